Background: an optimization exercise with open tools, aiming at small area. Do not read the settings as production practice. In this exercise RTL edits were held to simulation tests only and were not proved equivalent to the original. The runs stand in the order in which they began. Some may have run side by side, so a run need not build on the results above it, and the first need not be the original design. The series may have gaps, and a smaller design here may also do less where the tests do not look. No driver is modelled on the clock port, so clocking that relies on it looks cheaper here than on a real chip. Power and IR drop assume default switching activity.

==> design.v <==
module fault_fsm #(
    parameter int NUM_CELLS = 4,
    parameter int ADC_WIDTH = 12,
    parameter int V_WARN = 330,
    parameter int V_FAULT = 300,
    parameter int I_WARN = 150,
    parameter int I_FAULT = 200,
    parameter int T_WARN = 60,
    parameter int T_FAULT = 80,
    parameter int DEBOUNCE_CYCLES = 8,
    parameter int PERSIST_TO_FAULT = 50,
    parameter int TELEM_WIDTH = 16,
    localparam int DEBOUNCE_WIDTH = $clog2(DEBOUNCE_CYCLES+1)
) (
    input  logic                          clk,
    input  logic                          rst_n,
    input  logic [(NUM_CELLS*ADC_WIDTH)-1:0] cell_voltage_packed,
    input  logic [ADC_WIDTH-1:0]          current_raw,
    input  logic [ADC_WIDTH-1:0]          temp_raw,
    input  logic                          mask_voltage,
    input  logic                          mask_current,
    input  logic                          mask_temp,
    input  logic                          manual_reset,
    output logic [1:0]                    state_o,
    output logic                          fault_latched_o,
    output logic [1:0]                    active_fault_code_o,
    output logic [TELEM_WIDTH-1:0]        fault_count_o,
    output logic [TELEM_WIDTH-1:0]        warning_count_o,
    output logic [TELEM_WIDTH-1:0]        last_fault_cycle_o
);
    localparam STATE_NORMAL   = 2'd0;
    localparam STATE_WARNING  = 2'd1;
    localparam STATE_FAULT    = 2'd2;
    localparam STATE_SHUTDOWN = 2'd3;
    function automatic logic [ADC_WIDTH-1:0] get_cell(input int idx);
        get_cell = cell_voltage_packed[(idx+1)*ADC_WIDTH-1 -: ADC_WIDTH];
    endfunction
    function automatic logic [1:0] resolve_code(input logic v, input logic c, input logic t,
                                                 input logic m_v, input logic m_c, input logic m_t);
        if (t && !m_t) resolve_code = 2'd3;
        else if (c && !m_c) resolve_code = 2'd2;
        else if (v && !m_v) resolve_code = 2'd1;
        else resolve_code = 2'd0;
    endfunction
    logic [DEBOUNCE_WIDTH-1:0] cell_cnt [NUM_CELLS];
    logic [DEBOUNCE_WIDTH-1:0] curr_cnt;
    logic [DEBOUNCE_WIDTH-1:0] temp_cnt;
    logic cell_debounced [NUM_CELLS];
    logic curr_debounced;
    logic temp_debounced;
    logic [1:0] state_reg, state_nxt;
    logic [31:0] warning_persist_cnt;
    logic fault_latched_reg;
    logic [1:0] active_fault_code_reg;
    logic [TELEM_WIDTH-1:0] fault_count_reg;
    logic [TELEM_WIDTH-1:0] warning_count_reg;
    logic [TELEM_WIDTH-1:0] last_fault_cycle_reg;
    logic [TELEM_WIDTH-1:0] cycle_counter;
    logic any_cell_deb;
    logic any_cell_now;
    always_comb begin
        any_cell_now = 1'b0;
        for (int k=0;k<NUM_CELLS;k=k+1) any_cell_now = any_cell_now | cell_debounced[k];
    end
    logic [1:0] cur_code;
    int i;
    always_ff @(posedge clk or negedge rst_n) begin
        if (!rst_n) begin
            for (i=0;i<NUM_CELLS;i=i+1) begin
                cell_cnt[i] <= '0;
                cell_debounced[i] <= 1'b0;
            end
            curr_cnt <= '0; temp_cnt <= '0;
            curr_debounced <= 1'b0; temp_debounced <= 1'b0;
            state_reg <= STATE_NORMAL;
            warning_persist_cnt <= 32'd0;
            fault_latched_reg <= 1'b0;
            active_fault_code_reg <= 2'd0;
            fault_count_reg <= '0;
            warning_count_reg <= '0;
            last_fault_cycle_reg <= '0;
            cycle_counter <= '0;
            any_cell_deb <= 1'b0;
        end else begin
            cycle_counter <= cycle_counter + 1;
            for (i=0;i<NUM_CELLS;i=i+1) begin
                if (get_cell(i) < ADC_WIDTH'(V_WARN))
                    cell_cnt[i] <= (cell_cnt[i] == DEBOUNCE_WIDTH'(DEBOUNCE_CYCLES)) ? cell_cnt[i] : cell_cnt[i] + 1;
                else
                    cell_cnt[i] <= '0;
                cell_debounced[i] <= (cell_cnt[i] >= DEBOUNCE_WIDTH'(DEBOUNCE_CYCLES));
            end
            if (current_raw > ADC_WIDTH'(I_WARN))
                curr_cnt <= (curr_cnt == DEBOUNCE_WIDTH'(DEBOUNCE_CYCLES)) ? curr_cnt : curr_cnt + 1;
            else curr_cnt <= '0;
            curr_debounced <= (curr_cnt >= DEBOUNCE_WIDTH'(DEBOUNCE_CYCLES));
            if (temp_raw > ADC_WIDTH'(T_WARN))
                temp_cnt <= (temp_cnt == DEBOUNCE_WIDTH'(DEBOUNCE_CYCLES)) ? temp_cnt : temp_cnt + 1;
            else temp_cnt <= '0;
            temp_debounced <= (temp_cnt >= DEBOUNCE_WIDTH'(DEBOUNCE_CYCLES));
            any_cell_deb <= any_cell_now;
            cur_code = resolve_code(any_cell_deb, curr_debounced, temp_debounced,
                                   mask_voltage, mask_current, mask_temp);
            state_nxt = state_reg;
            case (state_reg)
                STATE_NORMAL: if (cur_code != 2'd0) begin state_nxt = STATE_WARNING; warning_count_reg <= warning_count_reg + 1; end
                STATE_WARNING: begin
                    if (cur_code == 2'd0) begin
                        if (warning_persist_cnt == 0) state_nxt = STATE_NORMAL;
                        else warning_persist_cnt <= warning_persist_cnt - 1;
                    end else begin
                        warning_persist_cnt <= warning_persist_cnt + 1;
                        if (warning_persist_cnt >= PERSIST_TO_FAULT) begin
                            state_nxt = STATE_FAULT;
                        end
                    end
                end
                STATE_FAULT: begin
                    if (manual_reset) begin
                        state_nxt = STATE_NORMAL;
                    end else if (temp_debounced && !mask_temp) begin
                        state_nxt = STATE_SHUTDOWN;
                    end
                end
                STATE_SHUTDOWN: if (manual_reset) state_nxt = STATE_NORMAL;
            endcase
            if (state_nxt == STATE_FAULT && state_reg != STATE_FAULT) begin
                fault_latched_reg <= 1'b1;
                active_fault_code_reg <= cur_code;
                fault_count_reg <= fault_count_reg + 1;
                last_fault_cycle_reg <= cycle_counter;
            end
            if (state_nxt == STATE_SHUTDOWN && state_reg != STATE_SHUTDOWN) begin
                fault_latched_reg <= 1'b1;
                active_fault_code_reg <= 2'd3;
                fault_count_reg <= fault_count_reg + 1;
                last_fault_cycle_reg <= cycle_counter;
            end
            if (manual_reset) begin
                fault_latched_reg <= 1'b0;
                active_fault_code_reg <= 2'd0;
                warning_persist_cnt <= 32'd0;
            end
            state_reg <= state_nxt;
        end
    end
    assign state_o = state_reg;
    assign fault_latched_o = fault_latched_reg;
    assign active_fault_code_o = active_fault_code_reg;
    assign fault_count_o = fault_count_reg;
    assign warning_count_o = warning_count_reg;
    assign last_fault_cycle_o = last_fault_cycle_reg;
endmodule
==> run.sh <==
#!/bin/bash
# synth_recipe.tcl (not shown) runs the flow's synth.tcl, then flattens the netlist and writes it again
# the make line also repeats each setting of config.mk as NAME=value (left out here)
make -C /OpenROAD-flow-scripts/flow DESIGN_CONFIG=/design/flow/config.mk WORK_HOME=/design/flow/orfs CLKGATE_MAP_FILE= SYNTH_SCRIPT=/design/flow/synth_recipe.tcl finish
==> config.mk <==
export PLATFORM = sky130hd
export DESIGN_NAME = fault_fsm
export DESIGN_NICKNAME = fault_fsm
export VERILOG_FILES = /design/flow/design.v
export SDC_FILE = /design/flow/constraint.sdc
export NUM_CORES = 4
export LEC_CHECK = 0
export CAP_MARGIN = 20
export CORE_MARGIN = 2
export CORE_UTILIZATION = 40
export PLACE_DENSITY = 0.6
export SLEW_MARGIN = 20
==> constraint.sdc <==
create_clock -name core_clock -period 10.0 [get_ports {clk}]
set_input_delay 2.0000 -clock core_clock [delete_from_list [all_inputs] [get_ports {clk}]]
set_output_delay 2.0000 -clock core_clock [all_outputs]
set_load 0.01 [all_outputs]
==> flow_metrics.py, run 1 <==
metrics = {
    "timing": {
        "max-slew-margin-rel": 0.523,
        "fin_skew_ns": 0.0102,
        "setup_viol": 0,
        "tightest_slew_ns": 0.709,
        "setup-tns-final_ns": 0,
        "rsz0062_at_grt": "false",
        "max_freq_mhz": 187,
        "final.min_clock_period_ns": 5.34,
        "finalCritPeriodShare": 0.534,
        "hold_violations": 0,
        "slew_viol_final": 0,
    },
    "placement": {
        "port_buffers": 126,
        "gp_congestion": 0.840,
        "hpwlAfterDp_mm": 12.1,
    },
    "setup_path": {
        "slowest_stage": "clkdlybuf4s50_1",
        "path_cells": "clkdlybuf4s50_1 > nand2b_1 > nor3b_4 > buf_4 > ha_1 > a21oi_1 > o211ai_1 > a21oi_1 > o2111ai_1 > a21o_1 > and3_1 > nor3_1 > mux2_2",
        "endpoint_kind": "flop",
        "cp_slowest_stage_delay_ns": 0.44,
        "cp_common_cell": "a21oi_1",
        "critPathArrivalTime_ns": 5.64,
        "critical_path.max_fanout": 38,
        "critPathLaunchType": "input port",
        "path_class": "input port to flop",
        "worst-path-buf-inv": 2,
        "required_ns": 10.30,
        "worst_path_dominant_cell_family": "compound AO/OA/AOI/OAI gates",
    },
    "layout": {
        "nNetsFinal": 1055,
        "most-common-layout-cells": "132 x dfrtp_1, 125 x clkdlybuf4s50_1, 95 x nand2_1, 74 x nor2_1, 58 x a21oi_1",
        "largest_reg_flops": 32,
        "final_core_util": 0.518,
        "syn2layout_area_growth_pct": 26.7,
        "mostFrequentLayoutCell": "dfrtp_1",
        "top_register": "warning_persist_cnt",
        "antenna_cells": 0,
        "drive_gt1_frac": 0.0847,
    },
    "grt": {
        "gr-total-overflow": 0,
        "grt.total_usage": 0.179,
        "grt_pass1_wl_mm": 29.5,
        "grt_pass1_vias": 6149,
        "grt_max_degree": 76,
        "antenna_found_initial": 0,
    },
    "cts": {
        "clk_pin_slew_ns": 0.06,
        "cts-root-buf": "clkbuf_16",
        "cts_resized": 0,
        "numCtsBuffers": 17,
        "cts_buffer_depth": 2,
        "htreeDepth": 4,
        "insertion_delay_ns": 0.42,
        "post_cts.repair.setup_buffers": 0,
        "cts_sinks": 132,
        "cts_tree": "yes",
        "cts_hold_buf": 0,
    },
    "routing": {
        "wl_mm": 17.1,
        "drtIter0Drc": 313,
        "routed-via-count": 6183,
        "wl_per_cell_um": 14.5,
        "drcViolationCount": 0,
        "vias_per_cell": 5.25,
        "ant_nets": 0,
        "first_pass_iters": 4,
    },
    "logic_synthesis": {
        "synthFlopType": "dfrtp_1",
        "syn-num-nets": 928,
        "async_flop_share": 1.00,
        "synth-edff-count": 0,
        "synthCells": 804,
        "yosysWarnings": 3,
        "syn_area_per_cell_um2": 9.51,
        "seq_area_frac_synth": 0.432,
        "synthDistinctLibCells": 68,
        "synth_area_mm2": 0.00765,
        "ys_seq_elements": 132,
    },
    "power_and_ir_drop": {
        "clkPwrFrac": 0.217,
        "p_int_mw": 1.58,
        "power.density_mw_per_mm2": 280,
        "switching_power_mw": 1.14,
        "seqPwrFrac": 0.279,
        "irDropWorstVdd_mv": 0.134,
        "combinationalPowerShare": 0.504,
        "leakage_nw": 4.21,
        "swShare": 0.418,
    },
    "floorplanning": {
        "dieArea_mm2": 0.0202,
        "die_h_um": 142,
        "rows": 50,
        "core_region_area_mm2": 0.0187,
        "fp.dieW_um": 142,
        "ios": 131,
        "initial_core_util": 0.409,
    },
    "status": {
        "status": "timing/DRC/antenna clean",
    },
    "run": {
        "cap_violations": 0,
    },
    "worst_hold_path": {
        "hold_path_class": "flop to flop",
    },
}
-- cell type report --
| class | instances | area [um^2] |
|---|---|---|
| Timing Repair Buffer | 132 | 1310 |
| Inverter | 27 | 101 |
| Clock buffer | 19 | 443 |
| Clock inverter | 13 | 111 |
| Multi-Input combinational cell | 621 | 4130 |
| Sequential cell | 132 | 3300 |
| Tap cell | 234 | 293 |
| Fill cell | 1750 | 9010 |
-- logic make-up after synthesis --
logic type | after synthesis | synth area share
flops | 132 | 0.432
compound gates | 174 | 0.150
simple gates | 301 | 0.190
buf+inv | 51 | 0.0299
xor+xnor | 74 | 0.0847
fa+ha+maj | 46 | 0.0762
mux | 26 | 0.0371
-- synth_stat cells (2+ instances only) --
| cell | count | share of area |
|---|---|---|
| dfrtp_1 | 132 | 0.43 |
| nand2_1 | 95 | 0.047 |
| nor2_1 | 74 | 0.036 |
| a21oi_1 | 58 | 0.038 |
| xnor2_1 | 47 | 0.054 |
| ha_1 | 45 | 0.074 |
| o21ai_0 | 36 | 0.024 |
| nand3_1 | 35 | 0.023 |
| inv_1 | 27 | 0.013 |
| xor2_1 | 27 | 0.031 |
| mux2_2 | 19 | 0.028 |
| nor3_1 | 19 | 0.012 |
| nand4_1 | 16 | 0.013 |
| clkbuf_1 | 14 | 0.0069 |
| a211oi_1 | 10 | 0.0098 |
| and3_1 | 9 | 0.0074 |
| nor4_1 | 9 | 0.0074 |
| a21boi_0 | 7 | 0.0069 |
| a21o_1 | 7 | 0.0069 |
| mux2i_1 | 7 | 0.0092 |
| nand2b_1 | 7 | 0.0057 |
| a31oi_1 | 6 | 0.0049 |
| o211ai_1 | 6 | 0.0059 |
| o21a_1 | 6 | 0.0059 |
| o21ai_1 | 6 | 0.0039 |
| or3_1 | 5 | 0.0041 |
| buf_2 | 4 | 0.0026 |
| nor2b_1 | 4 | 0.0033 |
| o21bai_1 | 4 | 0.0039 |
| or4_1 | 4 | 0.0039 |
| a31o_2 | 3 | 0.0034 |
| and2_1 | 3 | 0.0025 |
| and4_1 | 3 | 0.0034 |
| buf_6 | 3 | 0.0044 |
| nor4b_1 | 3 | 0.0034 |
| o2111ai_1 | 3 | 0.0034 |
| or2_2 | 3 | 0.0025 |
| a211o_1 | 2 | 0.0023 |
| a311oi_1 | 2 | 0.0023 |
| and2_4 | 2 | 0.0023 |
| and3_2 | 2 | 0.0020 |
| nand3b_1 | 2 | 0.0020 |
| o311ai_1 | 2 | 0.0023 |
| o31ai_1 | 2 | 0.0020 |
-- path summary, 6_finish.rpt --
| check | from | endpoint | slack, ns | cells past startpoint |
|---|---|---|---|---|
| max in group asynchronous | rst_n | warning_persist_cnt[22]$_DFFE_PN0P_ | 7.40 | 2 |
| worst min-delay path | temp_cnt[3]$_DFFE_PN0P_ | temp_debounced$_DFF_PN0_ | 0.44 | 0 |
| worst max register to register | temp_debounced$_DFF_PN0_ | warning_persist_cnt[31]$_DFFE_PN0P_ | 6.32 | 12 |
| min in group asynchronous | rst_n | cell_cnt[3][1]$_DFFE_PN0P_ | 1.52 | 1 |
| worst max-delay path | mask_current | warning_persist_cnt[31]$_DFFE_PN0P_ | 4.66 | 13 |
| worst min register to register | temp_cnt[3]$_DFFE_PN0P_ | temp_debounced$_DFF_PN0_ | 0.44 | 0 |
-- power by group through the flow --
stage	clock [mW]	sequential [mW]	combinational, mW
after global placement	0	0.764	1.35
final	0.590	0.757	1.37
after floorplan	0	0.757	1.01
after global routing	0.630	0.775	1.54
after CTS	0.606	0.756	1.37
after detailed placement	0	0.765	1.36
-- metrics by stage --
step | setup slack, ns | instances | total power [mW] | hold slack, ns | cell area (um^2)
4_1_cts | 4.67 | 1178 | 2.73 | 0.448 | 9690
6_report | 4.66 | 1178 | 2.72 | 0.445 | 9690
3_5_place_dp | 4.25 | 1146 | 2.12 | 0.432 | 9140
3_3_place_gp | 4.25 | 1146 | 2.11 | 0.425 | 9140
2_1_floorplan | 4.42 | 804 | 1.77 | 0.408 | 7650
5_1_grt | 4.42 | 1178 | 2.94 | 0.474 | 9690
-- worst register-to-register path, delay by kind of cell (launching register included) --
family	cells	cell delay, ns
buffers and inverters	1	0.43
adders and majority gates	1	0.43
DFF	1	0.37
and+or+nand+nor	4	0.67
muxes	1	0.35
AOI/OAI and AO/OA	5	1.30
-- per-layer routing --
metal | vias to the layer above | track usage | wire (um) | part of all wire
met5 | - | 0 | 0 | 0
met3 | 11 | 0.0404 | 783 | 0.046
li1 | 3122 | - | - | -
met1 | 2919 | 0.249 | 8160 | 0.48
met4 | 0 | 0.0463 | 176 | 0.010
met2 | 131 | 0.284 | 7930 | 0.47
==> inputs of run 2 (changes only) <==
==> design.v (replaced) <==
module fault_fsm (
    input  logic        clk,
    input  logic        rst_n,
    input  logic [47:0] cell_voltage_packed,
    input  logic [11:0] current_raw,
    input  logic [11:0] temp_raw,
    input  logic        mask_voltage,
    input  logic        mask_current,
    input  logic        mask_temp,
    input  logic        manual_reset,
    output logic [1:0]  state_o,
    output logic        fault_latched_o,
    output logic [1:0]  active_fault_code_o,
    output logic [15:0] fault_count_o,
    output logic [15:0] warning_count_o,
    output logic [15:0] last_fault_cycle_o
);
    localparam logic [1:0] S_NORMAL   = 2'd0;
    localparam logic [1:0] S_WARNING  = 2'd1;
    localparam logic [1:0] S_FAULT    = 2'd2;
    localparam logic [1:0] S_SHUTDOWN = 2'd3;
    logic [3:0] cell_low;
    always_comb
        for (int k = 0; k < 4; k++)
            cell_low[k] = cell_voltage_packed[12*k +: 12] < 12'd330;
    wire curr_high = current_raw > 12'd150;
    wire temp_high = temp_raw > 12'd60;
    logic [3:0] cell_cnt [4];
    logic [3:0] curr_cnt, temp_cnt;
    logic       cell_any_q;    
    logic       any_cell_deb;  
    logic       curr_deb, temp_deb;
    function automatic logic [3:0] deb_next(input logic cond, input logic [3:0] c);
        deb_next = cond ? (c[3] ? c : c + 4'd1) : 4'd0;
    endfunction
    logic [1:0] state;
    logic [5:0] persist;
    logic [1:0] code_q;
    logic [15:0] fault_cnt, warn_cnt, last_fault, cycle_cnt;
    logic [1:0] cur_code;
    always_comb begin
        if (temp_deb && !mask_temp)         cur_code = 2'd3;
        else if (curr_deb && !mask_current) cur_code = 2'd2;
        else if (any_cell_deb && !mask_voltage) cur_code = 2'd1;
        else                                cur_code = 2'd0;
    end
    wire code_nz   = cur_code != 2'd0;
    wire persist_z = persist == 6'd0;
    wire persist_hi = persist[5] & persist[4] & persist[1];  
    wire in_n = state == S_NORMAL;
    wire in_w = state == S_WARNING;
    wire in_f = state == S_FAULT;
    wire in_s = state == S_SHUTDOWN;
    wire enter_f = in_w & code_nz & persist_hi;
    wire enter_s = in_f & ~manual_reset & (cur_code == 2'd3);
    wire enter_w = in_n & code_nz;
    wire enter_any = enter_f | enter_s;
    logic [1:0] state_nxt;
    always_comb begin
        state_nxt = state;
        case (state)
            S_NORMAL:   if (code_nz) state_nxt = S_WARNING;
            S_WARNING:  if (!code_nz && persist_z) state_nxt = S_NORMAL;
                        else if (code_nz && persist_hi) state_nxt = S_FAULT;
            S_FAULT:    if (manual_reset) state_nxt = S_NORMAL;
                        else if (cur_code == 2'd3) state_nxt = S_SHUTDOWN;
            S_SHUTDOWN: if (manual_reset) state_nxt = S_NORMAL;
        endcase
    end
    logic [5:0] persist_nxt;
    always_comb begin
        if (manual_reset || !in_w) persist_nxt = 6'd0;
        else if (code_nz)          persist_nxt = persist + 6'd1;
        else if (persist_z)        persist_nxt = 6'd0;
        else                       persist_nxt = persist - 6'd1;
    end
    always_ff @(posedge clk or negedge rst_n) begin
        if (!rst_n) begin
            for (int k = 0; k < 4; k++) cell_cnt[k] <= 4'd0;
            curr_cnt <= 4'd0;
            temp_cnt <= 4'd0;
            cell_any_q <= 1'b0;
            any_cell_deb <= 1'b0;
            curr_deb <= 1'b0;
            temp_deb <= 1'b0;
            state <= S_NORMAL;
            persist <= 6'd0;
            code_q <= 2'd0;
            fault_cnt <= 16'd0;
            warn_cnt <= 16'd0;
            last_fault <= 16'd0;
            cycle_cnt <= 16'd0;
        end else begin
            for (int k = 0; k < 4; k++) cell_cnt[k] <= deb_next(cell_low[k], cell_cnt[k]);
            curr_cnt <= deb_next(curr_high, curr_cnt);
            temp_cnt <= deb_next(temp_high, temp_cnt);
            cell_any_q <= cell_cnt[0][3] | cell_cnt[1][3] | cell_cnt[2][3] | cell_cnt[3][3];
            any_cell_deb <= cell_any_q;
            curr_deb <= curr_cnt[3];
            temp_deb <= temp_cnt[3];
            state <= state_nxt;
            persist <= persist_nxt;
            if (manual_reset)  code_q <= 2'd0;
            else if (enter_f)  code_q <= cur_code;
            else if (enter_s)  code_q <= 2'd3;
            cycle_cnt <= cycle_cnt + 16'd1;
            if (enter_any) begin
                fault_cnt  <= fault_cnt + 16'd1;
                last_fault <= cycle_cnt;
            end
            if (enter_w) warn_cnt <= warn_cnt + 16'd1;
        end
    end
    assign state_o             = state;
    assign fault_latched_o     = code_q != 2'd0;
    assign active_fault_code_o = code_q;
    assign fault_count_o       = fault_cnt;
    assign warning_count_o     = warn_cnt;
    assign last_fault_cycle_o  = last_fault;
endmodule
==> run 2 against run 1 <==
Design area fell by 32%. Cell count shrank 41%. Sequential power fell by 34%. Still clean on timing, DRC and antenna. Synthesized area down 37%. Register-to-register slack gained 1.4 ns. Hold slack got worse by 0.082 ns. Power decreased by 59%. Largest cell class is now registers. Non-clock buffer count is 2 lower. Global-route usage shrank 1.4 points. Highest routed layer unchanged.
==> flow_metrics.py, run 2 <==
metrics = {
    "layout": {
        "seq_area_mm2": 0.00255,
        "multi_input_area_mm2": 0.00216,
        "syn2layout_area_growth_pct": 36.8,
        "mostFrequentLayoutCell": "clkdlybuf4s50_1",
        "nNetsFinal": 636,
        "antenna_cells": 0,
        "drive_gt1_frac": 0.0833,
        "final_area_mm2": 0.00659,
        "fill_cells": 1047,
        "most-common-layout-cells": "125 x clkdlybuf4s50_1, 102 x dfrtp_1, 37 x xnor2_1, 24 x nor3_1, 21 x nor2_1",
        "final_core_util": 0.556,
    },
    "setup_path": {
        "critPathLaunchType": "input port",
        "r2r_slack_ns": 7.68,
        "rr_endpoint": "last_fault[9]$_DFFE_PN0P_",
        "critical_path.max_fanout": 18,
        "critPathArrivalTime_ns": 4.32,
        "required_ns": 10.22,
        "path_class": "input port to flop",
        "startpoint": "mask_temp",
        "rr_startpoint": "state[0]$_DFFE_PN0P_",
        "reg2reg_depth": 5,
        "endpoint_kind": "flop",
    },
    "worst_hold_path": {
        "holdPathEnd": "any_cell_deb$_DFF_PN0_",
        "min_path_cells": 0,
        "hold_start": "cell_any_q$_DFF_PN0_",
        "hold_path_class": "flop to flop",
    },
    "cts": {
        "cts_hold_buf": 0,
        "cts_tree": "yes",
        "cts_buffer_depth": 2,
        "htreeDepth": 3,
        "cts_resized": 0,
        "insertion_delay_ns": 0.34,
        "numCtsBuffers": 9,
        "post_cts.repair.setup_buffers": 0,
        "cts_sinks": 102,
        "cts-root-buf": "clkbuf_16",
        "clk_pin_slew_ns": 0.06,
    },
    "timing": {
        "setup_viol": 0,
        "setup-tns-final_ns": 0,
        "final.min_clock_period_ns": 4.10,
        "max_freq_mhz": 244,
        "rsz0062_at_grt": "false",
        "whs_ns": 0.362,
        "max-slew-margin-rel": 0.401,
        "tightest_slew_ns": 0.892,
        "hold_violations": 0,
        "slew_viol_final": 0,
        "finalCritPeriodShare": 0.410,
        "fin_skew_ns": 0.00692,
    },
    "logic_synthesis": {
        "yosysWarnings": 2,
        "synthCells": 417,
        "synthDistinctLibCells": 48,
        "syn-num-nets": 506,
        "ys_seq_elements": 102,
        "synth-edff-count": 0,
        "async_flop_share": 1.00,
        "synth_top_area_cell": "dfrtp_1",
        "synth_simple_gate_area_frac": 0.168,
        "ys_top_cells_by_count": "102 x dfrtp_1, 37 x xnor2_1, 24 x nor3_1, 21 x nor2_1, 20 x xor2_1",
        "syn_area_per_cell_um2": 11.6,
        "synthMuxAreaShare": 0.0639,
        "yosys.area.top_type_share": 0.530,
        "seq_area_frac_synth": 0.530,
        "synthXorXnorAreaFrac": 0.104,
        "synthFlopType": "dfrtp_1",
        "yosys.area_share.adder": 0.0286,
        "synth_most_common_cell": "dfrtp_1",
        "synth_top_family_by_area": "simple AND/OR/NAND/NOR gates",
        "synth_area_mm2": 0.00482,
        "synthTopCellsByArea": "dfrtp_1 53%, xnor2_1 6.7%, xor2_1 3.6%",
        "synth_compound_area_frac": 0.0847,
    },
    "routing": {
        "vias_per_cell": 5.32,
        "drtIter0Drc": 212,
        "drcViolationCount": 0,
        "routed-via-count": 3718,
        "first_pass_iters": 4,
        "wl_mm": 10.2,
        "ant_nets": 0,
        "wl_per_cell_um": 14.6,
    },
    "floorplanning": {
        "core_region_area_mm2": 0.0119,
        "fp.dieW_um": 114,
        "ios": 131,
        "dieArea_mm2": 0.0129,
        "die_h_um": 114,
        "initial_core_util": 0.406,
        "rows": 40,
    },
    "placement": {
        "gp_congestion": 0.778,
        "postPlaceCellArea_mm2": 0.00624,
        "hpwlAfterDp_mm": 7.33,
        "port_buffers": 126,
    },
    "grt": {
        "grt.total_usage": 0.165,
        "met2_usage": 0.261,
        "antenna_found_initial": 0,
        "grt_max_degree": 85,
        "grt_pass1_vias": 3638,
        "grt_busiest_layer": "met2",
        "grt_pass1_wl_mm": 17.3,
        "use_met1": 0.228,
        "gr-total-overflow": 0,
        "met3_usage": 0.0393,
    },
    "power_and_ir_drop": {
        "leakage_nw": 2.87,
        "irDropWorstVdd_mv": 0.0841,
        "total_power_mw": 1.11,
        "power.density_mw_per_mm2": 168,
    },
    "run": {
        "cap_violations": 0,
    },
    "status": {
        "status": "timing/DRC/antenna clean",
    },
}
-- run 2: routing by layer --
metal / part of all wire / vias to the layer above
met4: 0.0097 / 0
met5: 0 / -
met3: 0.061 / 9
met1: 0.47 / 1815
li1: - / 1788
met2: 0.46 / 106
-- run 2: critical path: stages --
cell and delay (ns):
clkdlybuf4s50_1 0.42, nand2b_1 0.37, a311oi_4 0.85, nor2_2 0.08, buf_4 0.25, mux2_4 0.32
-- run 2: report_power, final --
group	leakage (nW)	total, mW	internal [mW]	switching, mW
clock	0.166	0.404	0.252	0.152
combinational	1.35	0.200	0.108	0.0922
sequential	1.36	0.501	0.451	0.0499
-- run 2: worst max-delay path by stage --
stage                            endpoint  cells after the start
3_3_place_gp   last_fault[14]$_DFFE_PN0P_                      6
4_1_cts         last_fault[9]$_DFFE_PN0P_                      6
6_report        last_fault[9]$_DFFE_PN0P_                      6
3_5_place_dp   last_fault[14]$_DFFE_PN0P_                      6
5_1_grt         last_fault[8]$_DFFE_PN0P_                      6
2_1_floorplan  last_fault[10]$_DFFE_PN0P_                      6
-- run 2: cell type report --
type	count	share of cell area
Multi-Input combinational cell	291	0.328
Tap cell	147	0.0279
Inverter	13	0.00740
Sequential cell	102	0.387
Clock buffer	11	0.0368
Clock inverter	5	0.0161
Timing Repair Buffer	130	0.196
-- run 2: logic make-up (layout without fill, tap and decap cells) --
kind of cell    Yosys count  after routing
fa+ha+maj                11             11
simple gates            145            145
compound gates           53             53
buf+inv                  24            159
mux                      25             25
flops                   102            102
xor+xnor                 57             57
-- run 2: through the flow --
step	std cells	setup slack, ns
2_1_floorplan	417	6.46
4_1_cts	699	5.89
6_report	699	5.90
3_3_place_gp	683	5.59
3_5_place_dp	683	5.54
5_1_grt	699	5.79
==> inputs of run 3 (changes only) <==
==> flow/run.sh (new file) <==
#!/bin/bash
# Standard synthesis and layout, with small port buffers and a lighter clock tree.
set -euo pipefail
cd "$(dirname "$0")/.."
# one buffer on every input and output port, as the standard flow does, but the smallest one
export BUFFER_PORTS_ARGS="-buffer_cell sky130_fd_sc_hd__buf_1"
# clock tree from small clock buffers, without dummy balancing loads
export CTS_ARGS="-sink_clustering_enable -repair_clock_nets -buf_list {sky130_fd_sc_hd__clkbuf_8 sky130_fd_sc_hd__clkbuf_4} -dont_use_dummy_load"
bash standard.sh synth > synth.log 2>&1
bash standard.sh finish > layout.log 2>&1
==> standard.sh (new file) <==
#!/bin/bash
# synth_recipe.tcl (not shown) runs the flow's synth.tcl, then flattens the netlist and writes it again
# the make line also repeats each setting of config.mk as NAME=value (left out here)
make -C /OpenROAD-flow-scripts/flow DESIGN_CONFIG=/design/flow/config.mk WORK_HOME=/design/flow/orfs CLKGATE_MAP_FILE= SYNTH_SCRIPT=/design/flow/synth_recipe.tcl "${@:-finish}"
removed: run.sh
==> run 3 against run 2 <==
Non-clock buffer count did not move. Utilization shrank 8.5 points. Synthesized cell count unchanged. Highest routed layer unchanged. Combinational power decreased by 18%. Critical path depth did not move. Sequential share of layout area grew 7.0 points. Hold slack gained 0.0044 ns.
==> flow_metrics.py, run 3 <==
metrics = {
    "layout": {
        "mostFrequentLayoutCell": "buf_1",
        "most-common-layout-cells": "125 x buf_1, 102 x dfrtp_1, 37 x xnor2_1, 24 x nor3_1, 21 x nor2_1",
        "final_area_mm2": 0.00558,
        "syn2layout_area_growth_pct": 15.9,
        "nNetsFinal": 636,
        "instances_no_fill": 692,
        "drive_gt1_frac": 0.0734,
        "antenna_cells": 0,
        "final_core_util": 0.471,
    },
    "cts": {
        "insertion_delay_ns": 0.36,
        "htreeDepth": 3,
        "cts_buffer_depth": 2,
        "cts-root-buf": "clkbuf_8",
        "cts_hold_buf": 0,
        "cts_sinks": 102,
        "clk_pin_slew_ns": 0.09,
        "numCtsBuffers": 9,
        "post_cts.repair.setup_buffers": 0,
        "cts_tree": "yes",
        "cts_resized": 0,
    },
    "grt": {
        "grt.total_usage": 0.154,
        "antenna_found_initial": 0,
        "grt_pass1_vias": 3491,
        "gr-total-overflow": 0,
        "grt_pass1_wl_mm": 16.1,
        "grt_max_degree": 59,
    },
    "timing": {
        "final.min_clock_period_ns": 3.62,
        "hold_violations": 0,
        "finalCritPeriodShare": 0.362,
        "tightest_slew_ns": 0.800,
        "slew_viol_final": 0,
        "setup-tns-final_ns": 0,
        "fin_skew_ns": 0.0223,
        "max_freq_mhz": 276,
        "whs_ns": 0.367,
        "rsz0062_at_grt": "false",
        "setup_viol": 0,
        "max-slew-margin-rel": 0.463,
    },
    "floorplanning": {
        "rows": 40,
        "initial_core_util": 0.406,
        "ios": 131,
        "fp.dieW_um": 114,
        "core_region_area_mm2": 0.0119,
        "dieArea_mm2": 0.0129,
        "die_h_um": 114,
    },
    "power_and_ir_drop": {
        "power.density_mw_per_mm2": 156,
        "irDropWorstVdd_mv": 0.0538,
        "leakage_nw": 2.46,
    },
    "logic_synthesis": {
        "synth_simple_gate_area_frac": 0.168,
        "synth_area_mm2": 0.00482,
        "ys_top_cells_by_count": "102 x dfrtp_1, 37 x xnor2_1, 24 x nor3_1, 21 x nor2_1, 20 x xor2_1",
        "async_flop_share": 1.00,
        "synth_top_family_by_area": "simple AND/OR/NAND/NOR gates",
        "synth-edff-count": 0,
        "yosys.area_share.adder": 0.0286,
        "yosysWarnings": 2,
        "yosys.area.top_type_share": 0.530,
        "syn_area_per_cell_um2": 11.6,
        "synthDistinctLibCells": 48,
        "synth_top_area_cell": "dfrtp_1",
        "ys_seq_elements": 102,
        "synth_most_common_cell": "dfrtp_1",
        "synthMuxAreaShare": 0.0639,
        "synth_compound_area_frac": 0.0847,
        "synthFlopType": "dfrtp_1",
        "synthCells": 417,
        "seq_area_frac_synth": 0.530,
        "synthTopCellsByArea": "dfrtp_1 53%, xnor2_1 6.7%, xor2_1 3.6%",
        "synthXorXnorAreaFrac": 0.104,
        "syn-num-nets": 506,
    },
    "placement": {
        "dpl.cell_count": 683,
        "postPlaceCellArea_mm2": 0.00546,
        "port_buffers": 126,
        "hpwlAfterDp_mm": 6.91,
        "gp_congestion": 0.753,
    },
    "status": {
        "status": "timing/DRC/antenna clean",
    },
    "routing": {
        "dr.max_layer_used": "met4",
        "first_pass_iters": 5,
        "wl_mm": 9.45,
        "wl_met1_mm": 4.46,
        "drcViolationCount": 0,
        "wl_met2_mm": 4.33,
        "drtIter0Drc": 194,
        "wl_per_cell_um": 13.7,
        "routed-via-count": 3630,
        "vias_per_cell": 5.25,
        "ant_nets": 0,
        "wl_met3_um": 509,
    },
    "setup_path": {
        "critical_path.max_fanout": 18,
        "slowest_stage": "nor2_4",
        "reg2reg_depth": 5,
        "startpoint": "mask_temp",
        "path_class": "input port to flop",
        "rr_endpoint": "last_fault[4]$_DFFE_PN0P_",
        "required_ns": 10.24,
        "r2r_slack_ns": 7.77,
        "path_cells": "buf_1 > nand2b_1 > a311oi_4 > buf_4 > nor2_4 > mux2_2",
        "critPathLaunchType": "input port",
        "critPathArrivalTime_ns": 3.86,
        "cp_slowest_stage_delay_ns": 0.56,
        "endpoint_kind": "flop",
        "critPathCapture": "last_fault[4]$_DFFE_PN0P_",
        "rr_startpoint": "temp_deb$_DFF_PN0_",
    },
    "worst_hold_path": {
        "hold_path_class": "flop to flop",
    },
    "run": {
        "cap_violations": 0,
    },
}
==> run 3: area by class of cell <==
type,instances,area [um^2]
fillers,1112,6280
flip-flops and latches,102,2550
multi-input cells,291,2170
repair buffers,130,507
well taps,147,184
clock buffers,9,124
inverters,13,48.8
==> run 3: through the flow <==
step	setup WS [ns]	power, mW
after floorplan	6.46	0.615
after global placement	5.67	0.668
after detailed placement	6.02	0.674
after CTS	6.41	0.883
after global routing	6.27	0.932
final	6.38	0.869
==> run 3: how the worst min path moves through the flow <==
| stage | cells past startpoint | from | endpoint | slack (ns) |
|---|---|---|---|---|
| 2_1_floorplan | 0 | cell_any_q$_DFF_PN0_ | any_cell_deb$_DFF_PN0_ | 0.33 |
| 3_3_place_gp | 0 | cell_any_q$_DFF_PN0_ | any_cell_deb$_DFF_PN0_ | 0.36 |
| 3_5_place_dp | 0 | cell_any_q$_DFF_PN0_ | any_cell_deb$_DFF_PN0_ | 0.35 |
| 4_1_cts | 0 | cell_any_q$_DFF_PN0_ | any_cell_deb$_DFF_PN0_ | 0.37 |
| 5_1_grt | 0 | cell_any_q$_DFF_PN0_ | any_cell_deb$_DFF_PN0_ | 0.39 |
| 6_report | 0 | cell_any_q$_DFF_PN0_ | any_cell_deb$_DFF_PN0_ | 0.37 |
==> run 3: cells by family after synthesis <==
family | Yosys count
xor+xnor | 57
simple gates | 145
buf+inv | 24
compound gates | 53
mux | 25
fa+ha+maj | 11
flops | 102
==> run 3: where the power goes <==
| group | leakage [nW] | switching (mW) | total [mW] | internal [mW] |
|---|---|---|---|---|
| sequential | 1.36 | 0.0494 | 0.500 | 0.451 |
| combinational | 1.03 | 0.0893 | 0.165 | 0.0754 |
| clock | 0.0647 | 0.123 | 0.204 | 0.0810 |
| total | 2.46 | 0.262 | 0.869 | 0.607 |
==> run 3: metal layers <==
layer / up-vias / GRT usage
li1: 1762 / -
met1: 1751 / 0.205
met2: 104 / 0.248
met3: 13 / 0.0329
met4: 0 / 0.0585
met5: - / 0
==> run 3: worst max-delay path: cells and delay by family <==
kind	cells	cell delay, ns
multiplexers	1	0.41
AND/OR/NAND/NOR	2	0.98
buffers and inverters	2	0.30
AO/OA/AOI/OAI	1	0.14
==> inputs of run 4 (changes only) <==
--- a/design.v
+++ b/design.v
@@ -19,6 +19,32 @@
     localparam logic [1:0] S_WARNING  = 2'd1;
     localparam logic [1:0] S_FAULT    = 2'd2;
     localparam logic [1:0] S_SHUTDOWN = 2'd3;
+    function automatic logic [3:0] cnt_next(input logic c, input logic [3:0] s);
+        cnt_next[0] = (~s[3] & c) | (~s[1] & c);
+        cnt_next[1] = (s[2] & c) | (s[1] & s[3] & c);
+        cnt_next[2] = (~s[0] & c);
+        cnt_next[3] = (~s[2] & c) | (~s[1] & c);
+    endfunction
+    function automatic logic cnt_at8(input logic [3:0] s);
+        cnt_at8 = ~s[1] & ~s[2] & s[3];
+    endfunction
+    function automatic logic [3:0] deb_next(input logic c, input logic [3:0] s);
+        deb_next[0] = (~s[1] & ~s[2] & c) | (s[0] & s[1] & c);
+        deb_next[1] = (~s[0] & c) | (~s[3] & c) | (~s[1] & ~s[2] & c);
+        deb_next[2] = (~s[1] & c) | (s[2] & s[3] & c);
+        deb_next[3] = (s[0] & c) | (~s[0] & s[1] & ~s[2]);
+    endfunction
+    function automatic logic deb_flag(input logic [3:0] s);
+        deb_flag = ~s[0] & ~s[2] & s[3];
+    endfunction
+    function automatic logic [15:0] incr16(input logic [15:0] q, input logic inc);
+        logic t;
+        t = inc;
+        for (int i = 0; i < 16; i++) begin
+            incr16[i] = q[i] ^ t;
+            t = t & q[i];
+        end
+    endfunction
     logic [3:0] cell_low;
     always_comb
         for (int k = 0; k < 4; k++)
@@ -26,31 +52,28 @@
     wire curr_high = current_raw > 12'd150;
     wire temp_high = temp_raw > 12'd60;
     logic [3:0] cell_cnt [4];
-    logic [3:0] curr_cnt, temp_cnt;
+    logic [3:0] curr_s, temp_s;
     logic       cell_any_q;    
     logic       any_cell_deb;  
-    logic       curr_deb, temp_deb;
-    function automatic logic [3:0] deb_next(input logic cond, input logic [3:0] c);
-        deb_next = cond ? (c[3] ? c : c + 4'd1) : 4'd0;
-    endfunction
+    wire curr_deb = deb_flag(curr_s);
+    wire temp_deb = deb_flag(temp_s);
     logic [1:0] state;
     logic [5:0] persist;
     logic [1:0] code_q;
     logic [15:0] fault_cnt, warn_cnt, last_fault, cycle_cnt;
     logic [1:0] cur_code;
     always_comb begin
-        if (temp_deb && !mask_temp)         cur_code = 2'd3;
-        else if (curr_deb && !mask_current) cur_code = 2'd2;
+        if (temp_deb && !mask_temp)             cur_code = 2'd3;
+        else if (curr_deb && !mask_current)     cur_code = 2'd2;
         else if (any_cell_deb && !mask_voltage) cur_code = 2'd1;
-        else                                cur_code = 2'd0;
+        else                                    cur_code = 2'd0;
     end
-    wire code_nz   = cur_code != 2'd0;
-    wire persist_z = persist == 6'd0;
+    wire code_nz    = cur_code != 2'd0;
+    wire persist_z  = persist == 6'd0;
     wire persist_hi = persist[5] & persist[4] & persist[1];  
     wire in_n = state == S_NORMAL;
     wire in_w = state == S_WARNING;
     wire in_f = state == S_FAULT;
-    wire in_s = state == S_SHUTDOWN;
     wire enter_f = in_w & code_nz & persist_hi;
     wire enter_s = in_f & ~manual_reset & (cur_code == 2'd3);
     wire enter_w = in_n & code_nz;
@@ -77,12 +100,10 @@
     always_ff @(posedge clk or negedge rst_n) begin
         if (!rst_n) begin
             for (int k = 0; k < 4; k++) cell_cnt[k] <= 4'd0;
-            curr_cnt <= 4'd0;
-            temp_cnt <= 4'd0;
+            curr_s <= 4'd0;
+            temp_s <= 4'd0;
             cell_any_q <= 1'b0;
             any_cell_deb <= 1'b0;
-            curr_deb <= 1'b0;
-            temp_deb <= 1'b0;
             state <= S_NORMAL;
             persist <= 6'd0;
             code_q <= 2'd0;
@@ -91,24 +112,21 @@
             last_fault <= 16'd0;
             cycle_cnt <= 16'd0;
         end else begin
-            for (int k = 0; k < 4; k++) cell_cnt[k] <= deb_next(cell_low[k], cell_cnt[k]);
-            curr_cnt <= deb_next(curr_high, curr_cnt);
-            temp_cnt <= deb_next(temp_high, temp_cnt);
-            cell_any_q <= cell_cnt[0][3] | cell_cnt[1][3] | cell_cnt[2][3] | cell_cnt[3][3];
+            for (int k = 0; k < 4; k++) cell_cnt[k] <= cnt_next(cell_low[k], cell_cnt[k]);
+            curr_s <= deb_next(curr_high, curr_s);
+            temp_s <= deb_next(temp_high, temp_s);
+            cell_any_q <= cnt_at8(cell_cnt[0]) | cnt_at8(cell_cnt[1]) |
+                          cnt_at8(cell_cnt[2]) | cnt_at8(cell_cnt[3]);
             any_cell_deb <= cell_any_q;
-            curr_deb <= curr_cnt[3];
-            temp_deb <= temp_cnt[3];
             state <= state_nxt;
             persist <= persist_nxt;
             if (manual_reset)  code_q <= 2'd0;
             else if (enter_f)  code_q <= cur_code;
             else if (enter_s)  code_q <= 2'd3;
-            cycle_cnt <= cycle_cnt + 16'd1;
-            if (enter_any) begin
-                fault_cnt  <= fault_cnt + 16'd1;
-                last_fault <= cycle_cnt;
-            end
-            if (enter_w) warn_cnt <= warn_cnt + 16'd1;
+            cycle_cnt <= incr16(cycle_cnt, 1'b1);
+            fault_cnt <= incr16(fault_cnt, enter_any);
+            warn_cnt  <= incr16(warn_cnt, enter_w);
+            if (enter_any) last_fault <= cycle_cnt;
         end
     end
     assign state_o             = state;
==> run 4 against run 3 <==
Cell count decreased by 17%. Largest power group unchanged. Largest cell class unchanged. Synthesized cell count decreased by 27%. Non-clock buffer count decreased by 2. First-iteration DRC count decreased by 68%. Critical endpoint is now fault_cnt[15]$_DFF_PN0_. Design area decreased by 11%. Via count decreased by 20%. Utilization increased by 1.1 points. Clock power decreased by 3%. Still clean. Count of clock-buffer cells in the layout unchanged. Wire length decreased by 22%.
==> flow_metrics.py, run 4 <==
metrics = {
    "placement": {
        "port_buffers": 126,
        "dpl.cell_count": 565,
        "pre_cts_ws_ns": 3.92,
        "hpwlAfterDp_mm": 5.48,
        "postPlaceCellArea_mm2": 0.00483,
        "gp_congestion": 0.763,
    },
    "setup_path": {
        "cp_slowest_stage_delay_ns": 0.34,
        "critPathLaunchType": "input port",
        "slowest_stage": "and3_4",
        "path_cells": "buf_1 > nand2b_1 > and3_4 > o32ai_4 > buf_4 > ha_1 > ha_1 > ha_1 > ha_1 > ha_1 > ha_1 > ha_1 > ha_1 > ha_1 > ha_1 > ha_1 > ha_1 > ha_1 > ha_1 > ha_1 > xor2_1",
        "path_class": "input port to flop",
        "r2r_slack_ns": 5.64,
        "required_ns": 10.24,
        "endpoint_kind": "flop",
        "critical_path.max_fanout": 18,
        "critPathArrivalTime_ns": 5.91,
        "cp_common_cell": "ha_1",
    },
    "power_and_ir_drop": {
        "swShare": 0.288,
        "p_int_uw": 600,
        "irDropWorstVdd_mv": 0.0735,
        "seqPwrFrac": 0.570,
        "combinationalPowerShare": 0.195,
        "power.density_mw_per_mm2": 170,
        "total_power_uw": 844,
        "clkPwrFrac": 0.235,
        "switching_power_uw": 243,
        "leakage_nw": 2.46,
    },
    "cts": {
        "post_cts.repair.setup_buffers": 0,
        "cts-root-buf": "clkbuf_8",
        "clk_pin_slew_ns": 0.10,
        "insertion_delay_ns": 0.35,
        "cts_sinks": 100,
        "htreeDepth": 3,
        "cts_resized": 0,
        "cts_hold_buf": 0,
        "numCtsBuffers": 9,
        "cts_tree": "yes",
        "cts_buffer_depth": 2,
    },
    "logic_synthesis": {
        "ys_seq_elements": 100,
        "synth_most_common_cell": "dfrtp_1",
        "synth_area_mm2": 0.00421,
        "ys_top_cells_by_count": "100 x dfrtp_1, 46 x ha_1, 14 x nor2_1, 13 x nor3_1, 12 x a21oi_1",
        "synthDistinctLibCells": 42,
        "async_flop_share": 1.00,
        "syn_area_per_cell_um2": 13.8,
        "synthCells": 306,
        "synthFlopType": "dfrtp_1",
        "synth_top_area_cell": "dfrtp_1",
        "synthTopCellsByArea": "dfrtp_1 59%, ha_1 14%, mux2_4 2.9%",
        "synth-edff-count": 0,
        "yosysWarnings": 2,
        "yosys.area.top_type_share": 0.595,
        "seq_area_frac_synth": 0.595,
        "syn-num-nets": 430,
    },
    "timing": {
        "setup-tns-final_ns": 0,
        "final.min_clock_period_ns": 5.66,
        "slew_viol_final": 0,
        "hold_violations": 0,
        "finalCritPeriodShare": 0.566,
        "setup_viol": 0,
        "fin_ws_ns": 4.34,
        "tightest_slew_ns": 0.769,
        "whs_ns": 0.338,
        "fin_skew_ns": 0.0329,
        "rsz0062_at_grt": "false",
        "max_freq_mhz": 177,
        "max-slew-margin-rel": 0.487,
    },
    "routing": {
        "wl_per_cell_um": 12.9,
        "wl_mm": 7.38,
        "drtIter0Drc": 62,
        "routed-via-count": 2918,
        "drcViolationCount": 0,
        "first_pass_iters": 4,
        "vias_per_cell": 5.08,
        "ant_nets": 0,
    },
    "floorplanning": {
        "rows": 37,
        "die_h_um": 107,
        "fp.dieW_um": 107,
        "initial_core_util": 0.409,
        "dieArea_mm2": 0.0114,
        "ios": 131,
        "core_region_area_mm2": 0.0103,
    },
    "layout": {
        "drive_gt1_frac": 0.0913,
        "final_area_mm2": 0.00495,
        "instances_no_fill": 574,
        "antenna_cells": 0,
        "final_core_util": 0.482,
        "most-common-layout-cells": "125 x buf_1, 100 x dfrtp_1, 46 x ha_1, 14 x nor2_1, 13 x nor3_1",
        "nNetsFinal": 564,
        "syn2layout_area_growth_pct": 17.6,
        "mostFrequentLayoutCell": "buf_1",
    },
    "grt": {
        "antenna_found_initial": 0,
        "grt_max_degree": 64,
        "grt_pass1_vias": 2833,
        "gr-total-overflow": 0,
        "grt.total_usage": 0.140,
        "grt_pass1_wl_mm": 12.6,
    },
    "status": {
        "status": "timing/DRC/antenna clean",
    },
    "run": {
        "cap_violations": 0,
    },
    "worst_hold_path": {
        "hold_path_class": "flop to flop",
    },
}
==> run 4: final timing paths <==
check                                           from                 endpoint  cells past startpoint
min in group asynchronous                      rst_n   warn_cnt[14]$_DFF_PN0_                      1
worst max register to register   curr_s[3]$_DFF_PN0_  fault_cnt[15]$_DFF_PN0_                     20
worst min-delay path            cell_any_q$_DFF_PN0_   any_cell_deb$_DFF_PN0_                      0
worst max-delay path                    mask_voltage  fault_cnt[15]$_DFF_PN0_                     21
worst min register to register  cell_any_q$_DFF_PN0_   any_cell_deb$_DFF_PN0_                      0
max in group asynchronous                      rst_n    warn_cnt[3]$_DFF_PN0_                      2
==> run 4: area by class of cell <==
class                           count  area (um^2)
Timing Repair Buffer              128          492
Tap cell                          136          170
Multi-Input combinational cell    193         1630
Sequential cell                   100         2500
Fill cell                         974         5330
Clock buffer                        9          124
Inverter                            8         30.0
==> run 4: worst max-delay path: cells and delay by family <==
| kind | cells | cell delay (ns) |
|---|---|---|
| fa+ha+maj | 15 | 2.71 |
| xor+xnor | 1 | 0.16 |
| simple gates | 2 | 0.60 |
| buf+inv | 2 | 0.33 |
| compound gates | 1 | 0.10 |
==> run 4: power groups by stage <==
stage / logic (mW) / clock network, mW / registers (mW)
global route: 0.188 / 0.227 / 0.489
finish: 0.165 / 0.198 / 0.481
global placement: 0.162 / 0 / 0.486
CTS: 0.167 / 0.209 / 0.481
floorplan: 0.120 / 0 / 0.485
detailed placement: 0.166 / 0 / 0.489
==> run 4: routing by layer <==
layer	up-vias	GRT usage	wire [um]
met5	-	0	0
met1	1419	0.177	3230
li1	1392	-	-
met4	0	0.0584	86
met3	6	0.0319	464
met2	101	0.231	3600
==> run 4: logic make-up (layout without fill, tap and decap cells) <==
family | count (synthesis) | in the layout | share of synthesized area
AO/OA/AOI/OAI | 57 | 57 | 0.0984
XOR/XNOR | 5 | 5 | 0.0104
adder cells (fa/ha/maj) | 46 | 46 | 0.137
buffers and inverters | 13 | 145 | 0.0175
flip-flops | 100 | 100 | 0.595
multiplexers | 19 | 19 | 0.0571
AND/OR/NAND/NOR | 66 | 66 | 0.0850
==> inputs of run 5 (changes only) <==
--- a/design.v
+++ b/design.v
@@ -15,10 +15,6 @@
     output logic [15:0] warning_count_o,
     output logic [15:0] last_fault_cycle_o
 );
-    localparam logic [1:0] S_NORMAL   = 2'd0;
-    localparam logic [1:0] S_WARNING  = 2'd1;
-    localparam logic [1:0] S_FAULT    = 2'd2;
-    localparam logic [1:0] S_SHUTDOWN = 2'd3;
     function automatic logic [3:0] cnt_next(input logic c, input logic [3:0] s);
         cnt_next[0] = (~s[3] & c) | (~s[1] & c);
         cnt_next[1] = (s[2] & c) | (s[1] & s[3] & c);
@@ -57,9 +53,7 @@
     logic       any_cell_deb;  
     wire curr_deb = deb_flag(curr_s);
     wire temp_deb = deb_flag(temp_s);
-    logic [1:0] state;
-    logic [5:0] persist;
-    logic [1:0] code_q;
+    logic [5:0] fsm;
     logic [15:0] fault_cnt, warn_cnt, last_fault, cycle_cnt;
     logic [1:0] cur_code;
     always_comb begin
@@ -68,34 +62,30 @@
         else if (any_cell_deb && !mask_voltage) cur_code = 2'd1;
         else                                    cur_code = 2'd0;
     end
-    wire code_nz    = cur_code != 2'd0;
-    wire persist_z  = persist == 6'd0;
-    wire persist_hi = persist[5] & persist[4] & persist[1];  
-    wire in_n = state == S_NORMAL;
-    wire in_w = state == S_WARNING;
-    wire in_f = state == S_FAULT;
-    wire enter_f = in_w & code_nz & persist_hi;
+    wire code_nz = cur_code != 2'd0;
+    wire in_fs   = fsm[5] & fsm[4] & fsm[3];          
+    wire in_f    = in_fs & fsm[2];
+    wire at_n    = fsm == 6'd0;                       
+    wire at_top  = fsm[5] & fsm[4] & fsm[1] & fsm[0];  
+    wire enter_f = ~in_fs & code_nz & at_top;
     wire enter_s = in_f & ~manual_reset & (cur_code == 2'd3);
-    wire enter_w = in_n & code_nz;
+    wire enter_w = at_n & code_nz;
     wire enter_any = enter_f | enter_s;
-    logic [1:0] state_nxt;
+    logic [5:0] fsm_nxt;
     always_comb begin
-        state_nxt = state;
-        case (state)
-            S_NORMAL:   if (code_nz) state_nxt = S_WARNING;
-            S_WARNING:  if (!code_nz && persist_z) state_nxt = S_NORMAL;
-                        else if (code_nz && persist_hi) state_nxt = S_FAULT;
-            S_FAULT:    if (manual_reset) state_nxt = S_NORMAL;
-                        else if (cur_code == 2'd3) state_nxt = S_SHUTDOWN;
-            S_SHUTDOWN: if (manual_reset) state_nxt = S_NORMAL;
-        endcase
-    end
-    logic [5:0] persist_nxt;
-    always_comb begin
-        if (manual_reset || !in_w) persist_nxt = 6'd0;
-        else if (code_nz)          persist_nxt = persist + 6'd1;
-        else if (persist_z)        persist_nxt = 6'd0;
-        else                       persist_nxt = persist - 6'd1;
+        if (in_fs) begin
+            if (manual_reset)  fsm_nxt = 6'd0;
+            else if (enter_s)  fsm_nxt = 6'd59;
+            else               fsm_nxt = fsm;
+        end else if (enter_f) begin
+            fsm_nxt = manual_reset ? 6'd60 : {4'b1111, cur_code};
+        end else if (manual_reset) begin
+            fsm_nxt = (code_nz || (!at_n && fsm != 6'd1)) ? 6'd1 : 6'd0;
+        end else if (code_nz) begin
+            fsm_nxt = fsm + 6'd1;
+        end else begin
+            fsm_nxt = at_n ? 6'd0 : fsm - 6'd1;
+        end
     end
     always_ff @(posedge clk or negedge rst_n) begin
         if (!rst_n) begin
@@ -104,9 +94,7 @@
             temp_s <= 4'd0;
             cell_any_q <= 1'b0;
             any_cell_deb <= 1'b0;
-            state <= S_NORMAL;
-            persist <= 6'd0;
-            code_q <= 2'd0;
+            fsm <= 6'd0;
             fault_cnt <= 16'd0;
             warn_cnt <= 16'd0;
             last_fault <= 16'd0;
@@ -118,20 +106,16 @@
             cell_any_q <= cnt_at8(cell_cnt[0]) | cnt_at8(cell_cnt[1]) |
                           cnt_at8(cell_cnt[2]) | cnt_at8(cell_cnt[3]);
             any_cell_deb <= cell_any_q;
-            state <= state_nxt;
-            persist <= persist_nxt;
-            if (manual_reset)  code_q <= 2'd0;
-            else if (enter_f)  code_q <= cur_code;
-            else if (enter_s)  code_q <= 2'd3;
+            fsm <= fsm_nxt;
             cycle_cnt <= incr16(cycle_cnt, 1'b1);
             fault_cnt <= incr16(fault_cnt, enter_any);
             warn_cnt  <= incr16(warn_cnt, enter_w);
             if (enter_any) last_fault <= cycle_cnt;
         end
     end
-    assign state_o             = state;
-    assign fault_latched_o     = code_q != 2'd0;
-    assign active_fault_code_o = code_q;
+    assign state_o             = in_fs ? {1'b1, ~fsm[2]} : {1'b0, ~at_n};
+    assign active_fault_code_o = in_fs ? fsm[1:0] : 2'd0;
+    assign fault_latched_o     = in_fs & (fsm[1] | fsm[0]);
     assign fault_count_o       = fault_cnt;
     assign warning_count_o     = warn_cnt;
     assign last_fault_cycle_o  = last_fault;
==> flow/run.sh (replaced) <==
#!/bin/bash
# Standard synthesis steps with an area-oriented ABC mapping script, then the standard
# layout with the smallest port buffers and a lighter clock tree.
set -euo pipefail
cd "$(dirname "$0")/.."
# ORFS's scripts, with the ABC script that synthesis uses replaced by flow/abc_area.script
rm -rf scripts_area
cp -r "$FLOW_HOME/scripts" scripts_area
cp flow/abc_area.script scripts_area/abc_speed.script
export SCRIPTS_DIR="$PWD/scripts_area"
# one buffer on every input and output port, as the standard flow does, but the smallest one
export BUFFER_PORTS_ARGS="-buffer_cell sky130_fd_sc_hd__buf_1"
# clock tree without dummy balancing loads
export CTS_ARGS="-sink_clustering_enable -repair_clock_nets -buf_list {sky130_fd_sc_hd__clkbuf_8 sky130_fd_sc_hd__clkbuf_4} -dont_use_dummy_load"
bash standard.sh synth > synth.log 2>&1
bash standard.sh finish > layout.log 2>&1
==> flow/abc_area.script (new file) <==
strash
&get -n
&deepsyn -T 60
&put
dch -f
map -a
topo
==> run 5 against run 4 <==
Die area decreased by 5.2%. First-iteration DRC count increased by 97%. Clock power decreased by 2%. Sequential power decreased by 4%. Register-to-register slack got worse by 0.43 ns. Hold slack improved by 0.039 ns. Synthesized cell count increased by 17%. Largest cell class unchanged. Still clean on timing, DRC and antenna. Global-route usage increased by 0.95 points.
==> flow_metrics.py, run 5 <==
metrics = {
    "logic_synthesis": {
        "seq_area_frac_synth": 0.603,
        "synth_top_area_cell": "dfrtp_1",
        "yosys.area.top_type_share": 0.603,
        "syn_area_per_cell_um2": 11.1,
        "syn-num-nets": 483,
        "ys_top_cells_by_count": "96 x dfrtp_1, 68 x nand2_1, 47 x ha_1, 35 x nor2_1, 27 x clkinv_1",
        "synth_most_common_cell": "dfrtp_1",
        "synthTopCellsByArea": "dfrtp_1 60%, ha_1 15%, nand2_1 6.4%",
        "synth_area_mm2": 0.00398,
        "ys_seq_elements": 96,
        "synthDistinctLibCells": 22,
        "synthCells": 358,
        "yosysWarnings": 2,
        "synthFlopType": "dfrtp_1",
        "synth-edff-count": 0,
        "async_flop_share": 1.00,
    },
    "layout": {
        "antenna_cells": 0,
        "most-common-layout-cells": "125 x buf_1, 96 x dfrtp_1, 68 x nand2_1, 47 x ha_1, 35 x nor2_1",
        "instances_no_fill": 627,
        "nNetsFinal": 621,
        "mostFrequentLayoutCell": "buf_1",
        "drive_gt1_frac": 0.0304,
        "syn2layout_area_growth_pct": 19.4,
    },
    "power_and_ir_drop": {
        "power.density_mw_per_mm2": 179,
        "irDropWorstVdd_mv": 0.0819,
        "clkPwrFrac": 0.228,
        "p_int_uw": 585,
        "total_power_uw": 854,
        "switching_power_uw": 269,
        "combinationalPowerShare": 0.232,
        "seqPwrFrac": 0.541,
        "leakage_nw": 2.47,
        "swShare": 0.315,
    },
    "cts": {
        "clk_pin_slew_ns": 0.08,
        "cts_buffer_depth": 2,
        "post_cts.repair.setup_buffers": 0,
        "numCtsBuffers": 9,
        "cts_sinks": 96,
        "cts_tree": "yes",
        "htreeDepth": 3,
        "insertion_delay_ns": 0.36,
        "cts_resized": 0,
        "cts_hold_buf": 0,
        "cts-root-buf": "clkbuf_8",
    },
    "timing": {
        "rsz0062_at_grt": "false",
        "whs_ns": 0.376,
        "setup_viol": 0,
        "max-slew-margin-rel": 0.444,
        "setup-tns-final_ns": 0,
        "max_freq_mhz": 164,
        "fin_skew_ns": 0.0227,
        "slew_viol_final": 0,
        "final.min_clock_period_ns": 6.10,
        "hold_violations": 0,
        "tightest_slew_ns": 0.834,
        "finalCritPeriodShare": 0.610,
    },
    "setup_path": {
        "path_cells": "buf_1 > nor4_1 > clkinv_1 > nand2_1 > a21oi_1 > nor2_1 > nand2_1 > nand2_1 > ha_1 > ha_1 > ha_1 > ha_1 > ha_1 > ha_1 > ha_1 > ha_1 > ha_1 > ha_1 > ha_1 > ha_1 > ha_1 > ha_1 > ha_1 > xor2_1",
        "path_class": "input port to flop",
        "critPathLaunchType": "input port",
        "critical_path.max_fanout": 20,
        "worst_path_dominant_cell_family": "adder cells",
        "cp_common_cell": "ha_1",
        "slowest_stage": "nand2_1",
        "worst-path-buf-inv": 2,
        "endpoint_kind": "flop",
        "required_ns": 10.24,
        "critPathArrivalTime_ns": 6.35,
        "r2r_slack_ns": 5.21,
        "cp_slowest_stage_delay_ns": 0.43,
    },
    "placement": {
        "gp_congestion": 0.836,
        "dpl.cell_count": 618,
        "hpwlAfterDp_mm": 5.63,
        "port_buffers": 126,
    },
    "routing": {
        "wl_per_cell_um": 11.8,
        "vias_per_cell": 4.81,
        "first_pass_iters": 5,
        "drcViolationCount": 0,
        "wl_mm": 7.42,
        "routed-via-count": 3015,
        "ant_nets": 0,
        "drtIter0Drc": 122,
    },
    "floorplanning": {
        "core_region_area_mm2": 0.00973,
        "initial_core_util": 0.409,
        "ios": 131,
        "dieArea_mm2": 0.0108,
        "rows": 36,
        "die_h_um": 104,
        "fp.dieW_um": 104,
    },
    "grt": {
        "antenna_found_initial": 0,
        "gr-total-overflow": 0,
        "grt_pass1_wl_mm": 13.1,
        "grt_pass1_vias": 3054,
        "grt.total_usage": 0.149,
        "grt_max_degree": 69,
    },
    "worst_hold_path": {
        "hold_path_class": "flop to flop",
    },
    "status": {
        "status": "timing/DRC/antenna clean",
    },
    "run": {
        "cap_violations": 0,
    },
}
==> run 5: cell types whose count changed in the layout (fill, tap and decap cells not counted), moves of 5 or more <==
cell / delta
a21oi_1: +8
clkinv_1: +27
or3_1: -6
mux2_2: -8
nor2_1: +21
nand2_1: +60
inv_1: -8
a211oi_1: -10
nor4_1: +5
mux2_4: -8
o21ai_0: +8
==> run 5: cell families (layout without fill, tap and decap cells) <==
family                     after synthesis  in the layout  share of synthesized area
adders and majority gates               47             47                      0.148
AOI/OAI and AO/OA                       56             56                     0.0820
and+or+nand+nor                        126            126                      0.129
DFF                                     96             96                      0.603
xor gates and xnor gates                 5              5                     0.0110
buffers and inverters                   28            164                     0.0273
==> run 5: worst paths after layout <==
path,start,end,cells past startpoint
worst min-delay path,cell_any_q$_DFF_PN0_,any_cell_deb$_DFF_PN0_,0
worst min register to register,cell_any_q$_DFF_PN0_,any_cell_deb$_DFF_PN0_,0
min in group asynchronous,rst_n,curr_s[1]$_DFF_PN0_,1
worst max-delay path,mask_temp,fault_cnt[15]$_DFF_PN0_,24
worst max register to register,temp_s[3]$_DFF_PN0_,fault_cnt[15]$_DFF_PN0_,24
max in group asynchronous,rst_n,fault_cnt[4]$_DFF_PN0_,2
==> run 5: area by class of cell <==
type	count	area [um^2]
Sequential cell	96	2400
Inverter	27	101
Tap cell	133	166
Timing Repair Buffer	128	492
Multi-Input combinational cell	234	1470
Clock buffer	9	124
Fill cell	943	4970
==> run 5: power groups by stage <==
stage | combinational, mW | sequential, mW | clock [mW]
finish | 0.198 | 0.462 | 0.194
global route | 0.225 | 0.468 | 0.222
CTS | 0.197 | 0.462 | 0.205
detailed placement | 0.197 | 0.469 | 0
global placement | 0.191 | 0.468 | 0
floorplan | 0.131 | 0.469 | 0
==> run 5: metal layers <==
| metal | global-route usage | up-vias | routed length, um |
|---|---|---|---|
| met5 | 0 | - | 0 |
| met4 | 0.0598 | 0 | 105 |
| met3 | 0.0403 | 10 | 382 |
| met2 | 0.262 | 89 | 3770 |
| met1 | 0.173 | 1432 | 3160 |
| li1 | - | 1484 | - |
==> run 5: metrics by stage <==
| step | setup slack, ns | utilization | instance area [um^2] |
|---|---|---|---|
| floorplan | 4.16 | - | 3980 |
| global placement | 3.59 | 0.476 | 4630 |
| detailed placement | 3.47 | 0.476 | 4630 |
| CTS | 3.87 | 0.489 | 4760 |
| global route | 3.52 | 0.489 | 4760 |
| finish | 3.90 | 0.489 | 4760 |
==> inputs of run 6 (changes only) <==
--- a/design.v
+++ b/design.v
@@ -71,21 +71,27 @@
     wire enter_s = in_f & ~manual_reset & (cur_code == 2'd3);
     wire enter_w = at_n & code_nz;
     wire enter_any = enter_f | enter_s;
+    wire up = code_nz;
+    wire dn = ~code_nz & ~at_n;
+    logic [5:0] all1, all0, tog;
+    always_comb begin
+        all1[0] = 1'b1; all0[0] = 1'b1;
+        for (int i = 1; i < 6; i++) begin
+            all1[i] = all1[i-1] & fsm[i-1];
+            all0[i] = all0[i-1] & ~fsm[i-1];
+        end
+        for (int i = 0; i < 6; i++) tog[i] = (up & all1[i]) | (dn & all0[i]);
+    end
     logic [5:0] fsm_nxt;
     always_comb begin
-        if (in_fs) begin
-            if (manual_reset)  fsm_nxt = 6'd0;
-            else if (enter_s)  fsm_nxt = 6'd59;
-            else               fsm_nxt = fsm;
-        end else if (enter_f) begin
-            fsm_nxt = manual_reset ? 6'd60 : {4'b1111, cur_code};
-        end else if (manual_reset) begin
-            fsm_nxt = (code_nz || (!at_n && fsm != 6'd1)) ? 6'd1 : 6'd0;
-        end else if (code_nz) begin
-            fsm_nxt = fsm + 6'd1;
-        end else begin
-            fsm_nxt = at_n ? 6'd0 : fsm - 6'd1;
-        end
+        if (in_fs)
+            fsm_nxt = manual_reset ? 6'd0 : (enter_s ? 6'd59 : fsm);
+        else if (enter_f)
+            fsm_nxt = {4'b1111, manual_reset ? 2'd0 : cur_code};
+        else if (manual_reset)
+            fsm_nxt = {5'd0, code_nz | (|fsm[5:1])};
+        else
+            fsm_nxt = fsm ^ tog;
     end
     always_ff @(posedge clk or negedge rst_n) begin
         if (!rst_n) begin
==> run 6 against run 5 <==
Synthesized cell count decreased by 4.7%. Clock skew increased by 0.0066 ns. Hold slack got worse by 0.024 ns. Critical endpoint unchanged.
==> flow_metrics.py, run 6 <==
metrics = {
    "status": {
        "status": "timing/DRC/antenna clean",
    },
    "timing": {
        "fin_ws_ns": 3.45,
        "final.min_clock_period_ns": 6.55,
        "setup-tns-final_ns": 0,
        "setup_viol": 0,
        "tightest_slew_ns": 0.939,
        "finalCritPeriodShare": 0.655,
        "max-slew-margin-rel": 0.374,
        "fin_skew_ns": 0.0293,
        "hold_violations": 0,
        "rsz0062_at_grt": "false",
        "slew_viol_final": 0,
        "max_freq_mhz": 153,
    },
    "placement": {
        "hpwlAfterDp_mm": 5.36,
        "postPlaceCellArea_mm2": 0.00452,
        "port_buffers": 126,
        "pre_cts_ws_ns": 3.11,
        "gp_congestion": 0.806,
        "dpl.cell_count": 597,
    },
    "logic_synthesis": {
        "synthDistinctLibCells": 22,
        "synth_top_area_cell": "dfrtp_1",
        "syn_area_per_cell_um2": 11.4,
        "ys_seq_elements": 96,
        "synth_most_common_cell": "dfrtp_1",
        "synthFlopType": "dfrtp_1",
        "async_flop_share": 1.00,
        "ys_top_cells_by_count": "96 x dfrtp_1, 65 x nand2_1, 44 x ha_1, 32 x nor2_1, 26 x clkinv_1",
        "synthTopCellsByArea": "dfrtp_1 62%, ha_1 14%, nand2_1 6.3%",
        "seq_area_frac_synth": 0.621,
        "syn-num-nets": 463,
        "yosysWarnings": 2,
        "synthCells": 341,
        "synth-edff-count": 0,
        "yosys.area.top_type_share": 0.621,
        "synth_area_mm2": 0.00387,
    },
    "floorplanning": {
        "ios": 131,
        "dieArea_mm2": 0.0105,
        "fp.dieW_um": 102,
        "rows": 35,
        "die_h_um": 102,
        "initial_core_util": 0.415,
        "core_region_area_mm2": 0.00933,
    },
    "setup_path": {
        "slowest_stage": "nor4_1",
        "cp_common_cell": "ha_1",
        "worst_path_dominant_cell_family": "adder cells",
        "required_ns": 10.28,
        "worst-path-buf-inv": 7,
        "path_class": "input port to flop",
        "endpoint_kind": "flop",
        "reg2reg_depth": 30,
        "path_depth": 31,
        "cp_slowest_stage_delay_ns": 0.58,
        "r2r_slack_ns": 4.77,
        "critPathArrivalTime_ns": 6.83,
        "critical_path.max_fanout": 19,
        "critPathLaunchType": "input port",
        "rr_endpoint": "fault_cnt[15]$_DFF_PN0_",
        "rr_startpoint": "temp_s[2]$_DFF_PN0_",
    },
    "worst_hold_path": {
        "holdPathEnd": "any_cell_deb$_DFF_PN0_",
        "min_path_cells": 0,
        "hold_start": "cell_any_q$_DFF_PN0_",
        "hold_path_class": "flop to flop",
    },
    "grt": {
        "antenna_found_initial": 0,
        "grt.total_usage": 0.138,
        "grt_pass1_wl_mm": 11.3,
        "gr-total-overflow": 0,
        "grt_pass1_vias": 2608,
        "grt_max_degree": 78,
    },
    "cts": {
        "cts_buffer_depth": 2,
        "cts_hold_buf": 0,
        "clk_pin_slew_ns": 0.09,
        "cts_sinks": 96,
        "htreeDepth": 3,
        "insertion_delay_ns": 0.35,
        "cts_tree": "yes",
        "cts_resized": 0,
        "cts-root-buf": "clkbuf_8",
        "post_cts.repair.setup_buffers": 0,
        "numCtsBuffers": 9,
    },
    "layout": {
        "nNetsFinal": 601,
        "final_core_util": 0.498,
        "mostFrequentLayoutCell": "buf_1",
        "antenna_cells": 0,
        "most-common-layout-cells": "125 x buf_1, 96 x dfrtp_1, 65 x nand2_1, 44 x ha_1, 32 x nor2_1",
        "drive_gt1_frac": 0.0294,
        "syn2layout_area_growth_pct": 19.9,
        "final_area_mm2": 0.00464,
        "instances_no_fill": 606,
    },
    "routing": {
        "ant_nets": 0,
        "drcViolationCount": 0,
        "drtIter0Drc": 35,
        "vias_per_cell": 4.59,
        "routed-via-count": 2784,
        "first_pass_iters": 5,
        "wl_mm": 6.97,
        "wl_per_cell_um": 11.5,
    },
    "power_and_ir_drop": {
        "power.density_mw_per_mm2": 171,
        "irDropWorstVdd_mv": 0.0658,
        "leakage_nw": 2.41,
    },
    "run": {
        "cap_violations": 0,
    },
}
-- run 6: worst max path at each step --
stage	slack, ns	endpoint	from
3_5_place_dp	3.11	fault_cnt[15]$_DFF_PN0_	mask_temp
5_1_grt	3.02	fault_cnt[15]$_DFF_PN0_	mask_temp
4_1_cts	3.47	fault_cnt[15]$_DFF_PN0_	mask_temp
2_1_floorplan	3.40	fault_cnt[15]$_DFF_PN0_	mask_temp
3_3_place_gp	3.27	fault_cnt[15]$_DFF_PN0_	mask_temp
6_report	3.45	fault_cnt[15]$_DFF_PN0_	mask_temp
-- run 6: kinds of logic after synthesis --
family | count (synthesis) | share of synthesized area
flops | 96 | 0.621
compound gates | 52 | 0.0769
simple gates | 118 | 0.124
buf+inv | 27 | 0.0271
xor+xnor | 4 | 0.00905
fa+ha+maj | 44 | 0.142
-- run 6: stage by stage --
step | total power, mW | hold slack [ns]
floorplan | 0.557 | 0.331
global placement | 0.606 | 0.338
detailed placement | 0.613 | 0.335
CTS | 0.809 | 0.354
global route | 0.853 | 0.361
finish | 0.796 | 0.352
-- run 6: where the power goes --
group	leakage [nW]	internal [mW]	switching (mW)	total (mW)
clock network	0.0647	0.0809	0.112	0.192
logic	1.06	0.0563	0.0955	0.152
registers	1.29	0.425	0.0266	0.451
total	2.41	0.562	0.234	0.796
-- run 6: area by class of cell --
type                       instances  area, um^2
sequential                        96        2400
inverter                          26        97.6
fill                             917        4690
tap                              129         161
clock buffer                       9         124
multi-input combinational        218        1360
timing repair buffer             128         492
-- run 6: layer usage --
layer,global-route usage,share of wire,up-vias,routed length [um]
li1,-,-,1416,-
met1,0.170,0.44,1281,3040
met2,0.241,0.50,79,3490
met3,0.0253,0.048,8,336
met4,0.0523,0.014,0,100
met5,0,0,-,0
==> inputs of run 7 (changes only) <==
==> flow/abc_area.script (replaced) <==
strash
&get -n
&deepsyn -T 60
&put
dch -f
amap
topo
==> run 7 against run 6 <==
Maximum frequency is 6.0% higher. Global-route usage is 0.42 points lower. Synthesized cell count decreased by 13%. Sequential power about the same. Critical path depth is 3 lower. Clock skew is 0.0025 ns higher.
==> flow_metrics.py, run 7 <==
metrics = {
    "floorplanning": {
        "core_region_area_mm2": 0.00928,
        "die_h_um": 102,
        "rows": 35,
        "ios": 131,
        "initial_core_util": 0.413,
        "fp.dieW_um": 102,
        "dieArea_mm2": 0.0104,
    },
    "setup_path": {
        "slowest_stage": "nor4b_1",
        "critPathLaunchType": "input port",
        "rr_endpoint": "fault_cnt[15]$_DFF_PN0_",
        "cp_slowest_stage_delay_ns": 0.58,
        "rr_startpoint": "temp_s[2]$_DFF_PN0_",
        "path_class": "input port to flop",
        "critical_path.max_fanout": 19,
        "r2r_slack_ns": 5.08,
        "endpoint_kind": "flop",
        "required_ns": 10.29,
        "critPathArrivalTime_ns": 6.47,
        "reg2reg_depth": 27,
        "cp_common_cell": "ha_1",
    },
    "timing": {
        "hold_violations": 0,
        "setup_viol": 0,
        "whs_ns": 0.352,
        "max-slew-margin-rel": 0.506,
        "slew_viol_final": 0,
        "tightest_slew_ns": 0.741,
        "finalCritPeriodShare": 0.618,
        "max_freq_mhz": 162,
        "fin_skew_ns": 0.0318,
        "setup-tns-final_ns": 0,
        "rsz0062_at_grt": "false",
        "final.min_clock_period_ns": 6.18,
    },
    "logic_synthesis": {
        "synth_area_mm2": 0.00383,
        "seq_area_frac_synth": 0.627,
        "ys_top_cells_by_count": "96 x dfrtp_1, 44 x ha_1, 29 x nor2_1, 20 x a21oi_1, 19 x clkinv_1",
        "synth_most_common_cell": "dfrtp_1",
        "synth-edff-count": 0,
        "synthCells": 295,
        "synth_top_area_cell": "dfrtp_1",
        "syn_area_per_cell_um2": 13.0,
        "syn-num-nets": 417,
        "synthFlopType": "dfrtp_1",
        "async_flop_share": 1.00,
        "synthTopCellsByArea": "dfrtp_1 63%, ha_1 14%, o22a_1 3.4%",
        "ys_seq_elements": 96,
        "synthDistinctLibCells": 32,
        "yosys.area.top_type_share": 0.627,
        "yosysWarnings": 2,
    },
    "placement": {
        "dpl.cell_count": 551,
        "port_buffers": 126,
        "gp_congestion": 0.807,
        "postPlaceCellArea_mm2": 0.00448,
        "hpwlAfterDp_mm": 5.03,
    },
    "routing": {
        "vias_per_cell": 4.76,
        "routed-via-count": 2667,
        "wl_met2_mm": 3.30,
        "wl_met1_mm": 2.89,
        "first_pass_iters": 4,
        "dr.max_layer_used": "met4",
        "wl_mm": 6.62,
        "wl_per_cell_um": 11.8,
        "ant_nets": 0,
        "drcViolationCount": 0,
        "wl_met3_um": 313,
        "drtIter0Drc": 35,
    },
    "power_and_ir_drop": {
        "leakage_nw": 2.30,
        "irDropWorstVdd_mv": 0.0806,
        "power.density_mw_per_mm2": 169,
        "total_power_uw": 777,
    },
    "worst_hold_path": {
        "hold_path_class": "flop to flop",
        "hold_start": "cell_any_q$_DFF_PN0_",
        "holdPathEnd": "any_cell_deb$_DFF_PN0_",
        "min_path_cells": 0,
    },
    "layout": {
        "nNetsFinal": 555,
        "mostFrequentLayoutCell": "buf_1",
        "final_area_mm2": 0.00461,
        "syn2layout_area_growth_pct": 20.2,
        "drive_gt1_frac": 0.0278,
        "antenna_cells": 0,
        "instances_no_fill": 560,
        "most-common-layout-cells": "125 x buf_1, 96 x dfrtp_1, 44 x ha_1, 29 x nor2_1, 20 x a21oi_1",
    },
    "cts": {
        "cts_buffer_depth": 2,
        "insertion_delay_ns": 0.35,
        "cts_resized": 0,
        "cts_tree": "yes",
        "clk_pin_slew_ns": 0.10,
        "cts_hold_buf": 0,
        "numCtsBuffers": 9,
        "cts_sinks": 96,
        "htreeDepth": 3,
        "post_cts.repair.setup_buffers": 0,
        "cts-root-buf": "clkbuf_8",
    },
    "grt": {
        "grt.total_usage": 0.134,
        "grt_pass1_vias": 2438,
        "gr-total-overflow": 0,
        "grt_pass1_wl_mm": 10.8,
        "grt_max_degree": 87,
        "antenna_found_initial": 0,
    },
    "run": {
        "cap_violations": 0,
    },
    "status": {
        "status": "timing/DRC/antenna clean",
    },
}
==> run 7: changes by cell type in the layout (fill, tap and decap cells not counted), sizes merged, moves of 5 or more <==
cell    before  now
or4          0    5
nor3        11    3
o21a         0    6
nand2       65   11
clkinv      26   19
o22a         0   15
==> run 7: where the power goes <==
part / internal [mW] / total [mW] / switching, mW
clock: 0.0808 / 0.192 / 0.111
sequential: 0.423 / 0.451 / 0.0274
combinational: 0.0580 / 0.134 / 0.0763
==> run 7: metal layers <==
layer / track usage / vias up
met2: 0.221 / 75
met3: 0.0274 / 9
li1: - / 1333
met5: 0 / -
met1: 0.169 / 1250
met4: 0.0646 / 0
==> run 7: cells by family (layout without fill, tap and decap cells) <==
logic type,after synthesis,in the layout,synth area share
compound gates,72,72,0.131
fa+ha+maj,44,44,0.144
buf+inv,20,156,0.0206
flops,96,96,0.627
simple gates,63,63,0.0784
==> run 7: cell type report <==
type	instances	area [um^2]
well taps	129	161
repair buffers	128	495
fillers	844	4680
flip-flops and latches	96	2400
multi-input cells	179	1350
clock buffers	9	124
inverters	19	71.3
==> run 7: worst max-delay path, delay by kind of cell <==
kind | cells | cell delay (ns)
AOI/OAI and AO/OA | 3 | 0.48
and+or+nand+nor | 7 | 1.42
buffers and inverters | 3 | 0.48
adders and majority gates | 15 | 2.09
==> run 7: stage by stage <==
step	util	setup WS, ns
final	0.496	3.82
after global routing	0.496	3.28
after detailed placement	0.482	3.39
after floorplan	-	3.64
after global placement	0.482	3.48
after CTS	0.496	3.78
==> run 7: worst max-delay path by stage <==
stage | slack [ns] | endpoint | cells after the start | from
floorplan | 3.64 | fault_cnt[15]$_DFF_PN0_ | 26 | mask_temp
global placement | 3.48 | fault_cnt[15]$_DFF_PN0_ | 28 | mask_temp
detailed placement | 3.39 | fault_cnt[15]$_DFF_PN0_ | 28 | mask_temp
CTS | 3.78 | fault_cnt[15]$_DFF_PN0_ | 28 | mask_temp
global route | 3.28 | fault_cnt[15]$_DFF_PN0_ | 28 | mask_temp
finish | 3.82 | fault_cnt[15]$_DFF_PN0_ | 28 | mask_temp
==> inputs of run 8 (changes only) <==
--- a/flow/run.sh
+++ b/flow/run.sh
@@ -10,7 +10,9 @@
 export SCRIPTS_DIR="$PWD/scripts_area"
 # one buffer on every input and output port, as the standard flow does, but the smallest one
 export BUFFER_PORTS_ARGS="-buffer_cell sky130_fd_sc_hd__buf_1"
-# clock tree without dummy balancing loads
-export CTS_ARGS="-sink_clustering_enable -repair_clock_nets -buf_list {sky130_fd_sc_hd__clkbuf_8 sky130_fd_sc_hd__clkbuf_4} -dont_use_dummy_load"
+# clock tree of small clock buffers without dummy balancing loads; flow/post_cts.tcl then
+# upsizes the buffers whose flip-flops would see a slow clock edge
+export CTS_ARGS="-sink_clustering_enable -repair_clock_nets -buf_list {sky130_fd_sc_hd__clkbuf_4} -dont_use_dummy_load"
+export POST_CTS_TCL="$PWD/flow/post_cts.tcl"
 bash standard.sh synth > synth.log 2>&1
 bash standard.sh finish > layout.log 2>&1
==> flow/post_cts.tcl (new file) <==
# After clock tree synthesis with small clock buffers: upsize each clock buffer whose
# flip-flop loads see a slow clock edge (placement-estimated slew above the limit), then legalize.
set limit 0.115
estimate_parasitics -placement
set changed 0
foreach inst [get_cells clkbuf_*] {
  if {[get_property $inst ref_name] ne "sky130_fd_sc_hd__clkbuf_4"} { continue }
  set worst 0
  foreach pin [get_pins -of_objects $inst -filter "direction==output"] {
    foreach load [get_pins -of_objects [get_nets -of_objects $pin] -filter "direction==input"] {
      if {[get_property $load lib_pin_name] ne "CLK"} { continue }
      set s [get_property $load slew_max]
      if {$s > $worst} { set worst $s }
    }
  }
  if {$worst > $limit} {
    puts "post_cts: [get_full_name $inst] worst load slew $worst, upsizing"
    replace_cell $inst sky130_fd_sc_hd__clkbuf_8
    incr changed
  }
}
puts "post_cts: upsized $changed clock buffers"
if {$changed > 0} {
  estimate_parasitics -placement
  detailed_placement
  check_placement -verbose
}
--- a/config.mk
+++ b/config.mk
@@ -7,6 +7,6 @@
 export LEC_CHECK = 0
 export CAP_MARGIN = 20
 export CORE_MARGIN = 2
-export CORE_UTILIZATION = 40
-export PLACE_DENSITY = 0.6
+export CORE_UTILIZATION = 60
+export PLACE_DENSITY = 0.75
 export SLEW_MARGIN = 20
==> run 8 against run 7 <==
Cell count shrank 9.3%. Power shrank 3.2%. Hold slack lost 0.0013 ns. Die area shrank 32%. First-iteration DRC count grew 140%. Critical path depth is the same. Sequential cell count is the same. Count of clock-buffer cells in the layout is the same. Global-route usage grew 6.2 points. Utilization grew 22 points. Wire length shrank 1.7%.
==> flow_metrics.py, run 8 <==
metrics = {
    "setup_path": {
        "required_ns": 10.34,
        "critPathArrivalTime_ns": 6.50,
        "endpoint_kind": "flop",
        "slowest_stage": "nor4b_1",
        "worst-path-buf-inv": 3,
        "critical_path.max_fanout": 19,
        "critPathLaunchType": "input port",
        "path_class": "input port to flop",
        "worst_path_dominant_cell_family": "adder cells",
        "cp_common_cell": "ha_1",
        "cp_slowest_stage_delay_ns": 0.45,
    },
    "floorplanning": {
        "core_region_area_mm2": 0.00628,
        "die_h_um": 83.9,
        "fp.dieW_um": 83.9,
        "rows": 29,
        "ios": 131,
        "initial_core_util": 0.611,
        "dieArea_mm2": 0.00704,
    },
    "power_and_ir_drop": {
        "switching_power_uw": 213,
        "irDropWorstVdd_mv": 0.120,
        "p_int_uw": 540,
        "seqPwrFrac": 0.599,
        "leakage_nw": 2.29,
        "combinationalPowerShare": 0.179,
        "power.density_mw_per_mm2": 167,
        "swShare": 0.283,
        "clkPwrFrac": 0.223,
    },
    "layout": {
        "instances_no_fill": 508,
        "syn2layout_area_growth_pct": 17.6,
        "mostFrequentLayoutCell": "buf_1",
        "antenna_cells": 0,
        "most-common-layout-cells": "125 x buf_1, 96 x dfrtp_1, 44 x ha_1, 29 x nor2_1, 20 x a21oi_1",
        "drive_gt1_frac": 0.0278,
        "nNetsFinal": 555,
        "fill_cells": 494,
    },
    "placement": {
        "port_buffers": 126,
        "hpwlAfterDp_mm": 4.99,
        "gp_congestion": 0.810,
        "dpl.cell_count": 499,
    },
    "run": {
        "cap_violations": 0,
    },
    "grt": {
        "met2_usage": 0.340,
        "grt_pass1_wl_mm": 11.0,
        "met3_usage": 0.0366,
        "grt_max_degree": 59,
        "antenna_found_initial": 0,
        "grt_busiest_layer": "met2",
        "grt_pass1_vias": 2639,
        "use_met1": 0.240,
        "gr-total-overflow": 0,
        "grt.total_usage": 0.196,
    },
    "routing": {
        "routed-via-count": 2719,
        "first_pass_iters": 4,
        "drtIter0Drc": 83,
        "wl_mm": 6.51,
        "vias_per_cell": 5.35,
        "wl_per_cell_um": 12.8,
        "ant_nets": 0,
        "drcViolationCount": 0,
    },
    "logic_synthesis": {
        "yosys.area.top_type_share": 0.627,
        "seq_area_frac_synth": 0.627,
        "synth_most_common_cell": "dfrtp_1",
        "synth_top_area_cell": "dfrtp_1",
        "async_flop_share": 1.00,
        "synthCells": 295,
        "syn-num-nets": 417,
        "synth-edff-count": 0,
        "yosysWarnings": 2,
        "synthDistinctLibCells": 32,
        "ys_seq_elements": 96,
        "synth_area_mm2": 0.00383,
        "synthFlopType": "dfrtp_1",
        "synthTopCellsByArea": "dfrtp_1 63%, ha_1 14%, o22a_1 3.4%",
        "ys_top_cells_by_count": "96 x dfrtp_1, 44 x ha_1, 29 x nor2_1, 20 x a21oi_1, 19 x clkinv_1",
        "syn_area_per_cell_um2": 13.0,
    },
    "timing": {
        "rsz0062_at_grt": "false",
        "setup-tns-final_ns": 0,
        "fin_skew_ns": 0.0294,
        "max-slew-margin-rel": 0.529,
        "max_freq_mhz": 162,
        "finalCritPeriodShare": 0.617,
        "final.min_clock_period_ns": 6.17,
        "hold_violations": 0,
        "slew_viol_final": 0,
        "setup_viol": 0,
        "tightest_slew_ns": 0.700,
    },
    "worst_hold_path": {
        "hold_path_class": "flop to flop",
    },
    "cts": {
        "cts_tree": "yes",
        "insertion_delay_ns": 0.42,
        "clk_pin_slew_ns": 0.09,
        "cts_sinks": 96,
    },
    "status": {
        "status": "timing/DRC/antenna clean",
    },
}
==> run 8: power groups by stage <==
stage	Combinational (mW)	Sequential (mW)	Clock, mW
2_1_floorplan	0.0868	0.457	0
3_3_place_gp	0.129	0.456	0
3_5_place_dp	0.135	0.458	0
5_1_grt	0.154	0.456	0.187
6_report	0.135	0.450	0.168
==> run 8: layout make-up <==
type / count / area, um^2 / area share
Clock buffer: 9 / 92.6 / 0.0205
Inverter: 19 / 71.3 / 0.0158
Multi-Input combinational cell: 179 / 1350 / 0.300
Sequential cell: 96 / 2400 / 0.533
Tap cell: 77 / 96.3 / 0.0214
Timing Repair Buffer: 128 / 492 / 0.109
==> run 8: per-stage QoR <==
step,setup WS [ns],hold slack (ns),power (mW),instance area [um^2],utilization
6_report,3.83,0.351,0.753,4510,0.718
5_1_grt,3.32,0.357,0.797,4510,0.718
3_5_place_dp,3.48,0.336,0.593,4410,0.703
3_3_place_gp,3.64,0.333,0.586,4410,0.703
2_1_floorplan,3.64,0.331,0.544,3830,-
==> run 8: final timing paths <==
check	end	slack, ns	startpoint	cells after the start
max	fault_cnt[15]$_DFF_PN0_	3.83	mask_temp	28
min	any_cell_deb$_DFF_PN0_	0.35	cell_any_q$_DFF_PN0_	0
min in group asynchronous	warn_cnt[0]$_DFF_PN0_	1.57	rst_n	1
min reg2reg	any_cell_deb$_DFF_PN0_	0.35	cell_any_q$_DFF_PN0_	0
max in group asynchronous	cell_any_q$_DFF_PN0_	7.32	rst_n	2
max reg2reg	fault_cnt[15]$_DFF_PN0_	5.03	curr_s[2]$_DFF_PN0_	27
==> run 8: worst register-to-register path, stage by stage, from the launching register on <==
cell and delay, ns:
dfrtp_1 0.42, nor4b_1 0.50, nor2_1 0.10, o21ai_0 0.23
clkinv_1 0.21, nor2_1 0.19, nand2_1 0.09, nor3_1 0.26
a31oi_1 0.16, nor2_1 0.15, buf_4 0.26, ha_1 0.21
ha_1 0.15, ha_1 0.14, ha_1 0.15, ha_1 0.14
ha_1 0.14, ha_1 0.14, ha_1 0.14, ha_1 0.13
ha_1 0.14, ha_1 0.14, ha_1 0.13, ha_1 0.14
ha_1 0.13, ha_1 0.15, nor2_1 0.05, a21oi_1 0.10
==> run 8: cell families (layout without fill, tap and decap cells) <==
logic type | after synthesis | in the layout | share of synthesized area
buffers and inverters | 20 | 156 | 0.0206
AND/OR/NAND/NOR | 63 | 63 | 0.0784
adder cells (fa/ha/maj) | 44 | 44 | 0.144
AO/OA/AOI/OAI | 72 | 72 | 0.131
flip-flops | 96 | 96 | 0.627
==> run 8: layer usage <==
| metal | vias to the layer above | routed length, um |
|---|---|---|
| li1 | 1329 | - |
| met1 | 1292 | 2820 |
| met2 | 86 | 3220 |
| met3 | 12 | 354 |
| met4 | 0 | 127 |
| met5 | - | 0 |
==> inputs of run 9 (changes only) <==
--- a/config.mk
+++ b/config.mk
@@ -7,6 +7,6 @@
 export LEC_CHECK = 0
 export CAP_MARGIN = 20
 export CORE_MARGIN = 2
-export CORE_UTILIZATION = 60
-export PLACE_DENSITY = 0.75
+export CORE_UTILIZATION = 70
+export PLACE_DENSITY = 0.85
 export SLEW_MARGIN = 20
==> run 9 against run 8 <==
Sequential cell count is the same. Power grew 2.5%. First-iteration DRC count grew 51%. Synthesized area is the same. Count of clock-buffer cells in the layout is the same. Combinational power grew 5%. Global-route usage grew 9.5 points. Register-to-register slack lost 0.20 ns. Clock power grew 5%. Setup slack lost 0.14 ns. Critical path type unchanged. Clock skew is essentially flat.
==> flow_metrics.py, run 9 <==
metrics = {
    "floorplanning": {
        "dieArea_mm2": 0.00608,
        "initial_core_util": 0.736,
        "ios": 131,
        "die_h_um": 78.0,
        "fp.dieW_um": 78.0,
        "rows": 26,
        "core_region_area_mm2": 0.00520,
    },
    "status": {
        "status": "timing/DRC/antenna clean",
    },
    "routing": {
        "drcViolationCount": 0,
        "vias_per_cell": 5.63,
        "wl_per_cell_um": 16.4,
        "drtIter0Drc": 125,
        "routed-via-count": 2820,
        "ant_nets": 0,
        "first_pass_iters": 4,
        "wl_mm": 8.23,
    },
    "logic_synthesis": {
        "yosysWarnings": 2,
        "ys_top_cells_by_count": "96 x dfrtp_1, 44 x ha_1, 29 x nor2_1, 20 x a21oi_1, 19 x clkinv_1",
        "syn_area_per_cell_um2": 13.0,
        "synthDistinctLibCells": 32,
        "seq_area_frac_synth": 0.627,
        "async_flop_share": 1.00,
        "synth-edff-count": 0,
        "yosys.area.top_type_share": 0.627,
        "synthCells": 295,
        "syn-num-nets": 417,
        "synthFlopType": "dfrtp_1",
        "synth_area_mm2": 0.00383,
        "synthTopCellsByArea": "dfrtp_1 63%, ha_1 14%, o22a_1 3.4%",
        "synth_top_area_cell": "dfrtp_1",
        "ys_seq_elements": 96,
        "synth_most_common_cell": "dfrtp_1",
    },
    "grt": {
        "gr-total-overflow": 0,
        "use_met1": 0.326,
        "antenna_found_initial": 0,
        "met3_usage": 0.0570,
        "grt_pass1_vias": 2971,
        "grt_busiest_layer": "met2",
        "grt_max_degree": 60,
        "grt_pass1_wl_mm": 13.5,
        "grt.total_usage": 0.291,
        "met2_usage": 0.531,
    },
    "cts": {
        "cts_sinks": 96,
        "insertion_delay_ns": 0.45,
        "cts_tree": "yes",
        "clk_pin_slew_ns": 0.09,
    },
    "timing": {
        "tightest_slew_ns": 0.765,
        "max-slew-margin-rel": 0.485,
        "max_freq_mhz": 159,
        "hold_violations": 0,
        "setup_viol": 0,
        "fin_ws_ns": 3.70,
        "setup-tns-final_ns": 0,
        "whs_ns": 0.357,
        "rsz0062_at_grt": "false",
        "fin_skew_ns": 0.0293,
        "finalCritPeriodShare": 0.630,
        "final.min_clock_period_ns": 6.30,
        "slew_viol_final": 0,
    },
    "power_and_ir_drop": {
        "p_int_uw": 544,
        "clkPwrFrac": 0.228,
        "seqPwrFrac": 0.587,
        "combinationalPowerShare": 0.185,
        "total_power_uw": 771,
        "switching_power_uw": 227,
        "power.density_mw_per_mm2": 171,
        "swShare": 0.295,
        "leakage_nw": 2.29,
        "irDropWorstVdd_mv": 0.107,
    },
    "layout": {
        "nNetsFinal": 555,
        "most-common-layout-cells": "125 x buf_1, 96 x dfrtp_1, 44 x ha_1, 29 x nor2_1, 20 x a21oi_1",
        "drive_gt1_frac": 0.0278,
        "syn2layout_area_growth_pct": 17.5,
        "mostFrequentLayoutCell": "buf_1",
        "antenna_cells": 0,
        "fill_cells": 271,
    },
    "setup_path": {
        "required_ns": 10.35,
        "cp_common_cell": "ha_1",
        "critPathArrivalTime_ns": 6.65,
        "path_class": "input port to flop",
        "slowest_stage": "nor4b_1",
        "critical_path.max_fanout": 19,
        "cp_slowest_stage_delay_ns": 0.48,
        "endpoint_kind": "flop",
        "critPathLaunchType": "input port",
        "worst-path-buf-inv": 3,
        "worst_path_dominant_cell_family": "adder cells",
    },
    "placement": {
        "gp_congestion": 0.845,
        "port_buffers": 126,
        "pre_cts_ws_ns": 3.36,
        "hpwlAfterDp_mm": 6.21,
    },
    "worst_hold_path": {
        "hold_path_class": "flop to flop",
    },
    "run": {
        "cap_violations": 0,
    },
}
[run 9: cell counts after synthesis]
Identical to the previous run, type by type.
[run 9: worst paths after layout]
| kind | end | slack, ns | startpoint | cells past startpoint |
|---|---|---|---|---|
| worst max-delay path | fault_cnt[15]$_DFF_PN0_ | 3.70 | mask_temp | 28 |
| worst min-delay path | any_cell_deb$_DFF_PN0_ | 0.36 | cell_any_q$_DFF_PN0_ | 0 |
| worst max register to register | fault_cnt[15]$_DFF_PN0_ | 4.83 | temp_s[2]$_DFF_PN0_ | 27 |
| worst min register to register | any_cell_deb$_DFF_PN0_ | 0.36 | cell_any_q$_DFF_PN0_ | 0 |
| max in group asynchronous | fault_cnt[9]$_DFF_PN0_ | 7.34 | rst_n | 2 |
| min in group asynchronous | warn_cnt[15]$_DFF_PN0_ | 1.53 | rst_n | 1 |
[run 9: cells by family (layout without fill, tap and decap cells)]
kind of cell	after synthesis	in the layout	synth area share
buffers and inverters	20	156	0.0206
DFF	96	96	0.627
AOI/OAI and AO/OA	72	72	0.131
and+or+nand+nor	63	63	0.0784
adders and majority gates	44	44	0.144
[run 9: routing by layer]
layer | wire length, um | part of all wire
met3 | 409 | 0.050
met4 | 240 | 0.029
met5 | 0 | 0
met1 | 3050 | 0.37
met2 | 4520 | 0.55
[run 9: cell type report]
class | count | area [um^2] | area share
flip-flops and latches | 96 | 2400 | 0.533
multi-input cells | 179 | 1350 | 0.300
repair buffers | 128 | 492 | 0.109
clock buffers | 9 | 98.8 | 0.0220
well taps | 70 | 87.6 | 0.0194
inverters | 19 | 71.3 | 0.0158
[run 9: worst reg2reg max path: cells and delay by family (launching register included)]
family	cells	cell delay, ns
flip-flops	1	0.42
adder cells (fa/ha/maj)	15	2.22
buffers and inverters	2	0.45
AO/OA/AOI/OAI	3	0.51
AND/OR/NAND/NOR	7	1.47
[run 9: power by group through the flow]
stage | combinational [mW] | clock [mW] | sequential, mW
6_report | 0.142 | 0.176 | 0.453
5_1_grt | 0.162 | 0.190 | 0.458
3_5_place_dp | 0.141 | 0 | 0.461
3_3_place_gp | 0.128 | 0 | 0.456
2_1_floorplan | 0.0868 | 0 | 0.457
[run 9: through the flow]
step	util	cells	cell area, um^2
5_1_grt	0.865	501	4500
3_3_place_gp	0.846	492	4400
6_report	0.865	501	4500
2_1_floorplan	-	295	3830
3_5_place_dp	0.846	492	4400
==> inputs of run 10 (changes only) <==
--- a/config.mk
+++ b/config.mk
@@ -7,6 +7,7 @@
 export LEC_CHECK = 0
 export CAP_MARGIN = 20
 export CORE_MARGIN = 2
-export CORE_UTILIZATION = 70
-export PLACE_DENSITY = 0.85
+export CORE_UTILIZATION = 60
+export GPL_TIMING_DRIVEN = 0
+export PLACE_DENSITY = 0.75
 export SLEW_MARGIN = 20
==> run 10 against run 9 <==
Still clean on timing, DRC and antenna. Cell count rose by 1.8%. Sequential power is essentially flat. Synthesized cell count did not move. Synthesized area stayed put. Via count shrank 4.2%. Largest power group unchanged.
==> flow_metrics.py, run 10 <==
metrics = {
    "status": {
        "status": "timing/DRC/antenna clean",
    },
    "layout": {
        "instances_no_fill": 510,
        "most-common-layout-cells": "125 x buf_1, 96 x dfrtp_1, 44 x ha_1, 28 x nor2_1, 20 x a21oi_1",
        "drive_gt1_frac": 0.0346,
        "nNetsFinal": 557,
        "final_area_mm2": 0.00456,
        "syn2layout_area_growth_pct": 18.9,
        "multi_input_area_mm2": 0.00135,
        "seq_area_mm2": 0.00240,
        "fill_cells": 453,
        "antenna_cells": 0,
        "mostFrequentLayoutCell": "buf_1",
        "final_core_util": 0.726,
    },
    "placement": {
        "hpwlAfterDp_mm": 5.04,
        "gp_congestion": 0.777,
        "dpl.cell_count": 501,
        "postPlaceCellArea_mm2": 0.00447,
        "pre_cts_ws_ns": 3.06,
        "port_buffers": 126,
    },
    "timing": {
        "whs_ns": 0.351,
        "slew_viol_final": 0,
        "max-slew-margin-rel": 0.463,
        "fin_skew_ns": 0.0320,
        "final.min_clock_period_ns": 6.52,
        "fin_ws_ns": 3.48,
        "tightest_slew_ns": 0.805,
        "max_freq_mhz": 153,
        "hold_violations": 0,
        "finalCritPeriodShare": 0.652,
        "setup-tns-final_ns": 0,
        "setup_viol": 0,
        "rsz0062_at_grt": "false",
    },
    "logic_synthesis": {
        "synthTopCellsByArea": "dfrtp_1 63%, ha_1 14%, o22a_1 3.4%",
        "syn-num-nets": 417,
        "seq_area_frac_synth": 0.627,
        "yosysWarnings": 2,
        "synth-edff-count": 0,
        "syn_area_per_cell_um2": 13.0,
        "synth_top_area_cell": "dfrtp_1",
        "synth_most_common_cell": "dfrtp_1",
        "yosys.area.top_type_share": 0.627,
        "synthDistinctLibCells": 32,
        "ys_top_cells_by_count": "96 x dfrtp_1, 44 x ha_1, 29 x nor2_1, 20 x a21oi_1, 19 x clkinv_1",
        "ys_seq_elements": 96,
        "async_flop_share": 1.00,
        "synth_area_mm2": 0.00383,
        "synthCells": 295,
        "synthFlopType": "dfrtp_1",
    },
    "power_and_ir_drop": {
        "leakage_nw": 2.31,
        "power.density_mw_per_mm2": 165,
        "irDropWorstVdd_mv": 0.0974,
        "total_power_uw": 752,
    },
    "floorplanning": {
        "initial_core_util": 0.611,
        "dieArea_mm2": 0.00704,
        "ios": 131,
        "core_region_area_mm2": 0.00628,
        "rows": 29,
        "fp.dieW_um": 83.9,
        "die_h_um": 83.9,
    },
    "routing": {
        "routed-via-count": 2702,
        "first_pass_iters": 4,
        "drcViolationCount": 0,
        "wl_mm": 6.40,
        "ant_nets": 0,
        "vias_per_cell": 5.30,
        "wl_per_cell_um": 12.6,
        "drtIter0Drc": 103,
    },
    "grt": {
        "gr-total-overflow": 0,
        "antenna_found_initial": 0,
        "grt_max_degree": 31,
        "grt.total_usage": 0.193,
        "grt_pass1_vias": 2634,
        "grt_pass1_wl_mm": 10.8,
    },
    "cts": {
        "cts_sinks": 96,
        "clk_pin_slew_ns": 0.09,
        "cts_tree": "yes",
        "insertion_delay_ns": 0.42,
    },
    "worst_hold_path": {
        "hold_path_class": "flop to flop",
    },
    "setup_path": {
        "critPathArrivalTime_ns": 6.84,
        "endpoint_kind": "flop",
        "path_class": "input port to flop",
        "critPathLaunchType": "input port",
        "required_ns": 10.32,
        "critical_path.max_fanout": 19,
    },
    "run": {
        "cap_violations": 0,
    },
}
==> run 10: cell types whose count changed in the layout (fill, tap and decap cells not counted), sizes merged <==
cell,change
buf,+3
clkbuf,-1
==> run 10: cells by family after synthesis <==
kind of cell    after synthesis  synth area share
flops                        96             0.627
compound gates               72             0.131
simple gates                 63            0.0784
fa+ha+maj                    44             0.144
buf+inv                      20            0.0206
==> run 10: area by class of cell <==
| type | instances | area share |
|---|---|---|
| Tap cell | 77 | 0.0211 |
| Timing Repair Buffer | 129 | 0.117 |
| Clock buffer | 9 | 0.0203 |
| Sequential cell | 96 | 0.527 |
| Multi-Input combinational cell | 179 | 0.297 |
| Buffer | 1 | 0.00165 |
| Inverter | 19 | 0.0156 |
==> run 10: per-layer routing <==
metal  up-vias  share of wire  track usage
li1       1338              -            -
met1      1269           0.44        0.234
met2        87           0.49        0.330
met3         8          0.056       0.0406
met4         0          0.014       0.0909
met5         -              0            0
==> run 10: report_power, final <==
group	switching [mW]	internal (mW)	total [mW]
clock	0.107	0.0591	0.166
combinational	0.0766	0.0598	0.136
sequential	0.0272	0.423	0.450
total	0.210	0.542	0.752
==> run 10: path summary, 6_finish.rpt <==
| check | startpoint | to | slack [ns] | cells past startpoint |
|---|---|---|---|---|
| min in group asynchronous | rst_n | fault_cnt[1]$_DFF_PN0_ | 1.51 | 1 |
| setup reg to reg | temp_s[2]$_DFF_PN0_ | fault_cnt[15]$_DFF_PN0_ | 4.70 | 26 |
| hold / removal | cell_any_q$_DFF_PN0_ | any_cell_deb$_DFF_PN0_ | 0.35 | 0 |
| hold reg to reg | cell_any_q$_DFF_PN0_ | any_cell_deb$_DFF_PN0_ | 0.35 | 0 |
| setup / recovery | mask_temp | fault_cnt[15]$_DFF_PN0_ | 3.48 | 27 |
| max in group asynchronous | rst_n | cell_cnt[2][0]$_DFF_PN0_ | 7.60 | 4 |
==> run 10: worst max-delay path: stages <==
cell	delay (ns)
buf_1	0.07
nor4b_1	0.47
nor2_1	0.13
o21ai_0	0.21
clkinv_1	0.17
nor2_1	0.16
nand2_1	0.09
nor3_1	0.26
a31oi_1	0.16
nor2_2	0.69
ha_1	0.28
ha_1	0.15
ha_1	0.14
ha_1	0.13
ha_1	0.14
ha_1	0.13
ha_1	0.14
ha_1	0.14
ha_1	0.14
ha_1	0.14
ha_1	0.13
ha_1	0.14
ha_1	0.14
ha_1	0.14
ha_1	0.16
nor2_1	0.05
a21oi_1	0.11
==> inputs of run 11 (changes only) <==
--- a/config.mk
+++ b/config.mk
@@ -5,9 +5,8 @@
 export SDC_FILE = /design/flow/constraint.sdc
 export NUM_CORES = 4
 export LEC_CHECK = 0
-export CAP_MARGIN = 20
+export CAP_MARGIN = 0
 export CORE_MARGIN = 2
 export CORE_UTILIZATION = 60
-export GPL_TIMING_DRIVEN = 0
 export PLACE_DENSITY = 0.75
-export SLEW_MARGIN = 20
+export SLEW_MARGIN = 0
==> run 11 against run 10 <==
Clock skew is 0.0026 ns lower. Power hardly changed. Synthesized area stayed put. Largest power group unchanged. Register-to-register slack better by 0.33 ns. Cell count is 0.39% lower. Global-route usage is 0.31 points higher. Utilization is 0.84 points lower. Non-clock buffer count is 2 lower. Die area stayed put. Sequential cell count stayed put.
==> flow_metrics.py, run 11 <==
metrics = {
    "logic_synthesis": {
        "syn_area_per_cell_um2": 13.0,
        "synthCells": 295,
        "yosys.area.top_type_share": 0.627,
        "synth-edff-count": 0,
        "async_flop_share": 1.00,
        "syn-num-nets": 417,
        "synthTopCellsByArea": "dfrtp_1 63%, ha_1 14%, o22a_1 3.4%",
        "synth_most_common_cell": "dfrtp_1",
        "yosysWarnings": 2,
        "synth_area_mm2": 0.00383,
        "ys_top_cells_by_count": "96 x dfrtp_1, 44 x ha_1, 29 x nor2_1, 20 x a21oi_1, 19 x clkinv_1",
        "synth_top_area_cell": "dfrtp_1",
        "ys_seq_elements": 96,
        "seq_area_frac_synth": 0.627,
        "synthDistinctLibCells": 32,
        "synthFlopType": "dfrtp_1",
    },
    "layout": {
        "fill_cells": 494,
        "most-common-layout-cells": "125 x buf_1, 96 x dfrtp_1, 44 x ha_1, 29 x nor2_1, 20 x a21oi_1",
        "seq_area_mm2": 0.00240,
        "antenna_cells": 0,
        "multi_input_area_mm2": 0.00135,
        "drive_gt1_frac": 0.0278,
        "nNetsFinal": 555,
        "mostFrequentLayoutCell": "buf_1",
        "syn2layout_area_growth_pct": 17.6,
    },
    "cts": {
        "cts_sinks": 96,
        "insertion_delay_ns": 0.42,
        "clk_pin_slew_ns": 0.09,
        "cts_tree": "yes",
    },
    "grt": {
        "gr-total-overflow": 0,
        "antenna_found_initial": 0,
        "grt_pass1_wl_mm": 11.0,
        "grt_pass1_vias": 2639,
        "grt.total_usage": 0.196,
        "grt_max_degree": 59,
    },
    "worst_hold_path": {
        "holdPathEnd": "any_cell_deb$_DFF_PN0_",
        "hold_start": "cell_any_q$_DFF_PN0_",
        "min_path_cells": 0,
        "hold_path_class": "flop to flop",
    },
    "power_and_ir_drop": {
        "total_power_uw": 753,
        "clkPwrFrac": 0.223,
        "power.density_mw_per_mm2": 167,
        "combinationalPowerShare": 0.179,
        "swShare": 0.283,
        "seqPwrFrac": 0.599,
        "switching_power_uw": 213,
        "irDropWorstVdd_mv": 0.120,
        "leakage_nw": 2.29,
        "p_int_uw": 540,
    },
    "routing": {
        "dr.max_layer_used": "met4",
        "wl_mm": 6.51,
        "wl_met2_mm": 3.22,
        "ant_nets": 0,
        "drtIter0Drc": 83,
        "first_pass_iters": 4,
        "drcViolationCount": 0,
        "wl_per_cell_um": 12.8,
        "routed-via-count": 2719,
        "wl_met1_mm": 2.82,
        "vias_per_cell": 5.35,
        "wl_met3_um": 354,
    },
    "floorplanning": {
        "initial_core_util": 0.611,
        "ios": 131,
        "fp.dieW_um": 83.9,
        "dieArea_mm2": 0.00704,
        "core_region_area_mm2": 0.00628,
        "rows": 29,
        "die_h_um": 83.9,
    },
    "timing": {
        "final.min_clock_period_ns": 6.17,
        "setup_viol": 0,
        "setup-tns-final_ns": 0,
        "finalCritPeriodShare": 0.617,
        "tightest_slew_ns": 0.700,
        "fin_skew_ns": 0.0294,
        "max-slew-margin-rel": 0.529,
        "max_freq_mhz": 162,
        "rsz0062_at_grt": "false",
        "hold_violations": 0,
        "slew_viol_final": 0,
    },
    "setup_path": {
        "critical_path.max_fanout": 19,
        "rr_endpoint": "fault_cnt[15]$_DFF_PN0_",
        "critPathLaunchType": "input port",
        "reg2reg_depth": 27,
        "critPathArrivalTime_ns": 6.50,
        "cp_common_cell": "ha_1",
        "worst_path_dominant_cell_family": "adder cells",
        "worst-path-buf-inv": 3,
        "rr_startpoint": "curr_s[2]$_DFF_PN0_",
        "path_class": "input port to flop",
        "r2r_slack_ns": 5.03,
        "endpoint_kind": "flop",
        "slowest_stage": "nor4b_1",
        "required_ns": 10.34,
        "cp_slowest_stage_delay_ns": 0.45,
    },
    "status": {
        "status": "timing/DRC/antenna clean",
    },
    "placement": {
        "hpwlAfterDp_mm": 4.99,
        "gp_congestion": 0.810,
        "port_buffers": 126,
    },
    "run": {
        "cap_violations": 0,
    },
}
[run 11: cell counts after synthesis]
No cell type changed its count.
[run 11: worst max path at each step]
| stage | from | end | cells past startpoint |
|---|---|---|---|
| after detailed placement | mask_temp | fault_cnt[15]$_DFF_PN0_ | 28 |
| after global routing | mask_temp | fault_cnt[15]$_DFF_PN0_ | 28 |
| after global placement | mask_temp | fault_cnt[15]$_DFF_PN0_ | 28 |
| final | mask_temp | fault_cnt[15]$_DFF_PN0_ | 28 |
| after floorplan | mask_temp | fault_cnt[15]$_DFF_PN0_ | 26 |
[run 11: cell families (layout without fill, tap and decap cells)]
kind of cell,Yosys count,count (layout),share of synthesized area
buffers and inverters,20,156,0.0206
and+or+nand+nor,63,63,0.0784
adders and majority gates,44,44,0.144
AOI/OAI and AO/OA,72,72,0.131
DFF,96,96,0.627
[run 11: layout make-up]
cell class,count,area share
multi-input cells,179,0.300
inverters,19,0.0158
well taps,77,0.0214
flip-flops and latches,96,0.533
repair buffers,128,0.109
clock buffers,9,0.0205
[run 11: per-stage QoR]
stage	setup WS, ns	hold WS (ns)	util	instances	instance area (um^2)
6_report	3.83	0.351	0.718	508	4510
5_1_grt	3.32	0.357	0.718	508	4510
3_5_place_dp	3.48	0.336	0.703	499	4410
3_3_place_gp	3.64	0.333	0.703	499	4410
2_1_floorplan	3.64	0.331	-	295	3830
[run 11: per-layer routing]
metal,track usage,vias to the layer above
li1,-,1329
met1,0.240,1292
met2,0.340,86
met3,0.0366,12
met4,0.0850,0
met5,0,-
[run 11: worst reg2reg max path, cell delays in order (launching register included)]
cell and delay, ns:
dfrtp_1 0.42, nor4b_1 0.50, nor2_1 0.10, o21ai_0 0.23, clkinv_1 0.21, nor2_1 0.19, nand2_1 0.09, nor3_1 0.26
a31oi_1 0.16, nor2_1 0.15, buf_4 0.26, ha_1 0.21, ha_1 0.15, ha_1 0.14, ha_1 0.15, ha_1 0.14
ha_1 0.14, ha_1 0.14, ha_1 0.14, ha_1 0.13, ha_1 0.14, ha_1 0.14, ha_1 0.13, ha_1 0.14
ha_1 0.13, ha_1 0.15, nor2_1 0.05, a21oi_1 0.10
[run 11: power by group through the flow]
stage               Combinational (mW)  Clock, mW  Sequential (mW)
finish                           0.135      0.168            0.450
detailed placement               0.135          0            0.458
floorplan                       0.0868          0            0.457
global placement                 0.129          0            0.456
global route                     0.154      0.187            0.456

afterwards: timing with drivers on the ports:
No port has a modelled driver above. Below, the same layouts with a new extraction and two added sets of constraints. Step 1 sets driving cells, clkbuf_16 on the clock port and buf_2 on the other inputs (assumed; they add their load-dependent delay and slew). Step 2, shift: input delay + t, output delay - t, t = (earliest + latest rising clock arrival at the registers) / 2. This alone moves slack from input paths to output paths. Three values: no drivers, after step 1, after step 2; two values: the first two.
run | t, ns | setup WS [ns] | latest minus earliest clock arrival (ns) | worst register clock-pin slew, ns | worst slew at a driven data input, ns
run 1 | 0.461 | 4.658 / 4.658 / 4.198 | 0.011 / 0.011 | 0.06 / 0.06 | 0.05
run 2 | 0.373 | 5.902 / 5.913 / 5.540 | 0.007 / 0.007 | 0.07 / 0.07 | 0.04
run 3 | 0.383 | 6.380 / 6.383 / 6.000 | 0.022 / 0.023 | 0.09 / 0.09 | 0.03
run 4 | 0.370 | 4.335 / 4.345 / 3.974 | 0.035 / 0.035 | 0.10 / 0.10 | 0.04
run 5 | 0.377 | 3.898 / 3.907 / 3.531 | 0.022 / 0.023 | 0.09 / 0.09 | 0.03
run 6 | 0.360 | 3.449 / 3.452 / 3.091 | 0.029 / 0.029 | 0.09 / 0.09 | 0.03
run 7 | 0.367 | 3.819 / 3.826 / 3.459 | 0.032 / 0.032 | 0.10 / 0.10 | 0.03
run 8 | 0.434 | 3.834 / 3.841 / 3.407 | 0.030 / 0.030 | 0.11 / 0.11 | 0.03
run 9 | 0.463 | 3.697 / 3.701 / 3.239 | 0.030 / 0.029 | 0.11 / 0.11 | 0.05
run 10 | 0.428 | 3.482 / 3.489 / 3.061 | 0.032 / 0.032 | 0.11 / 0.11 | 0.03
run 11 | 0.434 | 3.834 / 3.841 / 3.407 | 0.030 / 0.030 | 0.11 / 0.11 | 0.03
After both steps setup and hold are still met in every run listed. The setup slack of run 1, which loses most, moves by 0.000 ns with the drivers and by -0.460 ns with both steps.
